This is an optimization exercise on Yosys and OpenROAD, whose aim is small area and a short achievable clock period, not a production implementation.
At most, simulation tests tie the RTL to the original design; equivalence was not proved.
Order is by start time. A run may have started before the one above it ended, and the first run may already hold edits.
Not every run is shown, and edits may drop behaviour that the tests do not exercise.
Only the layout flow was run in runs 2 to 6; the RTL was not checked for function there.
Power is estimated from default activity; no workload was simulated.

<file path="flow/config.mk">
export PLATFORM = sky130hd
export DESIGN_NAME = ALU
export DESIGN_NICKNAME = ALU
export VERILOG_FILES = /design/flow/design.v
export SDC_FILE = /design/flow/constraint.sdc
export NUM_CORES = 4
export LEC_CHECK = 0
export CAP_MARGIN = 20
export CORE_MARGIN = 2
export CORE_UTILIZATION = 40
export SLEW_MARGIN = 20
</file>
<file path="flow/constraint.sdc">
create_clock -name core_clock -period 11.5 [get_ports {Clk}]
set_input_delay 2.3000 -clock core_clock [delete_from_list [all_inputs] [get_ports {Clk}]]
set_output_delay 2.3000 -clock core_clock [all_outputs]
set_load 0.01 [all_outputs]
</file>
<file path="flow/design.v">
module plusless
  (input [3:0] A, B,
    input Cin,
    output [3:0] Sum,
    output Cout);
    wire [3:0] p,g,c;
    wire a,b,d,e,f,h,i,j,k,l,m,o,q,r,s,t;
    xor R1(p[0],A[0],B[0]);
    xor R2(p[1],A[1],B[1]);
    xor R3(p[2],A[2],B[2]);
    xor R4(p[3],A[3],B[3]);  
    and Q1(g[0],A[0],B[0]);
    and Q2(g[1],A[1],B[1]);
    and Q3(g[2],A[2],B[2]);
    and Q4(g[3],A[3],B[3]);  
    assign c[0]=Cin;
    and T1(a,p[0],c[0]);
    or  T2(c[1],g[0],a);  
    and T3(b,p[1],a);
    and T4(d,p[1],g[0]);
    or  T5(e,b,d);
    or  T6(c[2],g[1],e);  
    and T7(f,p[2],b);
    and T8(h,p[2],d);
    and T9(i,p[2],g[1]);
    or  Y1(j,f,h);
    or  Y2(k,j,i);
    or  Y3(c[3],g[2],k);
    and Y4(l,p[3],f);
    and Y5(m,p[3],h);
    and Y6(o,p[3],i);
    and Y7(q,p[3],g[2]);
    or  Y8(r,l,m);
    or  Y9(s,r,o);
    or  U1(t,s,q);
    or  U2(Cout,g[3],t);
    xor U3(Sum[0],p[0],c[0]);
    xor U4(Sum[1],p[1],c[1]);
    xor U5(Sum[2],p[2],c[2]);
    xor U6(Sum[3],p[3],c[3]);
endmodule  
module Twos
  (input [31:0] A,
    output [31:0] B);
    assign B = ~A+1;
endmodule  
module suma
  (input [31:0] A,B,
    input cin,
    output [31:0] Sum,
    output  cout);
    wire [31:0] Sal;
    carry_look_ahead_32bit cla3(.a(A),.b(B), .cin(cin), .sum(Sal),.cout(cout));
    assign Sum=Sal;
endmodule  
module DespD
	(input [31:0] A,B,
	input AluFlagIn,
	output reg [31:0] Y,
	output Flags);
reg Ne;	  
reg C;
reg Ca;   
	always @(A or B or AluFlagIn) begin
		Y <= (A >> B)|((AluFlagIn *(2**B -1)) << (32-B));
		end
assign Flags=(B < 32) ? A[31-B] : 1'b0;
endmodule
module DespI
	(input [31:0] A,B,
	input AluFlagIn,
	output reg [31:0] Y,
	output  Flags);
reg Ne;	  
reg C;
reg Ca;   
	always @(A or B or AluFlagIn) begin
		Y <= (A << B)|(AluFlagIn *(2**B -1));
		end
assign Flags=(B < 32) ? A[31-B] : 1'b0;
endmodule
module carry_look_ahead_32bit(a,b, cin, sum,cout);
input [31:0] a,b;
input cin;
output [31:0] sum;
output cout;
wire c1,c2,c3,c4,c5,c6,c7;
plusless cla1 (.A(a[3:0]), .B(b[3:0]), .Cin(cin), .Sum(sum[3:0]), .Cout(c1));
plusless cla2 (.A(a[7:4]), .B(b[7:4]), .Cin(c1), .Sum(sum[7:4]), .Cout(c2));
plusless cla3 (.A(a[11:8]), .B(b[11:8]), .Cin(c2), .Sum(sum[11:8]), .Cout(c3));
plusless cla4 (.A(a[15:12]), .B(b[15:12]), .Cin(c3), .Sum(sum[15:12]), .Cout(c4));
plusless cla5 (.A(a[19:16]), .B(b[19:16]), .Cin(c4), .Sum(sum[19:16]), .Cout(c5));
plusless cla6 (.A(a[23:20]), .B(b[23:20]), .Cin(c5), .Sum(sum[23:20]), .Cout(c6));
plusless cla7 (.A(a[27:24]), .B(b[27:24]), .Cin(c6), .Sum(sum[27:24]), .Cout(c7));
plusless cla8 (.A(a[31:28]), .B(b[31:28]), .Cin(c7), .Sum(sum[31:28]), .Cout(cout));
endmodule
module ALU
  (input [31:0] ALUA,
    input [31:0] ALUB,
    input [3:0] ALUControl,  
    input ALUFlagIn,
    input Clk,
    output [31:0] ALUResult,
    output [3:0]ALUFlags);   
  wire [31:0] Add, Btwos, Menos1, Mas1, Sub, And, Or, Xor, NotA, NotB, DespD, DespI;
  wire c1, c2, c3, c4, c5, c6;
  reg [31:0]ALU1;
  reg [3:0]ALU2;
    Twos A(.A(ALUB),.B(Btwos));
    suma D(.A(ALUA),.B(ALUB), .cin(ALUFlagIn), .Sum(Add),.cout(c1));
    suma DU(.A(ALUA),.B(Btwos), .cin(ALUFlagIn), .Sum(Sub),.cout(c2));
    suma DUT(.A(ALUA),.B(32'd1), .cin(ALUFlagIn), .Sum(Mas1),.cout(c3));
    suma DUT1(.A(ALUA),.B(32'd4294967295), .cin(ALUFlagIn), .Sum(Menos1),.cout(c4));
    DespD DUT2(.A(ALUA),.B(ALUB), .AluFlagIn(ALUFlagIn), .Y(DespD), .Flags(c5));
    DespI DUT3(.A(ALUA),.B(ALUB), .AluFlagIn(ALUFlagIn), .Y(DespI), .Flags(c6));      
    assign And=ALUA&ALUB;
    assign Or =ALUA|ALUB;
    assign Xor=ALUA ^ ALUB;
    assign NotA=~ALUA;
    assign NotB=~ALUB;
  always @(posedge Clk) begin
    ALU1 = func(ALUControl,ALUFlagIn, Add,Sub,Mas1,Menos1,And,Or,Xor,NotA,NotB);
    ALU2 = flag(ALUA,ALUB,ALU1,ALUControl,c1,c2,c3,c4,c5,c6);
  end
  assign ALUResult = ALU1;
  assign ALUFlags = ALU2;
  function [31:0] func(input [3:0] ALUControl,input ALUFlagIn,input [31:0] Add, input [31:0]Sub, input [31:0] Mas1,input[31:0] Menos1,input [31:0] And, input [31:0] Or, input [31:0] Xor, input [31:0] NotA, input [31:0] notB );
    case (ALUControl)
      4'h0: func=Add;
      4'h1: func=Sub;
      4'h2: func=Mas1;
      4'h3: func=Menos1;
      4'h4: func=And;
      4'h5: func=Or;
      4'h6: begin
            case (ALUFlagIn)
              1'b0: func=NotA;
              default: func=NotB;
            endcase
            end
      4'h7: func=Xor;
      4'h8: func=DespD;
      4'h9: func=DespI;
      default: func=32'd0;
    endcase
  endfunction
function [3:0] flag(input [31:0]ALUA,ALUB, input [31:0] ALUResult, input [3:0] ALUControl, input c1,c2,c3,c4,c5,c6);
  case (ALUControl)
  4'h0: begin
        flag[3]=0;
        flag[2]=c1;
        flag[0]=0;
        if (ALUResult=='b0)
          flag[1]=1;
        else
          flag[1]=0;
        end
  4'h1: begin
        flag[3]=c2;
        flag[2]=0;
        if (ALUB>ALUA)
          flag[0]=1;
        else
          flag[0]=0;
        if (ALUResult=='b0)
          flag[1]=1;
        else
          flag[1]=0;
        end
  4'h2: begin
        flag[3]=0;
        flag[2]=c3;
        flag[0]=0;
        if (ALUResult=='b0)
          flag[1]=1;
        else
          flag[1]=0;
        end
  4'h3: begin
        flag[3]=c4;
        flag[2]=0;
        if (ALUA==0)
          flag[0]=1;
        else
          flag[0]=0;
        if (ALUResult=='b0)
          flag[1]=1;
        else
          flag[1]=0;
        end
  4'h4: begin
        flag[3]=0;
        flag[2]=0;
        if (ALUResult=='b0)
          flag[1]=1;
        else
          flag[1]=0;
        flag[0]=0;
        end
  4'h5: begin
        flag[3]=0;
        flag[2]=0;
        if (ALUResult=='b0)
          flag[1]=1;
        else
          flag[1]=0;
        flag[0]=0;
        end
  4'h6: begin
        flag[3]=0;
        flag[2]=0;
        if (ALUResult=='b0)
          flag[1]=1;
        else
          flag[1]=0;
        flag[0]=0;
        end
  4'h7: begin
        flag[3]=0;
        flag[2]=0;
        if (ALUResult=='b0)
          flag[1]=1;
        else
          flag[1]=0;
        flag[0]=0;
        end
  4'h8: begin
        flag[3]=0;
        flag[2]=c5;
        if (ALUResult=='b0)
          flag[1]=1;
        else
          flag[1]=0;
        flag[0]=0;
        end
  4'h9: begin
        flag[3]=0;
        flag[2]=c6;
        if (ALUResult=='b0)
          flag[1]=1;
        else
          flag[1]=0;
        flag[0]=0;
        end
  default: flag=4'b0000;
  endcase
endfunction
endmodule
</file>
<file path="flow/run.sh">
#!/bin/bash
# synth_recipe.tcl (not shown) runs the flow's synth.tcl, then flattens the netlist and writes it again
# the make line also repeats each setting of config.mk as NAME=value (left out here)
make -C /OpenROAD-flow-scripts/flow DESIGN_CONFIG=/design/flow/config.mk WORK_HOME=/design/flow/orfs CLKGATE_MAP_FILE= SYNTH_SCRIPT=/design/flow/synth_recipe.tcl finish
</file>
==> results of run 1 <==
[layer usage]
layer	vias up	routed length, µm	global-route usage, %
met5	-	25	0
met4	4	8225	31.86
met3	415	10820	11.68
met2	1599	43300	70.63
met1	10090	37340	56.97
li1	8739	-	-
[cell type report]
type,count,area (µm²)
Clock buffer,5,125.1
Tap cell,532,665.6
Sequential cell,36,720.7
Multi-Input combinational cell,1909,14620
Fill cell,4184,21790
Clock inverter,3,18.77
Timing Repair Buffer,271,2283
Inverter,109,410.4
Antenna cell,6,15.01
[registers in the layout (all words and copies together), names as in the netlist]
signal / flops
ALU2: 4
ALU1: 32
[worst min-delay path, cell delays in order]
cell       delay [ps]
buf_4             120
inv_1             130
a21oi_1            90
o22ai_1           110
a221oi_1           90
o2111ai_1          90
a21oi_1            70
o31ai_1            90
[cell families after synthesis]
group | count (synthesis)
and+or+nand+nor | 778
muxes | 179
AOI/OAI and AO/OA | 674
DFF | 36
buffers and inverters | 316
xor gates and xnor gates | 73
adders and majority gates | 205
[layout by cell type, fill, tap and decap left out, drive strengths merged, types with 18 or more instances in the layout]
master,count
buf,173
o211ai,41
o21bai,18
o21a,22
a32oi,18
dfxtp,36
nor2,175
o21ai,136
a22oi,33
a31oi,29
nor4,54
nand3,72
or3,18
mux4,58
mux2,35
and3,27
inv,103
mux2i,86
ha,190
nor3,87
a211oi,35
nand2,186
or4,19
clkdlybuf4s50,98
xnor2,56
a21oi,134
nand4,47
o22ai,33
nand2b,31
[stage by stage]
step	TNS [ps]	power [mW]	hold WS (ps)	utilization [%]
global placement	-301.6	0.9885	3041	45.67
CTS	0	1.138	2824	46.03
finish	0	1.189	2844	46.39
floorplan	0	0.6278	2519	-
global route	-79.31	1.232	2895	46.35
detailed placement	-275.7	0.9884	3037	45.67
[Yosys cell counts, types with 13 or more instances]
cell	count	area (µm²)
o22ai_1	33	206.5
mux2i_1	86	860.8
a21oi_1	134	670.6
nor4_1	49	306.5
a22oi_1	33	247.7
o211ai_1	41	307.8
inv_1	102	382.9
a21o_1	17	127.6
mux4_2	58	1306
nor3_1	84	420.4
a221oi_1	16	140.1
o21a_1	22	165.2
a211oi_1	35	262.8
o21ai_0	131	655.6
nand3_1	71	355.3
fa_1	15	300.3
or2_2	13	81.33
xor2_1	17	148.9
o221ai_1	17	148.9
o21bai_1	17	127.6
nand4_1	47	294.0
buf_2	18	90.09
dfxtp_1	36	720.7
and3_1	27	168.9
or3_1	16	100.1
buf_1	34	127.6
nor2_1	172	645.6
nand2b_1	31	193.9
nand2_1	186	698.2
xnor2_1	56	490.5
mux2_2	35	394.1
clkbuf_1	146	548.0
a32oi_1	17	148.9
a31oi_1	29	181.4
or4_1	17	127.6
ha_1	190	2377
[worst paths after layout]
check,slack [ps],to,cells after the start
max,500,ALU2[1]$_SDFF_PN0_,50
min,2840,ALU1[1]$_DFF_P_,8
[report_power, final]
part	switching, mW	internal, mW	total (mW)
Combinational	0.565	0.330	0.896
Clock	0.0666	0.0803	0.147
Sequential	0.00569	0.140	0.146
[repair_timing]
action	in CTS	in global routing
setup endpoints to repair	1	5
pin swaps	0	12
setup buffers	0	3
gates resized for setup	1	29
==> flow_summary.toml, run 1 <==
[place]
place_congestion = 1.046
placedCellCount = 2851
dp.final_hpwl_um = 74880
port_buffers = 105
placement.cell_area_um2 = 18560
place_ws_ps = -275.7

[timing]
setup_ws_ps = 503.1
maxSlewViolCount = 0
setup_viol = 0
hold_viol = 0
tightest_slew_ps = 1203
finalCritPeriodShare_pct = 95.63
max_freq_mhz = 90.93
layout_min_cycle_time_ps = 11000
relSlewSlack_pct = 18.95

[synthesis]
synth_cell_type_count = 97
synthAdderAreaFrac_pct = 16.31
ys_seq_elements = 36
synthMuxAreaShare_pct = 15.61
mappedNetlistNets = 2536
ys_warn_count = 3
synth_top_family_by_area = "compound AO/OA/AOI/OAI gates"
ys_seq_area_share_pct = 4.391
synth_xor_xnor_area_share_pct = 3.896
syn_area_per_cell_um2 = 7.259
synth_area_um2 = 16410
syn_inst = 2261
synth_compound_area_share_pct = 28.02
synthSimpleGateAreaFrac_pct = 24.09
synth_edf_count = 0
postSynth.asyncResetShare_pct = 0
synth_ff_type = "dfxtp_1"

[global_route]
grt_max_degree = 72
grt_overflow = 0
antenna_found_initial = 9
grt_pass1_vias = 19520
grtUsageTotal_pct = 46.20
grt_pass1_wl_um = 142400

[die]
ios = 106
core-area_um2 = 40650
num_rows = 74
die-width_um = 206.6
chipHeight_um = 206.6
die-area_um2 = 42670
start_util_pct = 40.38

[worst_setup_path]
worst_setup_path_start_kind = "input pin"
critPathTopFamily = "compound AO/OA/AOI/OAI gates"
slowest_stage = "clkdlybuf4s50_1"
critPathCaptureType = "flop"
crit_type = "input pin to flop"
max_stage_delay_ps = 480
startpoint = "ALUA[0]"
worstPathArrival_ps = 11200
critPathBufInv = 3
critPathRequiredTime_ps = 11700
worstPathMaxFanout = 3

[routing]
avgViaCountPerCell = 7.261
wire_per_inst_um = 34.73
ant_nets = 0
drc = 0
wirelength_um = 99700
drtIter0Drc = 2919
num_vias = 20850
firstDrtPassIters = 5

[layout]
final_nets = 2607
finalInstanceArea_um2 = 18860
area_growth_pct = 14.89
instances_no_fill = 2871
drive_gt1_share_pct = 15.22

[power_and_ir_drop]
p_leak_nw = 7.576
powerDensity_nw_per_um2 = 63.05
irDropWorstVdd_v = 0.00004648

[cts]
htreeDepth = 2
root_buffer = "clkbuf_16"
cts_tree = "built"
clkTransAtPathRegs_ps = 60
clock_tree.buffer_depth = 2
numCtsBuffers = 5
hold_buffers = 0
cts.sink_count = 36

[min_path]
min-delay-path-class = "input pin to flop"
worstHoldStart = "ALUB[1]"

[flow_run]
cap_violations = 0

[run_status]
status = "finished clean"
==> run 2: changes to the inputs <==
==> flow/design.v (replaced) <==
module ALU
  (input [31:0] ALUA,
    input [31:0] ALUB,
    input [3:0] ALUControl,
    input ALUFlagIn,
    input Clk,
    output reg [31:0] ALUResult,
    output reg [3:0] ALUFlags);
  wire [31:0] A = ALUA, B = ALUB;
  wire [3:0] op = ALUControl;
  wire f = ALUFlagIn;
  wire [31:0] T = ~B + 32'd1;
  reg [31:0] Y;
  always @* begin
    case (op[1:0])
      2'd0: Y = B;
      2'd1: Y = T;
      2'd2: Y = 32'd1;
      default: Y = 32'hFFFFFFFF;
    endcase
  end
  wire [32:0] S33 = {1'b0, A} + {1'b0, Y} + {32'd0, f};
  wire [31:0] sum = S33[31:0];
  wire cout = S33[32];
  function [31:0] rev(input [31:0] x);
    integer k;
    for (k = 0; k < 32; k = k + 1) rev[k] = x[31-k];
  endfunction
  wire big = |B[31:5];
  wire [4:0] n = B[4:0];
  wire [31:0] X = op[0] ? rev(A) : A;
  wire [63:0] xf = {{32{f}}, X} >> n;
  wire [31:0] shr = big ? ((op[0] | (B == 32'd32)) ? {32{f}} : 32'd0) : xf[31:0];
  wire [31:0] shres = op[0] ? rev(shr) : shr;
  wire S = ~big & A[~n];
  reg [31:0] R;
  always @* begin
    case (op)
      4'h0, 4'h1, 4'h2, 4'h3: R = sum;
      4'h4: R = A & B;
      4'h5: R = A | B;
      4'h6: R = f ? ~B : ~A;
      4'h7: R = A ^ B;
      4'h8, 4'h9: R = shres;
      default: R = 32'd0;
    endcase
  end
  wire Z = (R == 32'd0);
  wire bz = (B == 32'd0);
  reg [3:0] F;
  always @* begin
    F = 4'b0000;
    case (op)
      4'h0, 4'h2: F = {1'b0, cout, Z, 1'b0};
      4'h1: F = {cout, 1'b0, Z, ~bz & (~cout | (f & Z))};
      4'h3: F = {cout, 1'b0, Z, f ? Z : ~cout};
      4'h4, 4'h5, 4'h6, 4'h7: F = {2'b00, Z, 1'b0};
      4'h8, 4'h9: F = {1'b0, S, Z, 1'b0};
      default: F = 4'b0000;
    endcase
  end
  always @(posedge Clk) begin
    ALUResult <= R;
    ALUFlags <= F;
  end
endmodule
==> run 2 against run 1 <==
Wire length shrank 52%. Power fell by 28%. Sequential power barely moved. Final area is 40% lower. Critical path depth shrank 27. Core utilization is 1.0 points lower.
==> flow_summary.toml, run 2 <==
[run_status]
status = "finished clean"

[timing]
layout_min_cycle_time_ps = 8512
finalCritPeriodShare_pct = 74.01
maxSlewViolCount = 0
hold_viol = 0
max_freq_mhz = 117.5
setup_viol = 0
relSlewSlack_pct = 26.67
rsz0062_at_grt = "no"
final.setup.tns_ps = 0
tightest_slew_ps = 1092

[synthesis]
ys_seq_area_share_pct = 7.061
synthTopCellsByArea = "ha_1, mux4_2, mux2i_1"
synth_area_um2 = 10210
mappedNetlistNets = 1482
synth_most_common_cell = "nand2_1"
ys_warn_count = 1
ys_top_cells_by_count = "nand2_1, ha_1, o21ai_0, nor2_1, a21oi_1"
synth_top_area_share_pct = 12.63
synth_ff_type = "dfxtp_1"
postSynth.asyncResetShare_pct = 0
syn_area_per_cell_um2 = 7.810
syn_inst = 1307
ys_seq_elements = 36
post-synth-top-area-cell = "ha_1"
synth_edf_count = 0
synth_cell_type_count = 104

[routing]
drtIter0Drc = 1687
drc = 0
firstDrtPassIters = 7
num_vias = 11350
wire_per_inst_um = 28.63
avgViaCountPerCell = 6.827
ant_nets = 0
wirelength_um = 47610

[cts]
post_cts_resized = 0
clkTransAtPathRegs_ps = 50
hold_buffers = 0
numCtsBuffers = 5
root_buffer = "clkbuf_16"
clock_tree.buffer_depth = 2
htreeDepth = 2
post_cts_buffers = 0
cts.sink_count = 36
cts_tree = "built"

[layout]
largest_reg_flops = 32
final_nets = 1506
drive_gt1_share_pct = 11.34
area_growth_pct = 11.63
postLayoutCoreUtil_pct = 45.38
fillers = 2606
layout_commonest_cell = "nand2_1"
final_cell_mix = "nand2_1, ha_1, o21ai_0, clkdlybuf4s50_1, nor2_1"

[die]
die-area_um2 = 26810
ios = 106
core-area_um2 = 25110
num_rows = 58
chipHeight_um = 163.7
die-width_um = 163.7
start_util_pct = 40.65

[power_and_ir_drop]
irDropWorstVdd_v = 0.00008596
powerDensity_nw_per_um2 = 74.85
p_leak_nw = 4.574

[global_route]
grt_max_degree = 58
grt_pass1_vias = 10190
grtUsageTotal_pct = 34.92
grt_pass1_wl_um = 69650
grt_overflow = 0
antenna_found_initial = 1

[worst_setup_path]
crit_type = "input pin to flop"
critPathCaptureType = "flop"
critPathRequiredTime_ps = 11690
worstPathArrival_ps = 8700
crit_cells = 23
slowest_stage = "clkdlybuf4s50_1"
cp_cell_sequence = "clkdlybuf4s50_1 > buf_4 > or4b_2 > nor2_1 > nand4_1 > or3_1 > nor2_1 > nand3_1 > or4_1 > o21a_1 > nor2_1 > nor2_1 > ha_1 > nand3_1 > nor3_1 > o2111a_1 > o21ai_0 > a31oi_1 > mux2i_1 > o221ai_1 > nor4_1 > nand4b_1 > a21oi_1"
worst_setup_path_start_kind = "input pin"
critPathTopFamily = "simple AND/OR/NAND/NOR gates"
max_stage_delay_ps = 690
cpMostUsedCell = "nor2_1"
worstPathMaxFanout = 18
critPathBufInv = 2

[place]
place_congestion = 1.024
dp.final_hpwl_um = 36130
port_buffers = 105

[min_path]
min-delay-path-class = "input pin to flop"
whs_path_depth = 6

[flow_run]
cap_violations = 0
## run 2: cell count changes in the layout (fill, tap and decap cells not counted), moves of 34 or more
| cell | previous run | this run |
|---|---|---|
| nor4_1 | 47 | 10 |
| nand2_1 | 186 | 116 |
| nor3_1 | 80 | 20 |
| a21oi_1 | 129 | 84 |
| nand3_1 | 71 | 28 |
| nor2_1 | 170 | 91 |
| nand4_1 | 47 | 13 |
| buf_4 | 166 | 28 |
| ha_1 | 189 | 103 |
## run 2: power breakdown
part | internal (mW) | total (mW) | leakage, nW | switching, mW
clock network | 0.0851 | 0.132 | 0.0766 | 0.0464
logic | 0.229 | 0.572 | 4.20 | 0.344
registers | 0.144 | 0.149 | 0.299 | 0.00521
total | 0.457 | 0.853 | 4.57 | 0.395
## run 2: final timing paths
path,slack [ps],to,startpoint
setup / recovery,2990,ALUFlags[1]$_DFF_P_,ALUB[3]
hold / removal,2760,ALUResult[2]$_DFF_P_,ALUFlagIn
## run 2: tightest hold or removal path: stages
cell and delay, ps:
buf_2 190, nand2_1 150, a32oi_1 110, o211ai_1 100, a21oi_1 50, o21ai_0 90
## run 2: routing by layer
layer / up-vias / global-route usage (%) / routed length [µm]
li1: 5033 / - / -
met1: 5413 / 50.51 / 20310
met2: 802 / 50.04 / 19660
met3: 105 / 9.015 / 5882
met4: 0 / 11.56 / 1750
met5: - / 0 / 0
## run 2: kinds of logic (layout without fill, tap and decap cells)
| logic type | Yosys count | count (layout) | synth area share, % |
|---|---|---|---|
| multiplexers | 157 | 157 | 22.20 |
| XOR/XNOR | 36 | 36 | 3.089 |
| adder cells (fa/ha/maj) | 105 | 105 | 13.02 |
| AO/OA/AOI/OAI | 425 | 425 | 28.43 |
| other | 0 | 1 | 0 |
| AND/OR/NAND/NOR | 358 | 358 | 17.27 |
| flip-flops | 36 | 36 | 7.061 |
| buffers and inverters | 190 | 215 | 8.936 |
## run 2: layout make-up
| cell class | count | area (µm²) | area share [%] |
|---|---|---|---|
| Inverter | 75 | 281.5 | 2.471 |
| Timing Repair Buffer | 132 | 1231 | 10.80 |
| Sequential cell | 36 | 720.7 | 6.325 |
| Tap cell | 330 | 412.9 | 3.624 |
| Multi-Input combinational cell | 1081 | 8597 | 75.45 |
| Antenna cell | 1 | 2.502 | 0.02196 |
| Clock inverter | 2 | 10.01 | 0.08784 |
| Clock buffer | 6 | 138.9 | 1.219 |
## run 2: through the flow
step           power (mW)  setup slack (ps)  hold WS [ps]  instance area, µm²  cells
2_1_floorplan      0.4980              3289          2604               10210   1307
3_3_place_gp       0.7048              3018          3009               11240   1654
3_5_place_dp       0.7036              2941          3000               11240   1654
4_1_cts            0.8360              3197          2721               11390   1662
5_1_grt            0.8966              2638          2823               11390   1662
6_report           0.8529              2988          2760               11390   1663
==> run 3: changes to the inputs <==
==> flow/design.v (replaced) <==
module ALU
  (input [31:0] ALUA,
    input [31:0] ALUB,
    input [3:0] ALUControl,
    input ALUFlagIn,
    input Clk,
    output reg [31:0] ALUResult,
    output reg [3:0] ALUFlags);
  wire [31:0] A = ALUA, B = ALUB;
  wire [3:0] op = ALUControl;
  wire f = ALUFlagIn;
  wire arith = (op[3:2] == 2'b00);
  wire o_sub = (op == 4'h1);
  wire o_inc = (op == 4'h2);
  wire o_dec = (op == 4'h3);
  wire o_and = (op == 4'h4);
  wire o_or  = (op == 4'h5);
  wire o_not = (op == 4'h6);
  wire o_xor = (op == 4'h7);
  wire o_shr = (op == 4'h8);
  wire o_shl = (op == 4'h9);
  wire [31:0] Y;
  assign Y[0] = o_dec | o_inc | (B[0] ^ o_sub);
  assign Y[31:1] = {31{o_dec}} | ({31{~o_inc & ~o_dec}} & (B[31:1] ^ {31{o_sub}}));
  wire [31:0] S, C;
  assign S[0] = A[0] ^ Y[0] ^ o_sub;
  assign C[0] = (A[0] & Y[0]) | (o_sub & (A[0] ^ Y[0]));
  assign S[31:1] = A[31:1] ^ Y[31:1];
  assign C[31:1] = A[31:1] & Y[31:1];
  wire [31:0] p, g;
  assign p = S ^ {C[30:0], 1'b0};
  assign g = {S[31:1] & C[30:0], S[0] & f};
  wire [31:0] gl [0:5];
  wire [31:0] pl [0:5];
  assign gl[0] = g;
  assign pl[0] = p;
  genvar l, i;
  generate
    for (l = 0; l < 5; l = l + 1) begin : lev
      for (i = 0; i < 32; i = i + 1) begin : bt
        if ((i >> l) & 1) begin : comb
          localparam integer j = ((i >> l) << l) - 1;
          assign gl[l+1][i] = gl[l][i] | (pl[l][i] & gl[l][j]);
          assign pl[l+1][i] = pl[l][i] & pl[l][j];
        end else begin : pass
          assign gl[l+1][i] = gl[l][i];
          assign pl[l+1][i] = pl[l][i];
        end
      end
    end
  endgenerate
  wire [32:0] c = {gl[5], f};
  wire [31:0] sum = p ^ c[31:0];
  wire v32 = c[32] ^ C[31];        
  function [31:0] rev(input [31:0] x);
    integer k;
    for (k = 0; k < 32; k = k + 1) rev[k] = x[31-k];
  endfunction
  wire big = |B[31:5];
  wire [4:0] n = B[4:0];
  wire [31:0] X = op[0] ? rev(A) : A;
  wire [31:0] s0 = n[0] ? {f, X[31:1]} : X;
  wire [31:0] s1 = n[1] ? {{2{f}}, s0[31:2]} : s0;
  wire [31:0] s2 = n[2] ? {{4{f}}, s1[31:4]} : s1;
  wire [31:0] s3 = n[3] ? {{8{f}}, s2[31:8]} : s2;
  wire [31:0] s4 = n[4] ? {{16{f}}, s3[31:16]} : s3;
  wire fb = f & (op[0] | ((n == 5'd0) & (B[31:6] == 26'd0)));
  wire [31:0] sh = big ? {32{fb}} : s4;
  wire sflag = ~big & A[~n];
  wire [31:0] R = ({32{arith}} & sum)
                | ({32{o_and}} & (A & B))
                | ({32{o_or}}  & (A | B))
                | ({32{o_not}} & (f ? ~B : ~A))
                | ({32{o_xor}} & (A ^ B))
                | ({32{o_shr}} & sh)
                | ({32{o_shl}} & rev(sh));
  wire Z = ~|R;
  wire bz = ~|B;
  wire az = ~|A;
  wire [3:0] F;
  assign F[3] = (o_sub & (v32 ^ bz)) | (o_dec & v32);
  assign F[2] = ((op == 4'h0) | o_inc) & v32 | ((o_shr | o_shl) & sflag);
  assign F[1] = Z & ~(op[3] & (op[2] | op[1]));
  assign F[0] = (o_sub & ~bz & (~v32 | (f & Z))) | (o_dec & az);
  always @(posedge Clk) begin
    ALUResult <= R;
    ALUFlags <= F;
  end
endmodule
==> run 3 against run 2 <==
Critical path depth is the same. Wire length shrank 11%. First-iteration DRC count shrank 28%. Global-route usage shrank 2.9 points. Final cell count shrank 2.3%. Maximum frequency shrank 2.1%. Hold slack gained 40 ps. Final area shrank 1.4%. Worst setup slack lost 180 ps. Flip-flop and latch count is the same. Clock power shrank 4%. Count of clock-buffer cells in the layout shrank 1. Critical path type unchanged. Largest cell class unchanged. Largest power group unchanged. Highest routed layer is now met5.
==> flow_summary.toml, run 3 <==
[run_status]
status = "finished clean"

[timing]
rsz0062_at_grt = "no"
max_freq_mhz = 115.0
relSlewSlack_pct = 35.42
maxSlewViolCount = 0
setup_ws_ps = 2808
layout_min_cycle_time_ps = 8692
tightest_slew_ps = 944.3
setup_viol = 0
final.setup.tns_ps = 0
finalCritPeriodShare_pct = 75.59
hold_viol = 0

[synthesis]
mappedNetlistNets = 1458
synth_ff_type = "dfxtp_1"
synth_compound_area_share_pct = 23.54
ys_seq_area_share_pct = 7.320
synth_top_family_by_area = "compound AO/OA/AOI/OAI gates"
synthMuxAreaShare_pct = 21.90
synth_cell_type_count = 80
ys_warn_count = 1
syn_inst = 1256
syn_area_per_cell_um2 = 7.839
synthTopCellsByArea = "ha_1, mux2i_1, mux4_2"
synthAdderAreaFrac_pct = 17.23
synth_edf_count = 0
synth_top_area_share_pct = 16.01
ys_seq_elements = 36
post-synth-top-area-cell = "ha_1"
synth_xor_xnor_area_share_pct = 4.092
postSynth.asyncResetShare_pct = 0
synthSimpleGateAreaFrac_pct = 17.79
synth_area_um2 = 9846
synth_most_common_cell = "nand2_1"
ys_top_cells_by_count = "nand2_1, ha_1, mux2i_1, inv_1, nor2_1"

[cts]
root_buffer = "clkbuf_16"
numCtsBuffers = 5
htreeDepth = 2
post_cts_buffers = 0
cts.sink_count = 36
clkTransAtPathRegs_ps = 50
post_cts_resized = 0
cts_tree = "built"
hold_buffers = 0
clock_tree.buffer_depth = 2

[power_and_ir_drop]
powerDensity_nw_per_um2 = 78.29
p_sw_share_pct = 46.12
irDropWorstVdd_v = 0.0001116
switching_power_mw = 0.4055
p_leak_nw = 4.941
clkPwrFrac_pct = 14.4
p_seq_share_pct = 17.1
p_int_mw = 0.4738
p_total_mw = 0.8794
combinationalPowerShare_pct = 68.4

[die]
num_rows = 57
core-area_um2 = 24250
start_util_pct = 40.60
chipHeight_um = 160.9
die-width_um = 160.9
ios = 106
die-area_um2 = 25890

[global_route]
grtUsageTotal_pct = 32.04
grt_max_degree = 59
grt_pass1_wl_um = 62670
antenna_found_initial = 2
grt_overflow = 0
grt_pass1_vias = 9682

[layout]
final_nets = 1500
layout_commonest_cell = "nand2_1"
largest_reg_flops = 32
drive_gt1_share_pct = 9.854
finalInstanceArea_um2 = 11230
final_cell_mix = "nand2_1, ha_1, clkdlybuf4s50_1"
postLayoutCoreUtil_pct = 46.32
fillers = 2488
area_growth_pct = 14.08

[routing]
ant_nets = 0
wirelength_um = 42540
drtIter0Drc = 1208
drc = 0
num_vias = 10560
wire_per_inst_um = 26.19
firstDrtPassIters = 6
avgViaCountPerCell = 6.505

[worst_setup_path]
crit_type = "input pin to flop"
worst_setup_path_start_kind = "input pin"
critPathRequiredTime_ps = 11680
slowest_stage = "or2_2"
critPathCaptureType = "flop"
worstPathArrival_ps = 8880
cp_cell_sequence = "clkdlybuf4s50_1 > or2_2 > or3_1 > fa_1 > inv_1 > ha_1 > inv_1 > fa_1 > nand2b_1 > a211oi_1 > nor2_1 > a31oi_1 > a21oi_1 > fa_1 > xnor2_1 > a222oi_1 > nand2_1 > a221o_1 > or4_1 > or4_1 > nor3_2 > nand3_1 > nor4b_2"
worstPathMaxFanout = 23
max_stage_delay_ps = 590
cpMostUsedCell = "fa_1"

[flow_run]
cap_violations = 0

[min_path]
min-delay-path-class = "input pin to flop"

[place]
dp.final_hpwl_um = 33390
place_ws_ps = 2606
place_congestion = 0.9570
placement.cell_area_um2 = 11080
port_buffers = 105
## run 3: cell types whose count changed after synthesis, moves of 8 or more
cell       change
o21ai_0       -55
a21oi_1       -34
ha_1          +23
mux2i_1       +22
nor2_1        -20
inv_1         +16
mux4_2        -14
nand2_1       +13
xnor2_1       +12
o2111ai_1     -10
clkbuf_8       -9
nor4_1         +9
and3_1         +8
o21a_1         -8
## run 3: kinds of logic (layout without fill, tap and decap cells)
group | Yosys count | in the layout
XOR/XNOR | 46 | 46
multiplexers | 164 | 164
buffers and inverters | 194 | 237
other | 0 | 1
AO/OA/AOI/OAI | 322 | 322
adder cells (fa/ha/maj) | 132 | 132
flip-flops | 36 | 36
AND/OR/NAND/NOR | 362 | 362
## run 3: cell type report
cell class                      count  area, µm²  area share, %
Timing Repair Buffer              138       1276          11.36
Inverter                           91      341.6          3.041
Sequential cell                    36      720.7          6.416
Antenna cell                        1      2.502        0.02228
Tap cell                          324      405.4          3.609
Clock buffer                        5      125.1          1.114
Clock inverter                      3      18.77         0.1671
Multi-Input combinational cell   1026       8342          74.27
## run 3: metrics by stage
| step | hold slack, ps | instances |
|---|---|---|
| global placement | 3036 | 1615 |
| floorplan | 2496 | 1256 |
| finish | 2800 | 1624 |
| detailed placement | 3036 | 1615 |
| CTS | 2784 | 1623 |
| global route | 2901 | 1623 |
## run 3: worst paths after layout
kind / from / end / slack (ps) / cells past startpoint
worst max-delay path: ALUControl[3] / ALUFlags[1]$_DFF_P_ / 2810 / 23
worst min-delay path: ALUControl[1] / ALUFlags[3]$_DFF_P_ / 2800 / 4
## run 3: critical path: cells and delay by family
kind                       cells  cell delay (ps)
and+or+nand+nor               10             3020
adders and majority gates      4             1450
xor gates and xnor gates       1              140
buffers and inverters          3              690
AOI/OAI and AO/OA              5             1260
## run 3: power by group through the flow
stage | Sequential [mW] | Clock [mW] | Combinational (mW)
final | 0.151 | 0.127 | 0.602
after global placement | 0.154 | 0 | 0.583
after floorplan | 0.164 | 0 | 0.354
after CTS | 0.151 | 0.130 | 0.586
after global routing | 0.153 | 0.134 | 0.644
after detailed placement | 0.154 | 0 | 0.583
## run 3: metal layers
metal | vias up | global-route usage (%) | share of wire (%)
li1 | 4789 | - | -
met1 | 4999 | 44.49 | 43
met2 | 655 | 47.46 | 42
met3 | 119 | 8.316 | 11
met4 | 2 | 12.05 | 4.9
met5 | - | 0.9470 | 0.040
==> run 4: changes to the inputs <==
--- a/flow/config.mk
+++ b/flow/config.mk
@@ -9,3 +9,4 @@
 export CORE_MARGIN = 2
 export CORE_UTILIZATION = 40
+export SETUP_SLACK_MARGIN = 5
 export SLEW_MARGIN = 20
==> run 4 against run 3 <==
Critical path depth up 1. Power up 5.5%. Sequential share of layout area down 0.22 points. Clock power up 17%. Still clean. Synthesized area unchanged. Highest routed layer unchanged.
==> flow_summary.toml, run 4 <==
[run_status]
status = "finished clean"

[routing]
drc = 0
num_vias = 10750
wire_per_inst_um = 26.37
drtIter0Drc = 1238
wirelength_um = 43330
ant_nets = 0
firstDrtPassIters = 6
avgViaCountPerCell = 6.545

[synthesis]
synthTopCellsByArea = "ha_1, mux2i_1, mux4_2"
ys_seq_area_share_pct = 7.320
ys_seq_elements = 36
syn_area_per_cell_um2 = 7.839
synth_area_um2 = 9846
synth_edf_count = 0
syn_inst = 1256
ys_warn_count = 1
synth_cell_type_count = 80
ys_top_cells_by_count = "nand2_1, ha_1, mux2i_1, inv_1, nor2_1"
synth_top_area_share_pct = 16.01
post-synth-top-area-cell = "ha_1"
synth_most_common_cell = "nand2_1"
mappedNetlistNets = 1458
postSynth.asyncResetShare_pct = 0
synth_ff_type = "dfxtp_1"

[die]
ios = 106
die-area_um2 = 25890
chipHeight_um = 160.9
num_rows = 57
core-area_um2 = 24250
start_util_pct = 40.60
die-width_um = 160.9

[timing]
rsz0062_at_grt = "yes"
hold_viol = 0
tightest_slew_ps = 918.2
final.setup.tns_ps = 0
setup_viol = 0
whs_ps = 2507
maxSlewViolCount = 0
max_freq_mhz = 134.7
finalCritPeriodShare_pct = 64.54
relSlewSlack_pct = 37.21
layout_min_cycle_time_ps = 7422

[power_and_ir_drop]
irDropWorstVdd_v = 0.00007615
p_seq_share_pct = 16.3
p_leak_nw = 5.121
switching_power_mw = 0.4149
powerDensity_nw_per_um2 = 79.77
p_sw_share_pct = 44.71
p_total_mw = 0.9279
combinationalPowerShare_pct = 67.7
clkPwrFrac_pct = 16.0
p_int_mw = 0.5130

[cts]
clkTransAtPathRegs_ps = 50
numCtsBuffers = 5
root_buffer = "clkbuf_16"
clock_tree.buffer_depth = 2
htreeDepth = 2
cts.sink_count = 36
cts_tree = "built"

[layout]
final_nets = 1518
drive_gt1_share_pct = 12.68
largest_reg_flops = 32
layout_commonest_cell = "nand2_1"
area_growth_pct = 18.15
final_cell_mix = "nand2_1, ha_1, mux2i_1"
postLayoutCoreUtil_pct = 47.97
finalInstanceArea_um2 = 11630

[global_route]
grtUsageTotal_pct = 32.76
grt_pass1_wl_um = 64490
antenna_found_initial = 3
grt_max_degree = 57
grt_pass1_vias = 9979
grt_overflow = 0

[min_path]
min-delay-path-class = "input pin to flop"
whs_path_depth = 4

[place]
port_buffers = 105
placement.cell_area_um2 = 11090
place_congestion = 1.007
dp.final_hpwl_um = 33300

[worst_setup_path]
critPathCaptureType = "flop"
critPathRequiredTime_ps = 11690
worst_setup_path_start_kind = "input pin"
worstPathArrival_ps = 7610
crit_type = "input pin to flop"
worstPathMaxFanout = 4

[flow_run]
cap_violations = 0
## run 4: cell counts after synthesis
Identical to the previous run, type by type.
## run 4: metrics by stage
| stage | cells | setup WS, ps |
|---|---|---|
| global placement | 1613 | 2928 |
| global route | 1641 | 3867 |
| detailed placement | 1613 | 2835 |
| CTS | 1633 | 4183 |
| finish | 1643 | 4078 |
| floorplan | 1256 | 3811 |
## run 4: final timing paths
kind | startpoint | endpoint | slack [ps]
worst min-delay path | ALUControl[3] | ALUResult[6]$_DFF_P_ | 2510
worst max-delay path | ALUControl[0] | ALUFlags[1]$_DFF_P_ | 4080
## run 4: power by group through the flow
stage,Sequential (mW),Combinational (mW),Clock (mW)
3_3_place_gp,0.154,0.583,0
6_report,0.151,0.628,0.148
3_5_place_dp,0.154,0.583,0
4_1_cts,0.152,0.601,0.149
2_1_floorplan,0.164,0.359,0
5_1_grt,0.153,0.672,0.155
## run 4: kinds of logic (layout without fill, tap and decap cells)
| family | count (synthesis) | after routing | share of synthesized area [%] |
|---|---|---|---|
| fa+ha+maj | 132 | 132 | 17.23 |
| xor+xnor | 46 | 46 | 4.092 |
| buf+inv | 194 | 254 | 8.133 |
| flops | 36 | 36 | 7.320 |
| compound gates | 322 | 322 | 23.54 |
| mux | 164 | 164 | 21.90 |
| other cells | 0 | 2 | 0 |
| simple gates | 362 | 363 | 17.79 |
## run 4: final cells by class
cell class / count / area [µm²]
diodes: 2 / 5.005
clock buffers: 6 / 128.9
clock inverters: 2 / 35.03
fillers: 2424 / 12620
inverters: 91 / 345.3
multi-input cells: 1027 / 8454
flip-flops and latches: 36 / 720.7
well taps: 324 / 405.4
repair buffers: 155 / 1538
## run 4: critical path, stage by stage
cell,delay [ps]
buf_12,80
buf_12,110
clkinvlp_4,150
or3_4,430
fa_1,460
inv_1,70
ha_2,160
inv_2,40
fa_2,380
nand2b_4,170
a211oi_4,260
nor2_2,70
a31oi_2,180
a21oi_2,90
fa_2,350
xnor2_1,120
a222oi_1,240
nand2_1,170
a221o_1,310
or4_1,510
or4_4,440
nor3_4,150
nand3_1,110
nor4b_2,230
## run 4: timing repair
item | in CTS | in global routing
resized for setup | 48 | 13
setup buffers | 10 | 8
hold buffers | 0 | 0
pin swaps | 7 | 5
gates cloned | 2 | 0
setup endpoints to repair | 23 | 5
## run 4: metal layers
layer,vias up,GRT usage (%),wire length [µm]
li1,4835,-,-
met5,-,0,13
met2,702,48.48,17900
met1,5109,44.76,18050
met3,106,9.323,5262
met4,2,13.15,2104
==> run 5: changes to the inputs <==
==> flow/flow/run.sh (new file) <==
#!/bin/bash
# The standard layout, with Yosys's full/half adder extraction turned off
# (ADDER_MAP_FILE empty) so that ABC maps the whole datapath itself.
set -euo pipefail
bash standard.sh ADDER_MAP_FILE= finish > flow_make.log 2>&1
==> flow/standard.sh (new file) <==
#!/bin/bash
# synth_recipe.tcl (not shown) runs the flow's synth.tcl, then flattens the netlist and writes it again
# the make line also repeats each setting of config.mk as NAME=value (left out here)
make -C /OpenROAD-flow-scripts/flow DESIGN_CONFIG=/design/flow/config.mk WORK_HOME=/design/flow/orfs CLKGATE_MAP_FILE= SYNTH_SCRIPT=/design/flow/synth_recipe.tcl "${@:-finish}"
--- a/flow/config.mk
+++ b/flow/config.mk
@@ -6,4 +6,5 @@
 export NUM_CORES = 4
 export LEC_CHECK = 0
+export ABC_AREA = 1
 export CAP_MARGIN = 20
 export CORE_MARGIN = 2
removed: flow/run.sh
==> run 5 against run 4 <==
Still clean on timing, DRC and antenna. Count of clock-buffer cells in the layout is the same. Combinational power shrank 25%. Synthesized cell count grew 36%. Worst setup slack gained 1200 ps. Sequential share of layout area grew 1.1 points. Synthesized area shrank 14%. Maximum frequency grew 20%. Via count grew 11%. Non-clock buffer count shrank 30. Wire length shrank 8.7%. Die area shrank 13%. Critical path type unchanged.
==> flow_summary.toml, run 5 <==
[run_status]
status = "finished clean"

[worst_setup_path]
worstPathArrival_ps = 6450
critPathRequiredTime_ps = 11740
worstPathMaxFanout = 32
critPathCaptureType = "flop"
startpoint = "ALUControl[3]"
worst_setup_path_start_kind = "input pin"
critPathCapture = "ALUFlags[0]$_DFF_P_"
crit_type = "input pin to flop"

[layout]
num_antenna_cells = 0
area_growth_pct = 15.60
largest_reg_flops = 32
final_cell_mix = "nand2_1, nand3_1, nor2_1"
final_nets = 1827
layout_commonest_cell = "nand2_1"
drive_gt1_share_pct = 6.716

[routing]
drc = 0
firstDrtPassIters = 6
drtIter0Drc = 1276
num_vias = 11950
wire_per_inst_um = 19.46
avgViaCountPerCell = 5.883
ant_nets = 0
wirelength_um = 39540

[global_route]
grtUsageTotal_pct = 34.69
gr-usage-met3_pct = 6.921
grt_pass1_vias = 10560
use_met2_pct = 52.92
grt_overflow = 0
grt-busiest-layer = "met2"
grt_pass1_wl_um = 60130
met1_usage_pct = 46.23
antenna_found_initial = 0
grt_max_degree = 75

[synthesis]
synth_edf_count = 0
postSynth.asyncResetShare_pct = 0
synth_most_common_cell = "nand2_1"
ys_seq_area_share_pct = 8.468
synth_xor_xnor_area_share_pct = 0.9997
synth_cell_type_count = 50
ys_seq_elements = 36
synth_top_area_share_pct = 25.23
post-synth-top-area-cell = "nand2_1"
synthSimpleGateAreaFrac_pct = 55.56
synth_area_um2 = 8511
mappedNetlistNets = 1784
synthAdderAreaFrac_pct = 0
ys_top_cells_by_count = "nand2_1, nand3_1, nor2_1, o21ai_0, inv_1"
synthTopCellsByArea = "nand2_1, nand3_1, dfxtp_1"
synth_compound_area_share_pct = 22.96
ys_warn_count = 1
syn_area_per_cell_um2 = 4.965
synthMuxAreaShare_pct = 0.4704
synth_top_family_by_area = "simple AND/OR/NAND/NOR gates"
synth_ff_type = "dfxtp_1"
syn_inst = 1714

[power_and_ir_drop]
p_sw_share_pct = 49.17
powerDensity_nw_per_um2 = 76.91
combinationalPowerShare_pct = 62.4
switching_power_mw = 0.3720
p_leak_nw = 4.768
irDropWorstVdd_v = 0.00004815
clkPwrFrac_pct = 18.3
p_seq_share_pct = 19.3
p_int_mw = 0.3846

[cts]
cts_tree = "built"
root_buffer = "clkbuf_16"
hold_buffers = 0
htreeDepth = 2
numCtsBuffers = 5
clkTransAtPathRegs_ps = 60
cts.sink_count = 36
clock_tree.buffer_depth = 2

[die]
die-area_um2 = 22460
chipHeight_um = 149.9
num_rows = 53
start_util_pct = 40.61
core-area_um2 = 20960
die-width_um = 149.9
ios = 106

[min_path]
min-delay-path-class = "input pin to flop"

[place]
place_ws_ps = 4247
dp.final_hpwl_um = 30220
port_buffers = 105
place_congestion = 1.036

[timing]
setup_viol = 0
setup_ws_ps = 5295
maxSlewViolCount = 0
tightest_slew_ps = 832.8
hold_viol = 0
final.setup.tns_ps = 0
relSlewSlack_pct = 44.39
layout_min_cycle_time_ps = 6205
finalCritPeriodShare_pct = 53.96
rsz0062_at_grt = "no"
max_freq_mhz = 161.2

[flow_run]
cap_violations = 0
[run 5: changes by cell type after synthesis, moves of 42 or more]
cell     change
mux2i_1     -94
nor2_1      +88
inv_1       +42
a21oi_1     +43
nand2_1    +443
o21ai_0     +99
nand3_1    +226
ha_1       -126
[run 5: kinds of logic after synthesis]
logic type	after synthesis
XOR/XNOR	8
AO/OA/AOI/OAI	342
flip-flops	36
multiplexers	4
buffers and inverters	235
AND/OR/NAND/NOR	1089
[run 5: metrics by stage]
stage	total power [mW]	utilization (%)	cell area [µm²]	hold WS, ps	instances
detailed placement	0.6058	45.86	9610	3017	2024
finish	0.7566	46.95	9838	2715	2032
global route	0.8137	46.95	9838	2734	2032
global placement	0.6020	45.86	9610	2986	2024
floorplan	0.4501	-	8511	2388	1714
CTS	0.7456	46.64	9774	2722	2031
[run 5: repair_timing]
item | 4_1_cts | 5_1_grt
endpoints found under the setup margin | 2 | 2
cloned | 0 | 1
gates resized for setup | 8 | 19
pin swaps | 0 | 2
setup buffers | 0 | 0
[run 5: area by class of cell]
class / instances / area [µm²]
clock inverters: 1 / 5.005
repair buffers: 125 / 1216
multi-input cells: 1444 / 6857
fillers: 2421 / 11120
inverters: 145 / 566.8
flip-flops and latches: 36 / 720.7
clock buffers: 6 / 128.9
well taps: 275 / 344.1
[run 5: per-layer routing]
layer,vias up,wire length [µm]
met5,-,0
met4,0,2184
met3,130,3717
met2,637,17140
met1,5347,16510
li1,5840,-
[run 5: worst min-delay path by stage]
stage,start,endpoint,slack (ps),depth (start not counted)
floorplan,ALUControl[3],ALUFlags[1]$_DFF_P_,2390,1
global placement,ALUControl[3],ALUFlags[1]$_DFF_P_,2990,2
detailed placement,ALUControl[3],ALUFlags[1]$_DFF_P_,3020,2
CTS,ALUControl[3],ALUFlags[1]$_DFF_P_,2720,2
global route,ALUControl[3],ALUFlags[1]$_DFF_P_,2730,2
finish,ALUControl[3],ALUFlags[1]$_DFF_P_,2720,2
[run 5: worst max-delay path, cell delays in order]
cell and delay (ps):
clkdlybuf4s50_1 490, nor2_4 160, buf_12 240, nand2_8 190, nor2_1 210, inv_1 150, o21ai_0 320, nor2_2 70
o21ai_2 160, nand2_1 90, nand2_2 130, nand2_2 90, nand2_4 120, nand2_2 90, nand2_4 180, nand2_1 120
nand2_1 80, nor2_1 40, nand2_1 80, nand2_1 60, nor2_1 130, nand2_1 110, nor2_4 200, nand4_1 270
nand2_1 180, nand2_1 60, nand2_1 60
[run 5: power groups by stage]
| stage | clock, mW | sequential (mW) | combinational, mW |
|---|---|---|---|
| final | 0.139 | 0.146 | 0.472 |
| after global routing | 0.145 | 0.148 | 0.521 |
| after floorplan | 0 | 0.158 | 0.292 |
| after CTS | 0.139 | 0.147 | 0.460 |
| after detailed placement | 0 | 0.149 | 0.457 |
| after global placement | 0 | 0.149 | 0.453 |
==> run 6: changes to the inputs <==
--- a/flow/config.mk
+++ b/flow/config.mk
@@ -10,4 +10,3 @@
 export CORE_MARGIN = 2
 export CORE_UTILIZATION = 40
-export SETUP_SLACK_MARGIN = 5
 export SLEW_MARGIN = 20
==> run 6 against run 5 <==
Still clean on timing, DRC and antenna. Final cell count is essentially flat. First-iteration DRC count shrank 3.3%. Hold slack gained 7.8 ps. Maximum frequency shrank 12%. Clock power is essentially flat. Combinational power shrank 1%. Non-clock buffer count is the same. Count of clock-buffer cells in the layout is the same. Largest cell class unchanged.
==> flow_summary.toml, run 6 <==
[power_and_ir_drop]
p_leak_nw = 4.745
irDropWorstVdd_v = 0.00004764
p_total_mw = 0.7499
powerDensity_nw_per_um2 = 76.93

[global_route]
grt_max_degree = 75
grt_pass1_wl_um = 60200
grt_pass1_vias = 10570
grtUsageTotal_pct = 34.74
grt_overflow = 0
antenna_found_initial = 0

[cts]
clock_tree.buffer_depth = 2
post_cts_buffers = 0
numCtsBuffers = 5
cts_tree = "built"
root_buffer = "clkbuf_16"
clkTransAtPathRegs_ps = 60
htreeDepth = 2
post_cts_resized = 0
cts.sink_count = 36
hold_buffers = 0

[timing]
setup_viol = 0
tightest_slew_ps = 852.8
rsz0062_at_grt = "no"
relSlewSlack_pct = 42.97
max_freq_mhz = 141.9
hold_viol = 0
setup_ws_ps = 4453
final.setup.tns_ps = 0
maxSlewViolCount = 0
finalCritPeriodShare_pct = 61.28
whs_ps = 2723
layout_min_cycle_time_ps = 7047

[worst_setup_path]
critPathBufInv = 2
worst_setup_path_start_kind = "input pin"
slowest_stage = "clkdlybuf4s50_1"
critPathCaptureType = "flop"
worstPathMaxFanout = 26
cpMostUsedCell = "nand2_1"
critPathTopFamily = "simple AND/OR/NAND/NOR gates"
max_stage_delay_ps = 940
crit_type = "input pin to flop"
worstPathArrival_ps = 7290
critPathRequiredTime_ps = 11740

[synthesis]
synth_cell_type_count = 50
postSynth.asyncResetShare_pct = 0
post-synth-top-area-cell = "nand2_1"
ys_top_cells_by_count = "nand2_1, nand3_1, nor2_1, o21ai_0, inv_1"
synth_ff_type = "dfxtp_1"
synth_edf_count = 0
ys_warn_count = 1
syn_area_per_cell_um2 = 4.965
syn_inst = 1714
ys_seq_area_share_pct = 8.468
ys_seq_elements = 36
synth_most_common_cell = "nand2_1"
synth_area_um2 = 8511
synthTopCellsByArea = "nand2_1, nand3_1, dfxtp_1"
synth_top_area_share_pct = 25.23
mappedNetlistNets = 1784

[die]
chipHeight_um = 149.9
ios = 106
start_util_pct = 40.61
core-area_um2 = 20960
num_rows = 53
die-area_um2 = 22460
die-width_um = 149.9

[layout]
final_cell_mix = "nand2_1, nand3_1, nor2_1"
area_growth_pct = 14.53
largest_reg_flops = 32
final_nets = 1826
layout_commonest_cell = "nand2_1"
fillers = 2432
num_antenna_cells = 0
drive_gt1_share_pct = 6.492

[routing]
num_vias = 11970
avgViaCountPerCell = 5.892
drc = 0
firstDrtPassIters = 6
wire_per_inst_um = 19.27
wirelength_um = 39140
drtIter0Drc = 1234
ant_nets = 0

[flow_run]
cap_violations = 0

[run_status]
status = "finished clean"

[min_path]
min-delay-path-class = "input pin to flop"

[place]
port_buffers = 105
place_congestion = 1.036
dp.final_hpwl_um = 30220
place_ws_ps = 4247
==> run 6: kinds of logic (layout without fill, tap and decap cells) <==
logic type | count (synthesis) | in the layout | share of synthesized area [%]
AOI/OAI and AO/OA | 342 | 342 | 22.96
xor gates and xnor gates | 8 | 8 | 0.9998
buffers and inverters | 235 | 277 | 11.54
DFF | 36 | 36 | 8.468
muxes | 4 | 4 | 0.4705
and+or+nand+nor | 1089 | 1089 | 55.56
==> run 6: final cells by class <==
| class | count | area (µm²) | area share (%) |
|---|---|---|---|
| clock buffer | 6 | 128.9 | 1.322 |
| clock inverter | 1 | 5.005 | 0.05135 |
| inverter | 145 | 546.8 | 5.610 |
| multi-input combinational | 1443 | 6815 | 69.92 |
| sequential | 36 | 720.7 | 7.394 |
| tap | 275 | 344.1 | 3.530 |
| timing repair buffer | 125 | 1186 | 12.17 |
==> run 6: power breakdown <==
group	switching, mW	total [mW]	leakage, nW	internal [mW]
Clock	0.0586	0.138	0.0667	0.0790
Combinational	0.304	0.466	4.38	0.162
Sequential	0.00422	0.146	0.300	0.142
==> run 6: per-stage QoR <==
step           cell area (µm²)  utilization, %  std cells
2_1_floorplan             8511               -       1714
3_3_place_gp              9610           45.86       2024
3_5_place_dp              9610           45.86       2024
4_1_cts                   9744           46.50       2031
5_1_grt                   9747           46.51       2031
6_report                  9747           46.51       2031
==> run 6: final timing paths <==
kind  cells past startpoint           from                  end  slack, ps
max                      25        ALUB[4]  ALUFlags[0]$_DFF_P_       4450
min                       2  ALUControl[3]  ALUFlags[1]$_DFF_P_       2720
==> run 6: metal layers <==
| metal | part of all wire, % | global-route usage (%) | vias up |
|---|---|---|---|
| met5 | 0 | 0 | - |
| met4 | 5.4 | 17.03 | 0 |
| li1 | - | - | 5830 |
| met2 | 43 | 53.38 | 645 |
| met1 | 42 | 46.55 | 5356 |
| met3 | 9.5 | 6.372 | 135 |
==> run 7: changes to the inputs <==
==> flow/design.v (replaced) <==
module ALU
  (input [31:0] ALUA,
    input [31:0] ALUB,
    input [3:0] ALUControl,
    input ALUFlagIn,
    input Clk,
    output reg [31:0] ALUResult,
    output reg [3:0] ALUFlags);
  wire [31:0] A = ALUA, B = ALUB;
  wire [3:0] op = ALUControl;
  wire f = ALUFlagIn;
  wire arith = (op[3:2] == 2'b00);
  wire o_add = (op == 4'h0);
  wire o_sub = (op == 4'h1);
  wire o_inc = (op == 4'h2);
  wire o_dec = (op == 4'h3);
  wire o_and = (op == 4'h4);
  wire o_or  = (op == 4'h5);
  wire o_not = (op == 4'h6);
  wire o_xor = (op == 4'h7);
  wire o_shr = (op == 4'h8);
  wire o_shl = (op == 4'h9);
  wire nt_f = o_not & f, nt_nf = o_not & ~f;
  wire u00 = o_sub | o_dec | o_not;
  wire u01 = o_add | o_dec | o_or | o_xor | nt_nf;
  wire u10 = o_add | o_inc | o_or | o_xor | nt_f;
  wire u11 = o_sub | o_inc | o_and | o_or;
  wire v00 = o_inc | o_dec | o_not;
  wire v01 = o_add | o_sub | o_inc | o_dec | o_or | o_xor | nt_nf;
  wire v10 = o_add | o_sub | o_or | o_xor | nt_f;
  wire v11 = o_and | o_or;
  wire wb1 = o_add | o_dec;
  wire wb0 = o_sub | o_dec;
  wire [31:0] U, W;
  assign U[0] = A[0] ? (B[0] ? v11 : v10) : (B[0] ? v01 : v00);
  assign W[0] = (A[0] & (o_add ? B[0] : (o_sub | o_inc | o_dec))) | (o_sub & ~B[0]);
  genvar q;
  generate
    for (q = 1; q < 32; q = q + 1) begin : lut
      assign U[q] = A[q] ? (B[q] ? u11 : u10) : (B[q] ? u01 : u00);
      assign W[q] = A[q] & (B[q] ? wb1 : wb0);
    end
  endgenerate
  wire cin = f & arith;
  wire [31:0] p = U ^ {W[30:0], 1'b0};
  wire [31:0] t = U | {W[30:0], 1'b0};
  wire [31:0] g = {U[31:1] & W[30:0], U[0] & cin};
  wire g_0_1 = g[1] | (p[1] & g[0]);
  wire p_0_1 = p[1] & p[0];
  wire g_0_3 = g[3] | (p[3] & g[2]);
  wire p_0_3 = p[3] & p[2];
  wire g_0_5 = g[5] | (p[5] & g[4]);
  wire p_0_5 = p[5] & p[4];
  wire g_0_7 = g[7] | (p[7] & g[6]);
  wire p_0_7 = p[7] & p[6];
  wire g_0_9 = g[9] | (p[9] & g[8]);
  wire p_0_9 = p[9] & p[8];
  wire g_0_11 = g[11] | (p[11] & g[10]);
  wire p_0_11 = p[11] & p[10];
  wire g_0_13 = g[13] | (p[13] & g[12]);
  wire p_0_13 = p[13] & p[12];
  wire g_0_15 = g[15] | (p[15] & g[14]);
  wire p_0_15 = p[15] & p[14];
  wire g_0_17 = g[17] | (p[17] & g[16]);
  wire p_0_17 = p[17] & p[16];
  wire g_0_19 = g[19] | (p[19] & g[18]);
  wire p_0_19 = p[19] & p[18];
  wire g_0_21 = g[21] | (p[21] & g[20]);
  wire p_0_21 = p[21] & p[20];
  wire g_0_23 = g[23] | (p[23] & g[22]);
  wire p_0_23 = p[23] & p[22];
  wire g_0_25 = g[25] | (p[25] & g[24]);
  wire p_0_25 = p[25] & p[24];
  wire g_0_27 = g[27] | (p[27] & g[26]);
  wire p_0_27 = p[27] & p[26];
  wire g_0_29 = g[29] | (p[29] & g[28]);
  wire p_0_29 = p[29] & p[28];
  wire g_0_31 = g[31] | (p[31] & g[30]);
  wire p_0_31 = p[31] & p[30];
  wire g_1_3 = g_0_3 | (p_0_3 & g_0_1);
  wire p_1_3 = p_0_3 & p_0_1;
  wire g_1_7 = g_0_7 | (p_0_7 & g_0_5);
  wire p_1_7 = p_0_7 & p_0_5;
  wire g_1_11 = g_0_11 | (p_0_11 & g_0_9);
  wire p_1_11 = p_0_11 & p_0_9;
  wire g_1_15 = g_0_15 | (p_0_15 & g_0_13);
  wire p_1_15 = p_0_15 & p_0_13;
  wire g_1_19 = g_0_19 | (p_0_19 & g_0_17);
  wire p_1_19 = p_0_19 & p_0_17;
  wire g_1_23 = g_0_23 | (p_0_23 & g_0_21);
  wire p_1_23 = p_0_23 & p_0_21;
  wire g_1_27 = g_0_27 | (p_0_27 & g_0_25);
  wire p_1_27 = p_0_27 & p_0_25;
  wire g_1_31 = g_0_31 | (p_0_31 & g_0_29);
  wire p_1_31 = p_0_31 & p_0_29;
  wire g_2_7 = g_1_7 | (p_1_7 & g_1_3);
  wire p_2_7 = p_1_7 & p_1_3;
  wire g_2_15 = g_1_15 | (p_1_15 & g_1_11);
  wire p_2_15 = p_1_15 & p_1_11;
  wire g_2_23 = g_1_23 | (p_1_23 & g_1_19);
  wire p_2_23 = p_1_23 & p_1_19;
  wire g_2_31 = g_1_31 | (p_1_31 & g_1_27);
  wire p_2_31 = p_1_31 & p_1_27;
  wire g_3_15 = g_2_15 | (p_2_15 & g_2_7);
  wire p_3_15 = p_2_15 & p_2_7;
  wire g_3_31 = g_2_31 | (p_2_31 & g_2_23);
  wire p_3_31 = p_2_31 & p_2_23;
  wire g_4_31 = g_3_31 | (p_3_31 & g_3_15);
  wire p_4_31 = p_3_31 & p_3_15;
  wire g_6_23 = g_2_23 | (p_2_23 & g_3_15);
  wire p_6_23 = p_2_23 & p_3_15;
  wire g_7_11 = g_1_11 | (p_1_11 & g_2_7);
  wire p_7_11 = p_1_11 & p_2_7;
  wire g_7_19 = g_1_19 | (p_1_19 & g_3_15);
  wire p_7_19 = p_1_19 & p_3_15;
  wire g_7_27 = g_1_27 | (p_1_27 & g_6_23);
  wire p_7_27 = p_1_27 & p_6_23;
  wire g_8_5 = g_0_5 | (p_0_5 & g_1_3);
  wire p_8_5 = p_0_5 & p_1_3;
  wire g_8_9 = g_0_9 | (p_0_9 & g_2_7);
  wire p_8_9 = p_0_9 & p_2_7;
  wire g_8_13 = g_0_13 | (p_0_13 & g_7_11);
  wire p_8_13 = p_0_13 & p_7_11;
  wire g_8_17 = g_0_17 | (p_0_17 & g_3_15);
  wire p_8_17 = p_0_17 & p_3_15;
  wire g_8_21 = g_0_21 | (p_0_21 & g_7_19);
  wire p_8_21 = p_0_21 & p_7_19;
  wire g_8_25 = g_0_25 | (p_0_25 & g_6_23);
  wire p_8_25 = p_0_25 & p_6_23;
  wire g_8_29 = g_0_29 | (p_0_29 & g_7_27);
  wire p_8_29 = p_0_29 & p_7_27;
  wire g_9_2 = g[2] | (p[2] & g_0_1);
  wire p_9_2 = p[2] & p_0_1;
  wire g_9_4 = g[4] | (p[4] & g_1_3);
  wire p_9_4 = p[4] & p_1_3;
  wire g_9_6 = g[6] | (p[6] & g_8_5);
  wire p_9_6 = p[6] & p_8_5;
  wire g_9_8 = g[8] | (p[8] & g_2_7);
  wire p_9_8 = p[8] & p_2_7;
  wire g_9_10 = g[10] | (p[10] & g_8_9);
  wire p_9_10 = p[10] & p_8_9;
  wire g_9_12 = g[12] | (p[12] & g_7_11);
  wire p_9_12 = p[12] & p_7_11;
  wire g_9_14 = g[14] | (p[14] & g_8_13);
  wire p_9_14 = p[14] & p_8_13;
  wire g_9_16 = g[16] | (p[16] & g_3_15);
  wire p_9_16 = p[16] & p_3_15;
  wire g_9_18 = g[18] | (p[18] & g_8_17);
  wire p_9_18 = p[18] & p_8_17;
  wire g_9_20 = g[20] | (p[20] & g_7_19);
  wire p_9_20 = p[20] & p_7_19;
  wire g_9_22 = g[22] | (p[22] & g_8_21);
  wire p_9_22 = p[22] & p_8_21;
  wire g_9_24 = g[24] | (p[24] & g_6_23);
  wire p_9_24 = p[24] & p_6_23;
  wire g_9_26 = g[26] | (p[26] & g_8_25);
  wire p_9_26 = p[26] & p_8_25;
  wire g_9_28 = g[28] | (p[28] & g_7_27);
  wire p_9_28 = p[28] & p_7_27;
  wire g_9_30 = g[30] | (p[30] & g_8_29);
  wire p_9_30 = p[30] & p_8_29;
  wire [32:0] c;
  assign c[0] = cin;
  assign c[1] = g[0];
  assign c[2] = g_0_1;
  assign c[3] = g_9_2;
  assign c[4] = g_1_3;
  assign c[5] = g_9_4;
  assign c[6] = g_8_5;
  assign c[7] = g_9_6;
  assign c[8] = g_2_7;
  assign c[9] = g_9_8;
  assign c[10] = g_8_9;
  assign c[11] = g_9_10;
  assign c[12] = g_7_11;
  assign c[13] = g_9_12;
  assign c[14] = g_8_13;
  assign c[15] = g_9_14;
  assign c[16] = g_3_15;
  assign c[17] = g_9_16;
  assign c[18] = g_8_17;
  assign c[19] = g_9_18;
  assign c[20] = g_7_19;
  assign c[21] = g_9_20;
  assign c[22] = g_8_21;
  assign c[23] = g_9_22;
  assign c[24] = g_6_23;
  assign c[25] = g_9_24;
  assign c[26] = g_8_25;
  assign c[27] = g_9_26;
  assign c[28] = g_7_27;
  assign c[29] = g_9_28;
  assign c[30] = g_8_29;
  assign c[31] = g_9_30;
  assign c[32] = g_4_31;
  wire [31:0] sum = p ^ c[31:0];
  wire v32 = c[32] ^ W[31];      
  wire zsum = ~(p[0] ^ cin) & (&(~(p[31:1] ^ t[30:0])));
  function [31:0] rev(input [31:0] x);
    integer k;
    for (k = 0; k < 32; k = k + 1) rev[k] = x[31-k];
  endfunction
  wire big = |B[31:5];
  wire [4:0] n = B[4:0];
  wire [31:0] X = op[0] ? rev(A) : A;
  wire [31:0] s0 = n[0] ? {f, X[31:1]} : X;
  wire [31:0] s1 = n[1] ? {{2{f}}, s0[31:2]} : s0;
  wire [31:0] s2 = n[2] ? {{4{f}}, s1[31:4]} : s1;
  wire [31:0] s3 = n[3] ? {{8{f}}, s2[31:8]} : s2;
  wire [31:0] s4 = n[4] ? {{16{f}}, s3[31:16]} : s3;
  wire fb = f & (op[0] | ((n == 5'd0) & (B[31:6] == 26'd0)));
  wire sflag = ~big & A[~n];
  wire shop = o_shr | o_shl;
  wire esr = o_shr & ~big;
  wire esl = o_shl & ~big;
  wire ef = shop & big & fb;
  wire [31:0] R = sum | ({32{esr}} & s4) | ({32{esl}} & rev(s4)) | {32{ef}};
  wire zsh = big ? ~fb : ~|s4;
  wire bz = ~|B;
  wire az = ~|A;
  wire [3:0] F;
  assign F[3] = (o_sub & (v32 ^ bz)) | (o_dec & v32);
  assign F[2] = ((o_add | o_inc) & v32) | (shop & sflag);
  assign F[1] = shop ? zsh : (zsum & ~op[3]);
  assign F[0] = (o_sub & ~bz & (~v32 | (f & zsum))) | (o_dec & az);
  always @(posedge Clk) begin
    ALUResult <= R;
    ALUFlags <= F;
  end
endmodule
==> flow/flow/run.sh (replaced) <==
#!/bin/bash
# The standard layout with two changes: Yosys's full/half adder extraction is off
# (ADDER_MAP_FILE empty) so that ABC maps the whole datapath, and the port buffers
# are buf_1 cells instead of the resizer's default pick.
set -euo pipefail
bash standard.sh ADDER_MAP_FILE= "BUFFER_PORTS_ARGS=-buffer_cell sky130_fd_sc_hd__buf_1" ${EXTRA_MAKE_ARGS:-} finish > flow_make.log 2>&1
--- a/flow/config.mk
+++ b/flow/config.mk
@@ -9,4 +9,5 @@
 export CAP_MARGIN = 20
 export CORE_MARGIN = 2
-export CORE_UTILIZATION = 40
+export CORE_UTILIZATION = 65
+export SETUP_SLACK_MARGIN = 5
 export SLEW_MARGIN = 20
==> run 7 against run 6 <==
Clock power about the same. Die area fell by 46%. Final cell count decreased by 21%. Critical endpoint unchanged. Sequential share of layout area increased by 1.8 points. Still clean. Flip-flop and latch count unchanged. Maximum frequency is 20% higher. Synthesized cell count fell by 19%. Via count down 12%. Synthesized area down 13%.
==> flow_summary.toml, run 7 <==
[timing]
whs_ps = 2470
layout_min_cycle_time_ps = 5882
max_freq_mhz = 170.0
final.setup.tns_ps = 0
maxSlewViolCount = 0
relSlewSlack_pct = 31.56
rsz0062_at_grt = "no"
setup_viol = 0
tightest_slew_ps = 1014
hold_viol = 0
finalCritPeriodShare_pct = 51.15

[synthesis]
postSynth.asyncResetShare_pct = 0
post-synth-top-area-cell = "nand2_1"
synth_ff_type = "dfxtp_1"
mappedNetlistNets = 1464
synth_area_um2 = 7387
synth_cell_type_count = 55
syn_area_per_cell_um2 = 5.299
ys_warn_count = 1
synth_edf_count = 0
ys_seq_elements = 36
synth_top_area_share_pct = 20.68
ys_seq_area_share_pct = 9.756
synth_most_common_cell = "nand2_1"
ys_top_cells_by_count = "nand2_1, o21ai_0, inv_1, nand3_1, nor2_1"
syn_inst = 1394
synthTopCellsByArea = "nand2_1, o21ai_0, dfxtp_1"

[die]
chipHeight_um = 110.6
die-area_um2 = 12230
die-width_um = 110.6
start_util_pct = 67.26
core-area_um2 = 10980
ios = 106
num_rows = 38

[worst_setup_path]
slowest_stage = "o22ai_1"
worstPathMaxFanout = 70
critPathCaptureType = "flop"
cp_cell_sequence = "clkbuf_2 > buf_4 > inv_4 > nand2_2 > nand3_4 > nand3_4 > nor2_1 > o22ai_1 > nor2_1 > inv_2 > nand2_1 > a22o_1 > nor2_1 > nand2_1 > nor2_1 > nand2_1 > nor2_1 > nand3_1 > nand3_1 > nand2_1 > nand2_1"
worstPathArrival_ps = 6120
critPathRequiredTime_ps = 11730
max_stage_delay_ps = 500
crit_type = "input pin to flop"
worst_setup_path_start_kind = "input pin"

[global_route]
grt_overflow = 0
grtUsageTotal_pct = 49.13
grt_max_degree = 71
grt_pass1_vias = 9255
grt_pass1_wl_um = 48220
antenna_found_initial = 0

[min_path]
min-delay-path-class = "input pin to flop"
whs_path_depth = 3

[layout]
layout_commonest_cell = "nand2_1"
area_growth_pct = 6.419
largest_reg_flops = 32
final_cell_mix = "nand2_1, o21ai_0, inv_1"
fillers = 1066
num_antenna_cells = 0
drive_gt1_share_pct = 6.529
postLayoutCoreUtil_pct = 71.58
final_nets = 1524

[power_and_ir_drop]
combinationalPowerShare_pct = 58.0
clkPwrFrac_pct = 20.2
p_seq_share_pct = 21.9
switching_power_mw = 0.3566
p_int_mw = 0.3443
p_sw_share_pct = 50.87
powerDensity_nw_per_um2 = 89.16
irDropWorstVdd_v = 0.00009888
p_leak_nw = 3.862

[cts]
cts.sink_count = 36
htreeDepth = 2
hold_buffers = 0
numCtsBuffers = 5
post_cts_resized = 0
post_cts_buffers = 0
clock_tree.buffer_depth = 2
clkTransAtPathRegs_ps = 70
root_buffer = "clkbuf_16"
cts_tree = "built"

[place]
place_congestion = 1.172
port_buffers = 105
dp.final_hpwl_um = 24350

[flow_run]
cap_violations = 0

[routing]
wire_per_inst_um = 19.42
avgViaCountPerCell = 6.585
wirelength_um = 30980
drtIter0Drc = 1887
firstDrtPassIters = 9
ant_nets = 0
drc = 0
num_vias = 10500

[run_status]
status = "finished clean"
run 7: cell count changes after synthesis, sizes merged, moves of 11 or more:
cell and change:
clkbuf -29, mux2i +24, nand3 -153, o211ai +17
nor2 -70, o21ai +17, or2 +11, nand2 -161
inv +18, a31oi -15
run 7: power groups by stage:
stage / Clock (mW) / Combinational [mW] / Sequential [mW]
floorplan: 0 / 0.254 / 0.167
global placement: 0 / 0.379 / 0.156
detailed placement: 0 / 0.384 / 0.156
CTS: 0.139 / 0.386 / 0.153
global route: 0.146 / 0.439 / 0.155
finish: 0.141 / 0.406 / 0.153
run 7: path summary, 6_finish.rpt:
path | startpoint | end | slack, ps
worst min-delay path | ALUControl[1] | ALUFlags[0]$_DFF_P_ | 2470
worst max-delay path | ALUControl[0] | ALUFlags[0]$_DFF_P_ | 5620
run 7: final cells by class:
class                      instances  area (µm²)  share of cell area [%]
clock inverter                     3       18.77                  0.2387
clock buffer                       5       125.1                   1.592
multi-input combinational       1133        5737                   72.97
timing repair buffer             115       470.5                   5.984
sequential                        36       720.7                   9.168
inverter                         163       614.3                   7.815
tap                              140       175.2                   2.228
run 7: critical path, delay by kind of cell:
kind	cells	cell delay [ps]
buffers and inverters	4	800
AOI/OAI and AO/OA	2	710
and+or+nand+nor	15	2210
run 7: kinds of logic after synthesis:
kind of cell           synth area share [%]
flip-flops                            9.756
buffers and inverters                 12.58
multiplexers                          3.794
XOR/XNOR                              1.660
AO/OA/AOI/OAI                         28.76
AND/OR/NAND/NOR                       43.45
run 7: per-stage QoR:
step / power (mW) / setup slack (ps) / instances / area [µm²]
2_1_floorplan: 0.4215 / 6976 / 1394 / 7387
3_5_place_dp: 0.5393 / 5681 / 1587 / 7717
5_1_grt: 0.7394 / 5489 / 1595 / 7861
3_3_place_gp: 0.5349 / 5769 / 1587 / 7717
4_1_cts: 0.6774 / 5966 / 1595 / 7861
6_report: 0.7009 / 5618 / 1595 / 7861
run 7: metal layers:
layer | global-route usage (%) | part of all wire [%] | wire length (µm) | vias up
met5 | 0 | 0 | 0 | -
met2 | 73.91 | 41 | 12730 | 928
li1 | - | - | - | 4822
met4 | 27.25 | 7.6 | 2365 | 0
met1 | 62.82 | 36 | 11040 | 4561
met3 | 14.32 | 16 | 4849 | 192
==> run 8: changes to the inputs <==
--- a/flow/config.mk
+++ b/flow/config.mk
@@ -9,5 +9,5 @@
 export CAP_MARGIN = 20
 export CORE_MARGIN = 2
-export CORE_UTILIZATION = 65
+export CORE_UTILIZATION = 40
 export SETUP_SLACK_MARGIN = 5
 export SLEW_MARGIN = 20
==> run 8 against run 7 <==
Critical endpoint is now ALUResult[30]$_DFF_P_. Still clean. Wire length increased by 11%. Global-route usage shrank 15 points. Final cell count grew 5.6%.
==> flow_summary.toml, run 8 <==
[run_status]
status = "finished clean"

[cts]
hold_buffers = 0
htreeDepth = 2
root_buffer = "clkbuf_16"
post_cts_resized = 0
clock_tree.buffer_depth = 2
clkTransAtPathRegs_ps = 60
cts.sink_count = 36
post_cts_buffers = 0
cts_tree = "built"
numCtsBuffers = 5

[worst_setup_path]
worst_setup_path_start_kind = "input pin"
critPathTopFamily = "simple AND/OR/NAND/NOR gates"
cpMostUsedCell = "nand2_1"
cp_cell_sequence = "clkbuf_2 > buf_4 > nand2_2 > nand3_4 > nand3_4 > o21ai_0 > nand2_1 > nand2_1 > nand2_1 > nor2_1 > nand3_1 > nor2_1 > nand2_1 > nand2_2 > nand2_2 > nand2_4 > nand2_2 > nand2_2 > nand2_1 > nand2_1 > nand2_1 > nand2_1 > o211ai_1"
critPathRequiredTime_ps = 11640
critPathCaptureType = "flop"
max_stage_delay_ps = 510
slowest_stage = "buf_4"
worstPathMaxFanout = 70
worstPathArrival_ps = 6070
startpoint = "ALUControl[0]"
critPathBufInv = 2
crit_type = "input pin to flop"

[die]
num_rows = 49
core-area_um2 = 18020
die-area_um2 = 19570
chipHeight_um = 139.9
die-width_um = 139.9
ios = 106
start_util_pct = 40.98

[timing]
setup_viol = 0
maxSlewViolCount = 0
hold_viol = 0
relSlewSlack_pct = 29.98
final.setup.tns_ps = 0
rsz0062_at_grt = "no"
tightest_slew_ps = 1046
max_freq_mhz = 168.6
finalCritPeriodShare_pct = 51.57
layout_min_cycle_time_ps = 5931

[synthesis]
syn_inst = 1394
synth_area_um2 = 7387
ys_seq_elements = 36
synthMuxAreaShare_pct = 3.794
synth_xor_xnor_area_share_pct = 1.660
mappedNetlistNets = 1464
synth_top_area_share_pct = 20.68
synth_compound_area_share_pct = 28.76
ys_seq_area_share_pct = 9.756
synth_edf_count = 0
syn_area_per_cell_um2 = 5.299
synth_top_family_by_area = "simple AND/OR/NAND/NOR gates"
synthSimpleGateAreaFrac_pct = 43.45
ys_top_cells_by_count = "nand2_1, o21ai_0, inv_1, nand3_1, nor2_1"
synth_ff_type = "dfxtp_1"
synthAdderAreaFrac_pct = 0
synthTopCellsByArea = "nand2_1, o21ai_0, dfxtp_1"
synth_most_common_cell = "nand2_1"
synth_cell_type_count = 55
ys_warn_count = 1
post-synth-top-area-cell = "nand2_1"
postSynth.asyncResetShare_pct = 0

[routing]
num_vias = 10030
avgViaCountPerCell = 5.958
drc = 0
drtIter0Drc = 1246
ant_nets = 0
wire_per_inst_um = 20.44
wirelength_um = 34420
firstDrtPassIters = 6

[global_route]
grt_pass1_vias = 9048
grtUsageTotal_pct = 34.46
grt_pass1_wl_um = 52310
antenna_found_initial = 0
met1_usage_pct = 44.89
gr-usage-met3_pct = 6.393
use_met2_pct = 54.56
grt_max_degree = 71
grt-busiest-layer = "met2"
grt_overflow = 0

[layout]
largest_reg_flops = 32
finalInstanceArea_um2 = 7980
num_antenna_cells = 0
final_cell_mix = "nand2_1, o21ai_0, inv_1"
layout_commonest_cell = "nand2_1"
area_growth_pct = 8.028
final_nets = 1524
drive_gt1_share_pct = 6.529

[power_and_ir_drop]
irDropWorstVdd_v = 0.00005882
p_leak_nw = 3.861
powerDensity_nw_per_um2 = 88.77

[min_path]
worstHoldStart = "ALUB[5]"
min-delay-path-class = "input pin to flop"

[place]
dp.final_hpwl_um = 28050
port_buffers = 105
placement.cell_area_um2 = 7830
place_congestion = 1.051

[flow_run]
cap_violations = 0
run 8: cell counts after synthesis:
No cell type changed its count.
run 8: logic make-up after synthesis:
group,count (synthesis)
AOI/OAI and AO/OA,369
muxes,28
DFF,36
and+or+nand+nor,722
xor gates and xnor gates,14
buffers and inverters,225
run 8: through the flow:
| stage | instances | utilization (%) | worst slack, ps | total power [mW] | hold slack (ps) |
|---|---|---|---|---|---|
| after floorplan | 1394 | - | 6976 | 0.4215 | 2460 |
| after global placement | 1676 | 43.44 | 5459 | 0.5555 | 2687 |
| after detailed placement | 1676 | 43.44 | 5404 | 0.5557 | 2686 |
| after CTS | 1684 | 44.27 | 5689 | 0.6995 | 2553 |
| after global routing | 1684 | 44.27 | 5240 | 0.7548 | 2580 |
| final | 1684 | 44.27 | 5569 | 0.7084 | 2549 |
run 8: metal layers:
metal  wire, µm  vias to the layer above
li1           -                     4815
met1      14240                     4492
met2      14700                      602
met3       3259                      125
met4       2213                        0
met5          0                        -
run 8: area by class of cell:
type	instances	area, µm²
timing repair buffer	115	471.7
sequential	36	720.7
inverter	163	614.3
clock buffer	7	142.6
fill	2113	10040
tap	229	286.5
clock inverter	1	7.507
multi-input combinational	1133	5737
run 8: path summary, 6_finish.rpt:
path	end	slack [ps]	depth (start not counted)
worst min-delay path	ALUFlags[3]$_DFF_P_	2550	4
worst max-delay path	ALUResult[30]$_DFF_P_	5570	23
run 8: report_power, final:
part | switching [mW] | internal, mW
sequential | 0.00555 | 0.147
combinational | 0.296 | 0.117
clock | 0.0563 | 0.0864
==> run 9: changes to the inputs <==
==> flow/flow/run.sh (replaced) <==
#!/bin/bash
# The standard layout (standard.sh) with these make settings on top of config.mk:
#  - ADDER_MAP_FILE empty: no Yosys full/half adder extraction, so ABC maps the whole datapath;
#  - port buffers are buf_1 cells instead of the resizer's default pick;
set -euo pipefail
bash standard.sh ADDER_MAP_FILE= "BUFFER_PORTS_ARGS=-buffer_cell sky130_fd_sc_hd__buf_1" SETUP_SLACK_MARGIN=6 finish > flow_make.log 2>&1
--- a/flow/config.mk
+++ b/flow/config.mk
@@ -9,5 +9,5 @@
 export CAP_MARGIN = 20
 export CORE_MARGIN = 2
-export CORE_UTILIZATION = 40
+export CORE_UTILIZATION = 65
 export SETUP_SLACK_MARGIN = 5
 export SLEW_MARGIN = 20
==> run 9 against run 8 <==
Critical path depth shrank 4. Core utilization grew 28 points. Clock power is essentially flat. Power shrank 0.41%. Wire length shrank 8.4%. Maximum frequency grew 11%. Still clean on timing, DRC and antenna. Worst setup slack gained 580 ps. Critical path type unchanged. Combinational power is essentially flat.
==> flow_summary.toml, run 9 <==
[synthesis]
syn_area_per_cell_um2 = 5.299
synth_edf_count = 0
postSynth.asyncResetShare_pct = 0
synth_top_family_by_area = "simple AND/OR/NAND/NOR gates"
synth_area_um2 = 7387
synth_compound_area_share_pct = 28.76
synthMuxAreaShare_pct = 3.794
synth_xor_xnor_area_share_pct = 1.660
ys_warn_count = 1
ys_top_cells_by_count = "nand2_1, o21ai_0, inv_1, nand3_1, nor2_1"
synth_top_area_share_pct = 20.68
mappedNetlistNets = 1464
synthSimpleGateAreaFrac_pct = 43.45
ys_seq_area_share_pct = 9.756
synthAdderAreaFrac_pct = 0
synth_cell_type_count = 55
synth_most_common_cell = "nand2_1"
ys_seq_elements = 36
post-synth-top-area-cell = "nand2_1"
synth_ff_type = "dfxtp_1"
syn_inst = 1394
synthTopCellsByArea = "nand2_1, o21ai_0, dfxtp_1"

[layout]
final_nets = 1528
num_antenna_cells = 0
final_cell_mix = "nand2_1, o21ai_0, inv_1"
largest_reg_flops = 32
layout_commonest_cell = "nand2_1"
area_growth_pct = 7.673
drive_gt1_share_pct = 7.128
finalInstanceArea_um2 = 7954

[die]
die-width_um = 110.6
chipHeight_um = 110.6
num_rows = 38
core-area_um2 = 10980
start_util_pct = 67.26
ios = 106
die-area_um2 = 12230

[routing]
num_vias = 10630
firstDrtPassIters = 9
drtIter0Drc = 2016
ant_nets = 0
avgViaCountPerCell = 6.645
wirelength_um = 31520
wire_per_inst_um = 19.71
drc = 0

[worst_setup_path]
critPathTopFamily = "simple AND/OR/NAND/NOR gates"
critPathCapture = "ALUResult[25]$_DFF_P_"
critPathBufInv = 3
critPathRequiredTime_ps = 11730
worstPathMaxFanout = 70
worstPathArrival_ps = 5580
cp_cell_sequence = "clkbuf_2 > buf_12 > inv_4 > nand2_2 > nand3_4 > nand3_4 > o21ai_1 > nand3_1 > nand2_2 > nor2_1 > a21oi_1 > nand2_1 > nand2_1 > nand2_2 > nand2_2 > nand2_4 > a21boi_1 > xor2_1 > or2_1"
cpMostUsedCell = "nand2_2"
slowest_stage = "xor2_1"
max_stage_delay_ps = 390
crit_type = "input pin to flop"
crit_cells = 19
worst_setup_path_start_kind = "input pin"
critPathCaptureType = "flop"
startpoint = "ALUControl[0]"

[place]
dp.final_hpwl_um = 24350
port_buffers = 105
place_congestion = 1.172
placement.cell_area_um2 = 7717

[global_route]
grt_pass1_wl_um = 48250
grt_overflow = 0
grt_pass1_vias = 9236
antenna_found_initial = 0
grtUsageTotal_pct = 49.24
grt_max_degree = 71

[cts]
numCtsBuffers = 5
cts_tree = "built"
root_buffer = "clkbuf_16"
htreeDepth = 2
clock_tree.buffer_depth = 2
cts.sink_count = 36
clkTransAtPathRegs_ps = 70

[flow_run]
cap_violations = 0

[timing]
hold_viol = 0
setup_viol = 0
max_freq_mhz = 186.8
final.setup.tns_ps = 0
relSlewSlack_pct = 30.01
finalCritPeriodShare_pct = 46.56
tightest_slew_ps = 1037
layout_min_cycle_time_ps = 5354
rsz0062_at_grt = "yes"
maxSlewViolCount = 0

[run_status]
status = "finished clean"

[power_and_ir_drop]
p_leak_nw = 3.898
powerDensity_nw_per_um2 = 88.70
irDropWorstVdd_v = 0.00009948

[min_path]
worstHoldStart = "ALUControl[1]"
whs_path_depth = 3
min-delay-path-class = "input pin to flop"
## run 9: cell types whose count changed in the layout (fill, tap and decap cells not counted), sizes merged
| cell | previous run | this run |
|---|---|---|
| clkbuf | 9 | 7 |
| clkinv | 4 | 6 |
| nand3 | 101 | 103 |
| buf | 113 | 115 |
## run 9: where the power goes
group | switching [mW] | internal (mW) | total, mW
sequential | 0.00616 | 0.147 | 0.153
combinational | 0.292 | 0.119 | 0.411
clock | 0.0611 | 0.0801 | 0.141
## run 9: stage by stage
step	worst slack, ps	instances	utilization, %	hold slack (ps)	power [mW]
after floorplan	6976	1394	-	2460	0.4215
after global placement	5769	1587	70.27	2685	0.5349
after detailed placement	5681	1587	70.27	2684	0.5393
after CTS	6110	1595	71.61	2440	0.6776
after global routing	5979	1599	72.42	2484	0.7439
final	6146	1599	72.42	2460	0.7055
## run 9: final cells by class
type / count / area (µm²)
clock buffers: 5 / 125.1
inverters: 163 / 620.6
flip-flops and latches: 36 / 720.7
clock inverters: 3 / 18.77
fillers: 1047 / 3029
well taps: 140 / 175.2
repair buffers: 117 / 499.2
multi-input cells: 1135 / 5794
## run 9: layer usage
metal	global-route usage [%]	part of all wire [%]	vias up
met5	0	0	-
met4	26.50	8.6	0
met3	14.00	16	246
met2	74.56	40	965
met1	63.09	36	4586
li1	-	-	4828
## run 9: cell families after synthesis
group / Yosys count
flops: 36
mux: 28
compound gates: 369
simple gates: 722
buf+inv: 225
xor+xnor: 14
## run 9: worst min path at each step
stage,endpoint,slack [ps]
after detailed placement,ALUResult[8],2680
after global routing,ALUFlags[0]$_DFF_P_,2480
after floorplan,ALUFlags[0]$_DFF_P_,2460
after CTS,ALUFlags[0]$_DFF_P_,2440
final,ALUFlags[0]$_DFF_P_,2460
after global placement,ALUResult[10],2680
## run 9: repair_timing
item | CTS | global route
hold buffers | 0 | 0
setup buffers | 0 | 2
endpoints found under the setup margin | 1 | 26
cloned | 0 | 2
pin swaps | 0 | 2
gates resized for setup | 1 | 13
==> run 10: changes to the inputs <==
==> flow/flow/run.sh (replaced) <==
#!/bin/bash
# The standard layout (standard.sh) with these make settings on top of config.mk:
#  - ADDER_MAP_FILE empty: no Yosys full/half adder extraction, so ABC maps the whole datapath;
#  - port buffers are buf_1 cells instead of the resizer's default pick;
#  - SKIP_GATE_CLONING=1: repair timing does not clone gates.
set -euo pipefail
bash standard.sh ADDER_MAP_FILE= "BUFFER_PORTS_ARGS=-buffer_cell sky130_fd_sc_hd__buf_1" SETUP_SLACK_MARGIN=6.2 SKIP_GATE_CLONING=1 finish > flow_make.log 2>&1
==> run 10 against run 9 <==
Power up 0.77%. Final area up 1.4%. Maximum frequency up 1.3%. Largest power group unchanged.
==> flow_summary.toml, run 10 <==
[cts]
htreeDepth = 2
cts_tree = "built"
hold_buffers = 0
clock_tree.buffer_depth = 2
root_buffer = "clkbuf_16"
cts.sink_count = 36
clkTransAtPathRegs_ps = 70
numCtsBuffers = 5

[layout]
area_growth_pct = 9.214
num_antenna_cells = 0
layout_commonest_cell = "nand2_1"
final_nets = 1538
instances_no_fill = 1609
largest_reg_flops = 32
drive_gt1_share_pct = 7.965
final_cell_mix = "nand2_1, o21ai_0, inv_1"

[routing]
drc = 0
firstDrtPassIters = 7
ant_nets = 0
num_vias = 10680
wire_per_inst_um = 19.68
drtIter0Drc = 1970
wirelength_um = 31670
avgViaCountPerCell = 6.637

[timing]
finalCritPeriodShare_pct = 45.98
tightest_slew_ps = 1155
final.setup.tns_ps = 0
setup_viol = 0
rsz0062_at_grt = "no"
layout_min_cycle_time_ps = 5288
relSlewSlack_pct = 22.00
hold_viol = 0
maxSlewViolCount = 0
max_freq_mhz = 189.1

[synthesis]
postSynth.asyncResetShare_pct = 0
post-synth-top-area-cell = "nand2_1"
ys_warn_count = 1
ys_top_cells_by_count = "nand2_1, o21ai_0, inv_1, nand3_1, nor2_1"
synth_area_um2 = 7387
syn_area_per_cell_um2 = 5.299
synth_top_area_share_pct = 20.68
ys_seq_elements = 36
synth_ff_type = "dfxtp_1"
syn_inst = 1394
synthTopCellsByArea = "nand2_1, o21ai_0, dfxtp_1"
synth_most_common_cell = "nand2_1"
synth_edf_count = 0
ys_seq_area_share_pct = 9.756
synth_cell_type_count = 55
mappedNetlistNets = 1464

[worst_setup_path]
slowest_stage = "a221oi_1"
critPathTopFamily = "simple AND/OR/NAND/NOR gates"
critPathBufInv = 4
worstPathArrival_ps = 5440
worst_setup_path_start_kind = "input pin"
cp_cell_sequence = "buf_1 > inv_1 > nand4_1 > nor3_1 > inv_1 > nor4_2 > nor2_1 > nand2_1 > clkinvlp_4 > a221oi_1 > nand3_1"
worstPathMaxFanout = 27
crit_type = "input pin to flop"
max_stage_delay_ps = 670
critPathRequiredTime_ps = 11650
cpMostUsedCell = "inv_1"
critPathCaptureType = "flop"

[die]
start_util_pct = 67.26
chipHeight_um = 110.6
die-width_um = 110.6
num_rows = 38
core-area_um2 = 10980
ios = 106
die-area_um2 = 12230

[global_route]
grtUsageTotal_pct = 49.50
grt_overflow = 0
grt_pass1_wl_um = 48550
grt_pass1_vias = 9286
antenna_found_initial = 0
grt_max_degree = 71

[place]
placedCellCount = 1587
place_congestion = 1.172
port_buffers = 105
dp.final_hpwl_um = 24350

[power_and_ir_drop]
p_leak_nw = 3.962
irDropWorstVdd_v = 0.00009928
powerDensity_nw_per_um2 = 88.12

[run_status]
status = "finished clean"

[flow_run]
cap_violations = 0

[min_path]
min-delay-path-class = "input pin to flop"
[run 10: cell count changes in the layout (fill, tap and decap cells not counted), sizes merged]
| cell | change |
|---|---|
| clkbuf | +2 |
| buf | +10 |
| nand3 | -2 |
[run 10: worst paths after layout]
path                           from                    end  slack (ps)  cells after the start
worst min-delay path  ALUControl[1]    ALUFlags[0]$_DFF_P_        2410                      3
worst max-delay path       ALUB[10]  ALUResult[21]$_DFF_P_        6210                     11
[run 10: area by class of cell]
cell class | instances | area (µm²)
clock buffer | 5 | 125.1
clock inverter | 3 | 18.77
fill | 1030 | 2915
inverter | 163 | 623.1
multi-input combinational | 1133 | 5782
sequential | 36 | 720.7
tap | 140 | 175.2
timing repair buffer | 129 | 623.1
[run 10: timing repair]
action	4_1_cts	5_1_grt
hold endpoints to repair	0	0
buffers inserted	3	11
resized for setup	2	16
setup endpoints to repair	24	34
pin swaps	1	5
[run 10: cells by family (layout without fill, tap and decap cells)]
group / after synthesis / after routing / share of synthesized area [%]
and+or+nand+nor: 722 / 722 / 43.45
AOI/OAI and AO/OA: 369 / 369 / 28.76
buffers and inverters: 225 / 300 / 12.58
DFF: 36 / 36 / 9.756
muxes: 28 / 28 / 3.794
xor gates and xnor gates: 14 / 14 / 1.660
[run 10: report_power, final]
part           switching, mW  internal [mW]
registers            0.00620          0.147
clock network         0.0610         0.0801
logic                  0.294          0.123
[run 10: tightest hold or removal path, delay by kind of cell]
| kind | cells | cell delay (ps) |
|---|---|---|
| buf+inv | 1 | 150 |
| simple gates | 2 | 190 |
[run 10: metal layers]
layer / GRT usage (%) / routed length (µm) / up-vias / part of all wire (%)
met4: 26.00 / 2603 / 0 / 8.2
met3: 14.60 / 4982 / 244 / 16
met5: 0 / 0 / - / 0
li1: - / - / 4855 / -
met1: 63.02 / 11240 / 4595 / 35
met2: 75.38 / 12840 / 985 / 41
[run 10: through the flow]
step / setup WS (ps) / utilization (%) / total power, mW / instance area, µm² / hold WS (ps)
finish: 6212 / 73.46 / 0.7109 / 8068 / 2411
CTS: 6236 / 71.88 / 0.6796 / 7895 / 2440
detailed placement: 5681 / 70.27 / 0.5393 / 7717 / 2684
global route: 6188 / 73.46 / 0.7495 / 8068 / 2433
floorplan: 6976 / - / 0.4215 / 7387 / 2460
global placement: 5769 / 70.27 / 0.5349 / 7717 / 2685
==> run 11: changes to the inputs <==
==> flow/flow/run.sh (replaced) <==
#!/bin/bash
# The standard layout (standard.sh) with these make settings on top of config.mk:
#  - ADDER_MAP_FILE empty: no Yosys full/half adder extraction, so ABC maps the whole datapath;
#  - port buffers are buf_1 cells instead of the resizer's default pick;
set -euo pipefail
bash standard.sh ADDER_MAP_FILE= "BUFFER_PORTS_ARGS=-buffer_cell sky130_fd_sc_hd__buf_1" SETUP_SLACK_MARGIN=6.2 finish > flow_make.log 2>&1
==> run 11 against run 10 <==
Non-clock buffer count unchanged. Synthesized area unchanged. Power increased by 1.0%. Final cell count increased by 0.19%. Synthesized cell count unchanged. Largest cell class unchanged.
==> flow_summary.toml, run 11 <==
[worst_setup_path]
crit_type = "input pin to flop"
critPathRequiredTime_ps = 11650
startpoint = "ALUB[10]"
critPathCaptureType = "flop"
worstPathMaxFanout = 27
worstPathArrival_ps = 5450
worst_setup_path_start_kind = "input pin"

[place]
port_buffers = 105
place_congestion = 1.172
dp.final_hpwl_um = 24350

[cts]
cts_tree = "built"
clkTransAtPathRegs_ps = 70
root_buffer = "clkbuf_16"
htreeDepth = 2
cts.sink_count = 36
numCtsBuffers = 5
clock_tree.buffer_depth = 2

[synthesis]
ys_seq_elements = 36
synth_cell_type_count = 55
ys_warn_count = 1
syn_area_per_cell_um2 = 5.299
post-synth-top-area-cell = "nand2_1"
ys_seq_area_share_pct = 9.756
synth_ff_type = "dfxtp_1"
ys_top_cells_by_count = "nand2_1, o21ai_0, inv_1, nand3_1, nor2_1"
synth_edf_count = 0
synthTopCellsByArea = "nand2_1, o21ai_0, dfxtp_1"
synth_top_area_share_pct = 20.68
synth_most_common_cell = "nand2_1"
syn_inst = 1394
postSynth.asyncResetShare_pct = 0
mappedNetlistNets = 1464
synth_area_um2 = 7387

[run_status]
status = "finished clean"

[routing]
wirelength_um = 32360
avgViaCountPerCell = 6.683
drc = 0
ant_nets = 0
wire_per_inst_um = 20.07
firstDrtPassIters = 8
drtIter0Drc = 2040
num_vias = 10770

[global_route]
antenna_found_initial = 0
grt_pass1_wl_um = 48660
grt_pass1_vias = 9281
grt_max_degree = 71
grtUsageTotal_pct = 49.53
grt_overflow = 0

[min_path]
worstHoldStart = "ALUControl[1]"
min-delay-path-class = "input pin to flop"

[layout]
num_antenna_cells = 0
final_nets = 1541
final_cell_mix = "nand2_1, o21ai_0, inv_1"
drive_gt1_share_pct = 8.764
fillers = 1024
seq_area_um2 = 720.7
area_growth_pct = 10.35
layout_commonest_cell = "nand2_1"
largest_reg_flops = 32
multi_input_area_um2 = 5861

[die]
core-area_um2 = 10980
chipHeight_um = 110.6
num_rows = 38
ios = 106
die-area_um2 = 12230
start_util_pct = 67.26
die-width_um = 110.6

[timing]
finalCritPeriodShare_pct = 46.07
rsz0062_at_grt = "no"
layout_min_cycle_time_ps = 5298
max_freq_mhz = 188.7
relSlewSlack_pct = 23.21
maxSlewViolCount = 0
setup_viol = 0
hold_viol = 0
final.setup.tns_ps = 0
tightest_slew_ps = 1137

[power_and_ir_drop]
p_total_mw = 0.7181
irDropWorstVdd_v = 0.00009942
powerDensity_nw_per_um2 = 88.09
p_leak_nw = 4.003

[flow_run]
cap_violations = 0
## run 11: layout make-up
class	instances	area share [%]
Inverter	163	7.613
Sequential cell	36	8.841
Clock buffer	5	1.535
Multi-Input combinational cell	1136	71.90
Tap cell	140	2.149
Timing Repair Buffer	129	7.736
Clock inverter	3	0.2302
## run 11: per-stage QoR
stage               util [%]  cell area (µm²)  hold WS, ps  setup slack [ps]  instances
finish                 74.22             8152         2413              6202       1612
global route           74.22             8152         2433              6154       1612
CTS                    71.74             7879         2440              6236       1596
detailed placement     70.27             7717         2684              5681       1587
global placement       70.27             7717         2685              5769       1587
floorplan                  -             7387         2460              6976       1394
## run 11: path summary, 6_finish.rpt
check                              endpoint  slack (ps)  cells after the start
worst max-delay path  ALUResult[21]$_DFF_P_        6200                     11
worst min-delay path    ALUFlags[0]$_DFF_P_        2410                      3
## run 11: routing by layer
metal	GRT usage, %	routed length [µm]
met5	0	0
met1	63.02	11350
met4	27.00	2810
met3	15.26	5296
met2	74.52	12900
## run 11: kinds of logic (layout without fill, tap and decap cells)
kind of cell	Yosys count	count (layout)	synth area share (%)
compound gates	369	369	28.76
xor+xnor	14	14	1.660
buf+inv	225	300	12.58
flops	36	36	9.756
mux	28	28	3.794
simple gates	722	725	43.45
## run 11: power by group
group | internal, mW | switching [mW] | leakage (nW)
Combinational | 0.124 | 0.297 | 3.63
Sequential | 0.147 | 0.00619 | 0.302
Clock | 0.0802 | 0.0628 | 0.0736
## run 11: critical path: stages
cell and delay [ps]:
buf_1 140, inv_1 170, nand4_1 180, nor3_1 450
inv_1 120, nor4_2 410, nor2_1 130, nand2_1 280
clkinvlp_4 450, a221oi_1 670, nand3_1 140
## run 11: what timing repair did
action | 4_1_cts | 5_1_grt
endpoints found under the setup margin | 24 | 34
hold buffers | 0 | 0
pin swaps | 1 | 7
setup buffers | 0 | 12
cloned | 1 | 4
gates resized for setup | 2 | 26
==> run 12: changes to the inputs <==
==> flow/run.sh (new file) <==
#!/bin/bash
# synth_recipe.tcl (not shown) runs the flow's synth.tcl, then flattens the netlist and writes it again
# the make line also repeats each setting of config.mk as NAME=value (left out here)
make -C /OpenROAD-flow-scripts/flow DESIGN_CONFIG=/design/flow/config.mk WORK_HOME=/design/flow/orfs CLKGATE_MAP_FILE= SYNTH_SCRIPT=/design/flow/synth_recipe.tcl finish
removed: flow/flow/run.sh
removed: flow/standard.sh
==> run 12 against run 11 <==
Sequential share of layout area is 1.3 points lower. First-iteration DRC count decreased by 5.3%. Highest routed layer unchanged. Flip-flop and latch count unchanged. Combinational power grew 23%. Largest cell class unchanged. Clock power about the same.
==> flow_summary.toml, run 12 <==
[worst_setup_path]
cp_cell_sequence = "dlymetal6s2s_1 > clkinvlp_4 > nor2_1 > inv_1 > a32oi_2 > buf_4 > buf_4 > buf_4 > ha_1 > inv_1 > nand3_1 > nand3_1 > nand2_1 > nand2_1 > nand2_1 > nand2_1 > nand2_2 > a21oi_2 > o21bai_1 > a31oi_1 > fa_1 > xor2_1 > nand4_1"
cpMostUsedCell = "nand2_1"
worstPathMaxFanout = 16
critPathRequiredTime_ps = 11640
max_stage_delay_ps = 660
critPathCaptureType = "flop"
crit_type = "input pin to flop"
crit_cells = 23
startpoint = "ALUB[3]"
worst_setup_path_start_kind = "input pin"
critPathBufInv = 7
slowest_stage = "dlymetal6s2s_1"
worstPathArrival_ps = 6500
critPathTopFamily = "buffers and inverters"

[power_and_ir_drop]
p_int_mw = 0.4351
switching_power_mw = 0.3887
p_seq_share_pct = 19.6
p_leak_nw = 4.539
irDropWorstVdd_v = 0.00006244
p_sw_share_pct = 47.18
p_total_mw = 0.8238
clkPwrFrac_pct = 17.3
combinationalPowerShare_pct = 63.1
powerDensity_nw_per_um2 = 86.75

[die]
die-area_um2 = 13090
num_rows = 40
chipHeight_um = 114.4
start_util_pct = 66.22
core-area_um2 = 11960
ios = 106
die-width_um = 114.4

[synthesis]
post-synth-top-area-cell = "nand3_1"
synth_area_um2 = 7921
postSynth.asyncResetShare_pct = 0
synth_top_area_share_pct = 15.23
syn_area_per_cell_um2 = 5.563
syn_inst = 1424
synth_most_common_cell = "nand2_1"
ys_seq_elements = 36
synth_cell_type_count = 44
mappedNetlistNets = 1572
ys_seq_area_share_pct = 9.098
ys_top_cells_by_count = "nand2_1, nand3_1, inv_1, nor2_1, ha_1"
synth_edf_count = 0
ys_warn_count = 1
synthTopCellsByArea = "nand3_1, nand2_1, ha_1"
synth_ff_type = "dfxtp_1"

[global_route]
grtUsageTotal_pct = 50.10
antenna_found_initial = 0
grt_pass1_wl_um = 51030
grt_pass1_vias = 9554
grt_overflow = 0
grt_max_degree = 57

[routing]
firstDrtPassIters = 8
wire_per_inst_um = 20.64
drtIter0Drc = 1931
ant_nets = 0
wirelength_um = 33950
num_vias = 10920
drc = 0
avgViaCountPerCell = 6.640

[timing]
setup_viol = 0
tightest_slew_ps = 881.1
hold_viol = 0
relSlewSlack_pct = 41.16
rsz0062_at_grt = "no"
whs_ps = 2508
max_freq_mhz = 157.2
maxSlewViolCount = 0
final.setup.tns_ps = 0
layout_min_cycle_time_ps = 6362
finalCritPeriodShare_pct = 55.32

[layout]
final_cell_mix = "nand2_1, nand3_1, inv_1"
num_antenna_cells = 0
layout_commonest_cell = "nand2_1"
drive_gt1_share_pct = 5.207
fillers = 940
largest_reg_flops = 32
final_nets = 1645
area_growth_pct = 19.89
instances_no_fill = 1645
postLayoutCoreUtil_pct = 79.39

[cts]
clkTransAtPathRegs_ps = 70
numCtsBuffers = 5
clock_tree.buffer_depth = 2
cts_tree = "built"
root_buffer = "clkbuf_16"
cts.sink_count = 36
htreeDepth = 2

[flow_run]
cap_violations = 0

[min_path]
whs_path_depth = 4
worstHoldStart = "ALUControl[1]"
min-delay-path-class = "input pin to flop"

[place]
placedCellCount = 1618
place_congestion = 1.109
port_buffers = 105
dp.final_hpwl_um = 25100

[run_status]
status = "finished clean"
## run 12: cell types whose count changed after synthesis, moves of 16 or more
cell / before / now
o31ai_1: 0 / 26
fa_1: 0 / 16
mux2i_1: 28 / 0
a21oi_1: 85 / 61
ha_1: 0 / 62
buf_2: 12 / 31
nor3_1: 14 / 35
o21ai_0: 164 / 35
nand3_1: 96 / 241
inv_1: 146 / 191
nand2_1: 407 / 314
nand2_2: 23 / 0
nor2_1: 96 / 170
nand4_1: 29 / 52
## run 12: kinds of logic after synthesis
group                    after synthesis  synth area share [%]
AO/OA/AOI/OAI                        189                 14.94
XOR/XNOR                              23                 2.543
buffers and inverters                269                 13.57
adder cells (fa/ha/maj)               78                 13.84
flip-flops                            36                 9.098
AND/OR/NAND/NOR                      829                 46.01
## run 12: path summary, 6_finish.rpt
path | to | slack (ps)
min | ALUFlags[3]$_DFF_P_ | 2510
max | ALUResult[31]$_DFF_P_ | 5140
## run 12: layout make-up
| type | count | area [µm²] | share of cell area (%) |
|---|---|---|---|
| Clock buffer | 5 | 125.1 | 1.318 |
| Clock inverter | 3 | 18.77 | 0.1976 |
| Inverter | 199 | 768.2 | 8.090 |
| Multi-Input combinational cell | 1121 | 6285 | 66.18 |
| Sequential cell | 36 | 720.7 | 7.589 |
| Tap cell | 147 | 183.9 | 1.937 |
| Timing Repair Buffer | 133 | 1390 | 14.64 |
| Timing Repair inverter | 1 | 5.005 | 0.05270 |
## run 12: per-stage QoR
stage | cell area (µm²) | setup WS, ps
2_1_floorplan | 7921 | 5739
3_3_place_gp | 8921 | 3516
3_5_place_dp | 8921 | 3325
4_1_cts | 9254 | 5027
5_1_grt | 9497 | 4994
6_report | 9497 | 5138
## run 12: worst min-delay path, stage by stage
cell,delay (ps)
dlymetal6s2s_1,240
nor2_2,90
nand3_1,70
nand2_1,60
## run 12: power by group through the flow
stage / sequential, mW / clock [mW] / combinational [mW]
final: 0.161 / 0.143 / 0.520
after global routing: 0.163 / 0.144 / 0.554
after CTS: 0.161 / 0.138 / 0.482
after detailed placement: 0.164 / 0 / 0.467
after global placement: 0.163 / 0 / 0.458
after floorplan: 0.176 / 0 / 0.272
## run 12: layer usage
metal  vias to the layer above  GRT usage [%]  wire (µm)
met5                         -              0          0
met4                         0          28.54       2968
met3                       279          15.51       5221
met2                       998          75.74      13760
met1                      4740          63.00      12000
li1                       4906              -          -
## run 12: what timing repair did
item                                    4_1_cts  5_1_grt
pin swaps                                     4        2
buffers inserted                              9        3
endpoints found under the setup margin       32       23
hold buffers                                  0        0
cloned                                        2        5
resized for setup                            27       26
==> run 13: changes to the inputs <==
==> flow/flow/run.sh (new file) <==
#!/bin/bash
# The standard layout (standard.sh) with these make settings on top of config.mk:
#  - ADDER_MAP_FILE empty: no Yosys full/half adder extraction, so ABC maps the whole datapath;
#  - port buffers are buf_1 cells instead of the resizer's default pick;
set -euo pipefail
bash standard.sh ADDER_MAP_FILE= "BUFFER_PORTS_ARGS=-buffer_cell sky130_fd_sc_hd__buf_1" SETUP_SLACK_MARGIN=6 finish > flow_make.log 2>&1
==> flow/standard.sh (new file) <==
#!/bin/bash
# synth_recipe.tcl (not shown) runs the flow's synth.tcl, then flattens the netlist and writes it again
# the make line also repeats each setting of config.mk as NAME=value (left out here)
make -C /OpenROAD-flow-scripts/flow DESIGN_CONFIG=/design/flow/config.mk WORK_HOME=/design/flow/orfs CLKGATE_MAP_FILE= SYNTH_SCRIPT=/design/flow/synth_recipe.tcl "${@:-finish}"
--- a/flow/config.mk
+++ b/flow/config.mk
@@ -10,4 +10,5 @@
 export CORE_MARGIN = 2
 export CORE_UTILIZATION = 65
+export CTS_BUF_LIST = sky130_fd_sc_hd__clkbuf_8
 export SETUP_SLACK_MARGIN = 5
 export SLEW_MARGIN = 20
removed: flow/run.sh
==> run 13 against run 12 <==
Maximum frequency rose by 18%. Wire length down 7.8%. Power fell by 19%. Via count down 3.5%. Non-clock buffer count shrank 15. Final area is 17% lower. Clock power shrank about 30%.
==> flow_summary.toml, run 13 <==
[run_status]
status = "finished clean"

[layout]
finalInstanceArea_um2 = 7899
final_cell_mix = "nand2_1, o21ai_0, inv_1"
num_antenna_cells = 0
largest_reg_flops = 32
drive_gt1_share_pct = 7.123
postLayoutCoreUtil_pct = 71.92
area_growth_pct = 6.928
layout_commonest_cell = "nand2_1"
final_nets = 1529

[place]
place_congestion = 1.172
dp.final_hpwl_um = 24350
placement.cell_area_um2 = 7717
port_buffers = 105
place_ws_ps = 5681

[cts]
clock_tree.buffer_depth = 2
root_buffer = "clkbuf_8"
numCtsBuffers = 5
cts_tree = "built"
cts.sink_count = 36
hold_buffers = 0
clkTransAtPathRegs_ps = 100
htreeDepth = 2

[die]
chipHeight_um = 110.6
num_rows = 38
ios = 106
die-width_um = 110.6
start_util_pct = 67.26
core-area_um2 = 10980
die-area_um2 = 12230

[worst_setup_path]
critPathCapture = "ALUResult[21]$_DFF_P_"
worstPathMaxFanout = 27
startpoint = "ALUB[10]"
worstPathArrival_ps = 5580
crit_type = "input pin to flop"
critPathCaptureType = "flop"
worst_setup_path_start_kind = "input pin"
critPathRequiredTime_ps = 11670

[timing]
final.setup.tns_ps = 0
layout_min_cycle_time_ps = 5409
rsz0062_at_grt = "no"
hold_viol = 0
relSlewSlack_pct = 27.42
setup_ws_ps = 6091
finalCritPeriodShare_pct = 47.04
setup_viol = 0
maxSlewViolCount = 0
tightest_slew_ps = 1075
max_freq_mhz = 184.9

[flow_run]
cap_violations = 0

[routing]
wire_per_inst_um = 19.57
avgViaCountPerCell = 6.587
drtIter0Drc = 1991
drc = 0
wirelength_um = 31310
num_vias = 10540
ant_nets = 0
firstDrtPassIters = 10

[power_and_ir_drop]
p_sw_share_pct = 53.53
p_seq_share_pct = 23.1
powerDensity_nw_per_um2 = 84.03
p_int_mw = 0.3085
clkPwrFrac_pct = 15.0
switching_power_mw = 0.3553
p_leak_nw = 3.876
p_total_mw = 0.6638
combinationalPowerShare_pct = 61.9
irDropWorstVdd_v = 0.00008532

[global_route]
grt_overflow = 0
grt_pass1_vias = 9226
grt_max_degree = 71
antenna_found_initial = 2
grtUsageTotal_pct = 49.22
grt_pass1_wl_um = 48180

[synthesis]
ys_seq_area_share_pct = 9.756
post-synth-top-area-cell = "nand2_1"
syn_inst = 1394
syn_area_per_cell_um2 = 5.299
synth_compound_area_share_pct = 28.76
synth_xor_xnor_area_share_pct = 1.660
synth_area_um2 = 7387
ys_warn_count = 1
synth_top_area_share_pct = 20.68
ys_seq_elements = 36
synthTopCellsByArea = "nand2_1, o21ai_0, dfxtp_1"
postSynth.asyncResetShare_pct = 0
synth_ff_type = "dfxtp_1"
mappedNetlistNets = 1464
ys_top_cells_by_count = "nand2_1, o21ai_0, inv_1, nand3_1, nor2_1"
synthSimpleGateAreaFrac_pct = 43.45
synthAdderAreaFrac_pct = 0
synth_most_common_cell = "nand2_1"
synth_cell_type_count = 55
synthMuxAreaShare_pct = 3.794
synth_edf_count = 0
synth_top_family_by_area = "simple AND/OR/NAND/NOR gates"

[min_path]
min-delay-path-class = "input pin to flop"
worstHoldStart = "ALUControl[1]"
run 13: cell count changes after synthesis, moves of 23 or more:
cell     change
a21oi_1     +24
ha_1        -62
inv_1       -45
mux2i_1     +28
nand2_1     +93
nand2_2     +23
nand3_1    -145
nand4_1     -23
nor2_1      -74
o21ai_0    +129
o31ai_1     -26
run 13: what timing repair did:
action | CTS | global route
gates cloned | 0 | 2
buffers inserted | 0 | 3
setup endpoints to repair | 1 | 26
resized for setup | 1 | 11
pin swaps | 0 | 4
run 13: per-layer routing:
layer	up-vias	global-route usage (%)	share of wire [%]
met3	232	14.71	15
met1	4534	62.72	36
met4	0	28.33	8.3
met5	-	0	0
li1	4841	-	-
met2	932	73.54	40
run 13: metrics by stage:
stage / cells / hold slack (ps)
floorplan: 1394 / 2460
global placement: 1587 / 2685
detailed placement: 1587 / 2684
CTS: 1595 / 2414
global route: 1600 / 2451
finish: 1600 / 2426
run 13: power by group through the flow:
stage | clock network [mW] | registers, mW | logic (mW)
after floorplan | 0 | 0.167 | 0.254
after global placement | 0 | 0.156 | 0.379
after detailed placement | 0 | 0.156 | 0.384
after CTS | 0.0972 | 0.153 | 0.385
after global routing | 0.104 | 0.155 | 0.443
final | 0.0998 | 0.153 | 0.411
run 13: area by class of cell:
cell class                      count  area (µm²)
Multi-Input combinational cell   1135        5788
Clock buffer                        5       68.82
Tap cell                          140       175.2
Sequential cell                    36       720.7
Clock inverter                      3       18.77
Timing Repair Buffer              118       506.7
Fill cell                        1062        3084
Inverter                          163       620.6
run 13: worst min path at each step:
stage | cells past startpoint | slack (ps) | end
after CTS | 3 | 2410 | ALUFlags[0]$_DFF_P_
final | 3 | 2430 | ALUFlags[0]$_DFF_P_
after global placement | 1 | 2680 | ALUResult[10]
after global routing | 3 | 2450 | ALUFlags[0]$_DFF_P_
after floorplan | 2 | 2460 | ALUFlags[0]$_DFF_P_
after detailed placement | 1 | 2680 | ALUResult[8]
run 13: cell families (layout without fill, tap and decap cells):
family | count (synthesis) | count (layout)
compound gates | 369 | 369
xor+xnor | 14 | 14
buf+inv | 225 | 289
flops | 36 | 36
mux | 28 | 28
simple gates | 722 | 724
run 13: worst max-delay path: stages:
cell        delay (ps)
buf_1              140
inv_1              170
nand4_1            160
nor3_1             450
inv_1               90
nor4_1             640
nor2_1             150
nand2_1            280
clkinvlp_4         430
a221oi_1           640
nand3_1            140
==> run 14: changes to the inputs <==
--- a/flow/design.v
+++ b/flow/design.v
@@ -217,11 +217,10 @@
   wire [31:0] R = sum | ({32{esr}} & s4) | ({32{esl}} & rev(s4)) | {32{ef}};
   wire zsh = big ? ~fb : ~|s4;
-  wire bz = ~|B;
-  wire az = ~|A;
+  wire bz = ~big & (n == 5'd0);
   wire [3:0] F;
   assign F[3] = (o_sub & (v32 ^ bz)) | (o_dec & v32);
   assign F[2] = ((o_add | o_inc) & v32) | (shop & sflag);
   assign F[1] = shop ? zsh : (zsum & ~op[3]);
-  assign F[0] = (o_sub & ~bz & (~v32 | (f & zsum))) | (o_dec & az);
+  assign F[0] = (o_sub & ~bz & (~v32 | (f & zsum))) | (o_dec & (f ? zsum : ~v32));    
   always @(posedge Clk) begin
     ALUResult <= R;
--- a/flow/config.mk
+++ b/flow/config.mk
@@ -10,5 +10,4 @@
 export CORE_MARGIN = 2
 export CORE_UTILIZATION = 65
-export CTS_BUF_LIST = sky130_fd_sc_hd__clkbuf_8
 export SETUP_SLACK_MARGIN = 5
 export SLEW_MARGIN = 20
==> run 14 against run 13 <==
Core utilization increased by 0.59 points. Die area decreased by 2.1%. Critical endpoint is now ALUFlags[2]$_DFF_P_. Combinational power about the same. Largest power group unchanged. Worst setup slack improved by 26 ps. Synthesized area decreased by 2.2%. Critical path depth increased by 10. Clock power decreased by 5.4%. Wire length decreased by 2.2%. Global-route usage increased by 0.52 points.
==> flow_summary.toml, run 14 <==
[routing]
firstDrtPassIters = 19
wire_per_inst_um = 19.48
drc = 0
num_vias = 10370
wirelength_um = 30620
avgViaCountPerCell = 6.595
ant_nets = 0
drtIter0Drc = 2057

[synthesis]
ys_seq_area_share_pct = 9.974
ys_top_cells_by_count = "nand2_1, o21ai_0, inv_1, a21oi_1, nand3_1"
post-synth-top-area-cell = "nand2_1"
synth_area_um2 = 7226
syn_area_per_cell_um2 = 5.286
synth_ff_type = "dfxtp_1"
synthTopCellsByArea = "nand2_1, o21ai_0, dfxtp_1"
synth_edf_count = 0
ys_warn_count = 1
mappedNetlistNets = 1437
syn_inst = 1367
ys_seq_elements = 36
synth_most_common_cell = "nand2_1"
synth_cell_type_count = 51
synth_top_area_share_pct = 22.34
postSynth.asyncResetShare_pct = 0

[global_route]
antenna_found_initial = 1
grt_max_degree = 68
grt_pass1_vias = 8481
grt_pass1_wl_um = 45630
grt_overflow = 0
grtUsageTotal_pct = 49.74

[worst_setup_path]
critPathCaptureType = "flop"
critPathRequiredTime_ps = 11710
worst_setup_path_start_kind = "input pin"
worstPathArrival_ps = 5590
crit_type = "input pin to flop"
worstPathMaxFanout = 67

[power_and_ir_drop]
powerDensity_nw_per_um2 = 83.33
irDropWorstVdd_v = 0.00009222
switching_power_mw = 0.3413
p_seq_share_pct = 23.2
p_int_mw = 0.3136
combinationalPowerShare_pct = 62.4
clkPwrFrac_pct = 14.4
p_leak_nw = 3.836
p_sw_share_pct = 52.11

[run_status]
status = "finished clean"

[layout]
area_growth_pct = 8.779
layout_commonest_cell = "nand2_1"
postLayoutCoreUtil_pct = 72.51
final_cell_mix = "nand2_1, o21ai_0, inv_1"
num_antenna_cells = 0
final_nets = 1501
finalInstanceArea_um2 = 7860
largest_reg_flops = 32
drive_gt1_share_pct = 6.634

[place]
port_buffers = 105
placement.cell_area_um2 = 7564
place_congestion = 1.121
dp.final_hpwl_um = 23740
place_ws_ps = 4779

[cts]
clock_tree.buffer_depth = 2
numCtsBuffers = 5
htreeDepth = 2
hold_buffers = 0
cts_tree = "built"
cts.sink_count = 36
root_buffer = "clkbuf_8"
clkTransAtPathRegs_ps = 80

[die]
start_util_pct = 66.66
ios = 106
die-width_um = 109.4
num_rows = 38
die-area_um2 = 11980
chipHeight_um = 109.4
core-area_um2 = 10840

[timing]
max_freq_mhz = 185.7
setup_viol = 0
layout_min_cycle_time_ps = 5384
finalCritPeriodShare_pct = 46.82
setup_ws_ps = 6116
whs_ps = 2511
relSlewSlack_pct = 44.25
final.setup.tns_ps = 0
rsz0062_at_grt = "no"
hold_viol = 0
tightest_slew_ps = 829.8
maxSlewViolCount = 0

[min_path]
whs_path_depth = 3
min-delay-path-class = "input pin to flop"

[flow_run]
cap_violations = 0
-- run 14: cell types whose count changed after synthesis, moves of 5 or more --
cell,delta
nand3_1,-11
nand3b_1,+5
nand2_2,-7
o211ai_1,-7
nand2_1,+23
a221oi_1,+7
nor3_1,-8
nor2_1,-14
inv_1,-11
or2_2,-8
-- run 14: layout make-up --
class | instances | area (µm²)
Tap cell | 140 | 175.2
Fill cell | 1036 | 2980
Timing Repair Buffer | 115 | 508.0
Clock buffer | 6 | 82.58
Sequential cell | 36 | 720.7
Multi-Input combinational cell | 1121 | 5779
Clock inverter | 2 | 13.76
Inverter | 152 | 580.6
-- run 14: timing repair --
action,CTS,global route
endpoints found under the setup margin,34,25
resized for setup,6,25
setup buffers,0,1
gates cloned,0,2
pin swaps,0,2
-- run 14: per-stage QoR --
step | power [mW] | instances
final | 0.6550 | 1572
after global routing | 0.6950 | 1572
after CTS | 0.6249 | 1568
after detailed placement | 0.5300 | 1560
after global placement | 0.5245 | 1560
after floorplan | 0.4138 | 1367
-- run 14: cells by family (layout without fill, tap and decap cells) --
kind of cell | after synthesis | after routing | share of synthesized area, %
AND/OR/NAND/NOR | 693 | 695 | 41.23
AO/OA/AOI/OAI | 385 | 385 | 31.36
buffers and inverters | 212 | 275 | 12.02
flip-flops | 36 | 36 | 9.974
multiplexers | 26 | 26 | 3.602
XOR/XNOR | 15 | 15 | 1.818
-- run 14: layer usage --
| metal | vias up | share of wire, % | global-route usage [%] |
|---|---|---|---|
| li1 | 4775 | - | - |
| met1 | 4375 | 37 | 65.60 |
| met2 | 1014 | 38 | 68.03 |
| met3 | 202 | 17 | 16.24 |
| met4 | 2 | 8.4 | 33.00 |
| met5 | - | 0.042 | 0 |
-- run 14: power by group through the flow --
stage / sequential [mW] / clock [mW] / combinational (mW)
after floorplan: 0.167 / 0 / 0.247
after CTS: 0.152 / 0.0956 / 0.377
final: 0.152 / 0.0944 / 0.409
after global routing: 0.155 / 0.100 / 0.440
after detailed placement: 0.155 / 0 / 0.375
after global placement: 0.154 / 0 / 0.370
-- run 14: worst paths after layout --
kind           from                   to  slack, ps
min       ALUFlagIn  ALUFlags[0]$_DFF_P_       2510
max   ALUControl[0]  ALUFlags[2]$_DFF_P_       6120
-- run 14: worst max-delay path, stage by stage --
cell	delay, ps
buf_12	220
inv_2	160
nand2_1	130
nand2_1	130
nand2_8	230
clkinvlp_4	250
buf_4	180
o21ai_0	150
a21oi_1	80
nand3b_1	290
nand2_1	290
nor2_2	80
nand2_1	90
a21oi_2	50
nor2_2	170
nor3_2	60
nor2_2	200
nand2_1	110
nand2_1	100
nand2_1	70
o21ai_1	190
==> run 15: changes to the inputs <==
==> flow/flow/run.sh (replaced) <==
#!/bin/bash
# The standard layout (standard.sh) with these make settings on top of config.mk:
#  - ADDER_MAP_FILE empty: no Yosys full/half adder extraction, so ABC maps the whole datapath;
#  - port buffers are buf_1 cells instead of the resizer's default pick;
set -euo pipefail
bash standard.sh ADDER_MAP_FILE= "BUFFER_PORTS_ARGS=-buffer_cell sky130_fd_sc_hd__buf_1" SETUP_SLACK_MARGIN=6.1 finish > flow_make.log 2>&1
==> run 15 against run 14 <==
First-iteration DRC count is 1.1% higher. Final cell count is 0.32% higher. Synthesized cell count stayed put. Flip-flop and latch count stayed put. Critical path type unchanged. Highest routed layer unchanged. Die area stayed put. Core utilization is 0.33 points higher. Hold slack worse by 85 ps. Via count is 1.0% higher.
==> flow_summary.toml, run 15 <==
[place]
placement.cell_area_um2 = 7564
placedCellCount = 1560
port_buffers = 105
dp.final_hpwl_um = 23740
place_ws_ps = 4779
place_congestion = 1.121

[routing]
num_vias = 10470
firstDrtPassIters = 10
avgViaCountPerCell = 6.640
drc = 0
wire_per_inst_um = 19.73
ant_nets = 0
wirelength_um = 31120
drtIter0Drc = 2080

[global_route]
grt_pass1_wl_um = 45820
grt_overflow = 0
grt_pass1_vias = 8518
grtUsageTotal_pct = 49.91
grt_max_degree = 68
antenna_found_initial = 1

[run_status]
status = "finished clean"

[flow_run]
cap_violations = 0

[synthesis]
synth_edf_count = 0
ys_seq_elements = 36
post-synth-top-area-cell = "nand2_1"
synth_cell_type_count = 51
ys_warn_count = 1
synth_ff_type = "dfxtp_1"
ys_seq_area_share_pct = 9.974
synth_area_um2 = 7226
syn_area_per_cell_um2 = 5.286
postSynth.asyncResetShare_pct = 0
mappedNetlistNets = 1437
syn_inst = 1367
synth_top_area_share_pct = 22.34
synth_most_common_cell = "nand2_1"
synthTopCellsByArea = "nand2_1, o21ai_0, dfxtp_1"
ys_top_cells_by_count = "nand2_1, o21ai_0, inv_1, a21oi_1, nand3_1"

[timing]
relSlewSlack_pct = 47.40
finalCritPeriodShare_pct = 46.26
tightest_slew_ps = 783.0
max_freq_mhz = 188.0
final.setup.tns_ps = 0
setup_viol = 0
maxSlewViolCount = 0
rsz0062_at_grt = "yes"
hold_viol = 0
setup_ws_ps = 6180
layout_min_cycle_time_ps = 5320

[worst_setup_path]
worst_setup_path_start_kind = "input pin"
crit_type = "input pin to flop"
startpoint = "ALUControl[1]"
worstPathArrival_ps = 5530
worstPathMaxFanout = 18
critPathCaptureType = "flop"
critPathRequiredTime_ps = 11710

[die]
die-area_um2 = 11980
num_rows = 38
start_util_pct = 66.66
ios = 106
core-area_um2 = 10840
die-width_um = 109.4
chipHeight_um = 109.4

[cts]
hold_buffers = 0
root_buffer = "clkbuf_8"
cts.sink_count = 36
cts_tree = "built"
clock_tree.buffer_depth = 2
numCtsBuffers = 5
clkTransAtPathRegs_ps = 80
htreeDepth = 2

[power_and_ir_drop]
p_leak_nw = 3.855
irDropWorstVdd_v = 0.00009210
powerDensity_nw_per_um2 = 83.51

[layout]
instances_no_fill = 1577
drive_gt1_share_pct = 7.098
final_cell_mix = "nand2_1, o21ai_0, inv_1"
final_nets = 1506
area_growth_pct = 9.281
largest_reg_flops = 32
postLayoutCoreUtil_pct = 72.84
finalInstanceArea_um2 = 7896
num_antenna_cells = 0
layout_commonest_cell = "nand2_1"

[min_path]
min-delay-path-class = "input pin to flop"
worstHoldStart = "ALUFlagIn"
-- run 15: cell type report --
| type | instances | area (µm²) |
|---|---|---|
| Clock inverter | 2 | 13.76 |
| Clock buffer | 6 | 82.58 |
| Sequential cell | 36 | 720.7 |
| Timing Repair inverter | 2 | 15.01 |
| Timing Repair Buffer | 117 | 516.7 |
| Fill cell | 1027 | 2944 |
| Tap cell | 140 | 175.2 |
| Multi-Input combinational cell | 1122 | 5786 |
| Inverter | 152 | 586.8 |
-- run 15: worst paths after layout --
| path | endpoint | cells past startpoint | slack (ps) |
|---|---|---|---|
| max | ALUFlags[2]$_DFF_P_ | 21 | 6180 |
| min | ALUFlags[0]$_DFF_P_ | 3 | 2430 |
-- run 15: critical path, stage by stage --
cell and delay, ps:
buf_1 280, inv_2 140, nand2_1 150, nand2_2 160
nand2_8 200, clkinvlp_4 210, buf_4 180, o21ai_0 150
a21oi_1 90, nand3b_1 290, nand2_1 300, nor2_2 80
nand2_1 90, a21oi_2 50, nor2_2 160, nor3_2 60
nor2_2 190, nand2_1 100, nand2_1 100, nand2_1 70
o21ai_1 170
-- run 15: cell families (layout without fill, tap and decap cells) --
| group | after synthesis | in the layout | synth area share (%) |
|---|---|---|---|
| xor+xnor | 15 | 15 | 1.818 |
| flops | 36 | 36 | 9.974 |
| mux | 26 | 26 | 3.602 |
| compound gates | 385 | 385 | 31.36 |
| simple gates | 693 | 696 | 41.23 |
| buf+inv | 212 | 279 | 12.02 |
-- run 15: what timing repair did --
action                                  4_1_cts  5_1_grt
pin swaps                                     0        5
buffers inserted                              0        4
resized for setup                             7       30
endpoints found under the hold margin         0        0
endpoints found under the setup margin       35       29
cloned                                        1        4
-- run 15: metal layers --
metal	global-route usage (%)	part of all wire [%]	up-vias
li1	-	-	4795
met1	65.64	35	4421
met2	67.81	37	1018
met3	16.89	18	236
met4	33.63	9.2	2
met5	0	0.042	-
-- run 15: power by group --
group	total, mW	internal [mW]	switching (mW)	leakage (nW)
clock	0.0949	0.0489	0.0460	0.0516
combinational	0.413	0.119	0.294	3.50
sequential	0.152	0.147	0.00532	0.302
total	0.659	0.314	0.345	3.86
-- run 15: stage by stage --
step	power, mW	hold slack [ps]
6_report	0.6595	2427
3_3_place_gp	0.5245	2685
2_1_floorplan	0.4138	2514
5_1_grt	0.6979	2430
4_1_cts	0.6253	2454
3_5_place_dp	0.5300	2685
==> run 16: changes to the inputs <==
==> flow/flow/run.sh (replaced) <==
#!/bin/bash
# The standard layout (standard.sh) with these make settings on top of config.mk:
#  - ADDER_MAP_FILE empty: no Yosys full/half adder extraction, so ABC maps the whole datapath;
#  - port buffers are buf_1 cells instead of the resizer's default pick;
set -euo pipefail
bash standard.sh ADDER_MAP_FILE= "BUFFER_PORTS_ARGS=-buffer_cell sky130_fd_sc_hd__buf_1" SETUP_SLACK_MARGIN=6 finish > flow_make.log 2>&1
--- a/flow/config.mk
+++ b/flow/config.mk
@@ -10,4 +10,5 @@
 export CORE_MARGIN = 2
 export CORE_UTILIZATION = 65
+export CTS_BUF_LIST = sky130_fd_sc_hd__clkbuf_8
 export SETUP_SLACK_MARGIN = 5
 export SLEW_MARGIN = 20
==> run 16 against run 15 <==
Still clean. Synthesized cell count did not move. Via count fell by 0.99%. Sequential power barely moved. Die area did not move. Wire length fell by 1.6%. Critical path depth did not move. Final cell count fell by 0.32%. Synthesized area did not move. Hold slack improved by 85 ps. Combinational power fell by 1%. Power fell by 0.68%. Largest power group unchanged.
==> flow_summary.toml, run 16 <==
[run_status]
status = "finished clean"

[global_route]
grtUsageTotal_pct = 49.74
antenna_found_initial = 1
grt_max_degree = 68
grt_overflow = 0
grt_pass1_vias = 8481
grt_pass1_wl_um = 45630

[timing]
hold_viol = 0
max_freq_mhz = 185.7
whs_ps = 2511
relSlewSlack_pct = 44.25
maxSlewViolCount = 0
tightest_slew_ps = 829.8
final.setup.tns_ps = 0
rsz0062_at_grt = "no"
setup_ws_ps = 6116
setup_viol = 0
finalCritPeriodShare_pct = 46.82
layout_min_cycle_time_ps = 5384

[die]
start_util_pct = 66.66
num_rows = 38
die-width_um = 109.4
chipHeight_um = 109.4
core-area_um2 = 10840
ios = 106
die-area_um2 = 11980

[routing]
wire_per_inst_um = 19.48
wirelength_met1_um = 11180
ant_nets = 0
drc = 0
firstDrtPassIters = 19
wl_met2_um = 11510
top_layer_used = "met5"
drtIter0Drc = 2057
wl_met3_um = 5326
num_vias = 10370
wirelength_um = 30620
avgViaCountPerCell = 6.595

[cts]
clock_tree.buffer_depth = 2
cts.sink_count = 36
cts_tree = "built"
root_buffer = "clkbuf_8"
numCtsBuffers = 5
htreeDepth = 2
clkTransAtPathRegs_ps = 80

[worst_setup_path]
crit_type = "input pin to flop"
critPathBufInv = 4
cpMostUsedCell = "nand2_1"
cp_cell_sequence = "buf_12 > inv_2 > nand2_1 > nand2_1 > nand2_8 > clkinvlp_4 > buf_4 > o21ai_0 > a21oi_1 > nand3b_1 > nand2_1 > nor2_2 > nand2_1 > a21oi_2 > nor2_2 > nor3_2 > nor2_2 > nand2_1 > nand2_1 > nand2_1 > o21ai_1"
critPathCapture = "ALUFlags[2]$_DFF_P_"
worstPathArrival_ps = 5590
max_stage_delay_ps = 290
worst_setup_path_start_kind = "input pin"
slowest_stage = "nand3b_1"
critPathRequiredTime_ps = 11710
critPathCaptureType = "flop"
worstPathMaxFanout = 67
crit_cells = 21
critPathTopFamily = "simple AND/OR/NAND/NOR gates"
startpoint = "ALUControl[0]"

[synthesis]
ys_top_cells_by_count = "nand2_1, o21ai_0, inv_1, a21oi_1, nand3_1"
synth_most_common_cell = "nand2_1"
syn_inst = 1367
synth_area_um2 = 7226
ys_warn_count = 1
synthTopCellsByArea = "nand2_1, o21ai_0, dfxtp_1"
ys_seq_elements = 36
syn_area_per_cell_um2 = 5.286
synth_cell_type_count = 51
synth_ff_type = "dfxtp_1"
postSynth.asyncResetShare_pct = 0
synth_edf_count = 0
synth_top_area_share_pct = 22.34
post-synth-top-area-cell = "nand2_1"
ys_seq_area_share_pct = 9.974
mappedNetlistNets = 1437

[place]
dp.final_hpwl_um = 23740
placement.cell_area_um2 = 7564
placedCellCount = 1560
place_ws_ps = 4779
place_congestion = 1.121
port_buffers = 105

[power_and_ir_drop]
p_total_mw = 0.6550
irDropWorstVdd_v = 0.00009222
p_leak_nw = 3.836
powerDensity_nw_per_um2 = 83.33

[layout]
layout_commonest_cell = "nand2_1"
drive_gt1_share_pct = 6.634
area_growth_pct = 8.779
postLayoutCoreUtil_pct = 72.51
seq_area_um2 = 720.7
largest_reg_flops = 32
finalInstanceArea_um2 = 7860
final_cell_mix = "nand2_1, o21ai_0, inv_1"
instances_no_fill = 1572
final_nets = 1501
multi_input_area_um2 = 5779
fillers = 1036
num_antenna_cells = 0

[flow_run]
cap_violations = 0

[min_path]
min-delay-path-class = "input pin to flop"
==> run 16: area by class of cell <==
cell class / instances / area share [%]
clock buffer: 6 / 1.051
clock inverter: 2 / 0.1751
inverter: 152 / 7.386
multi-input combinational: 1121 / 73.53
sequential: 36 / 9.169
tap: 140 / 2.229
timing repair buffer: 115 / 6.463
==> run 16: per-layer routing <==
layer | GRT usage [%] | up-vias
li1 | - | 4775
met1 | 65.60 | 4375
met2 | 68.03 | 1014
met3 | 16.24 | 202
met4 | 33.00 | 2
met5 | 0 | -
==> run 16: worst min-delay path by stage <==
stage	start	end	slack (ps)	depth (start not counted)
2_1_floorplan	ALUControl[3]	ALUFlags[1]$_DFF_P_	2510	3
3_3_place_gp	ALUFlags[0]$_DFF_P_	ALUFlags[0]	2680	1
3_5_place_dp	ALUResult[21]$_DFF_P_	ALUResult[21]	2680	1
4_1_cts	ALUFlagIn	ALUFlags[0]$_DFF_P_	2450	3
5_1_grt	ALUFlagIn	ALUFlags[0]$_DFF_P_	2520	3
6_report	ALUFlagIn	ALUFlags[0]$_DFF_P_	2510	3
==> run 16: logic make-up (layout without fill, tap and decap cells) <==
logic type	Yosys count	after routing	share of synthesized area (%)
AOI/OAI and AO/OA	385	385	31.36
xor gates and xnor gates	15	15	1.818
buffers and inverters	212	275	12.02
DFF	36	36	9.974
muxes	26	26	3.602
and+or+nand+nor	693	695	41.23
==> run 16: timing repair <==
item | in CTS | in global routing
endpoints found under the setup margin | 34 | 25
buffers inserted | 0 | 1
hold buffers | 0 | 0
pin swaps | 0 | 2
gates resized for setup | 6 | 25
cloned | 0 | 2
==> run 16: power by group <==
group | switching (mW) | total, mW | internal (mW)
sequential | 0.00530 | 0.152 | 0.147
combinational | 0.290 | 0.409 | 0.118
clock | 0.0456 | 0.0944 | 0.0489
total | 0.341 | 0.655 | 0.314
==> run 16: tightest hold or removal path: stages <==
cell and delay [ps]:
buf_1 240, nand2_1 160, a21boi_1 60

## port drivers added, routing unchanged
The flow's constraints put no driver on any port. The routed layouts listed below were extracted and timed again, unchanged, in two steps.
Step 1: set_driving_cell puts a clkbuf_16 on Clk and a buf_2 on each other input, an assumption about the parent block.
Step 2, shift: input delay + t, output delay - t, t = (earliest + latest rising clock arrival at the registers) / 2. This alone moves slack from input paths to output paths.
Slacks: no drivers / after step 1 / after step 2; pairs: no drivers / after step 1.
run | shift t [ns] | slack for setup (ns) | clock arrival spread, ns
run 1 | 0.349 | 0.503 / 0.527 / 0.178 | 0.025 / 0.025
run 2 | 0.309 | 2.988 / 2.995 / 2.686 | 0.005 / 0.005
run 3 | 0.302 | 2.808 / 2.801 / 2.499 | 0.003 / 0.004
run 4 | 0.301 | 4.078 / 4.044 / 3.743 | 0.003 / 0.004
run 5 | 0.340 | 5.295 / 5.314 / 4.974 | 0.007 / 0.007
run 6 | 0.341 | 4.453 / 4.476 / 4.136 | 0.007 / 0.007
run 7 | 0.320 | 5.618 / 5.632 / 5.312 | 0.013 / 0.012
run 8 | 0.326 | 5.569 / 5.579 / 5.253 | 0.005 / 0.006
run 9 | 0.321 | 6.146 / 6.161 / 5.841 | 0.013 / 0.013
run 10 | 0.322 | 6.212 / 6.227 / 5.905 | 0.013 / 0.013
run 11 | 0.323 | 6.202 / 6.215 / 5.892 | 0.016 / 0.016
run 12 | 0.326 | 5.138 / 5.155 / 4.829 | 0.014 / 0.014
run 13 | 0.340 | 6.091 / 6.101 / 5.761 | 0.022 / 0.022
run 14 | 0.325 | 6.116 / 6.066 / 5.742 | 0.013 / 0.013
run 15 | 0.323 | 6.180 / 6.185 / 5.862 | 0.012 / 0.012
run 16 | 0.325 | 6.116 / 6.066 / 5.742 | 0.013 / 0.013
After both steps every run listed still meets setup and hold.
